This is an optimization exercise on Yosys and OpenROAD, whose aim is small area, not a production implementation. Function was checked by simulation only, so behaviour that the tests miss may differ from the original. The runs stand in the order in which they began. Some may have run side by side, so a run need not build on the results above it, and the first need not be the original design. The series may have gaps, and a smaller design here may also do less where the tests do not look.

==> flow/design.v <==
module top(
	input      clk,
	input      rst,
	input      pio48,
	output     pio47
);
parameter TSLA                              = 0;
parameter AAPL                              = 1;
parameter WMT                               = 2;
parameter JNJ                               = 3;
parameter GOOG                              = 4;
parameter XOM                               = 5; 
parameter MSFT                              = 6; 
parameter GE                                = 7; 
parameter JPM                               = 8; 
parameter IBM                               = 9; 
parameter AMZN                              = 10; 
wire data_received_from_UART_is_valid;
wire [7:0] data_received_from_UART;
wire data_ready_for_mla;
wire [7:0] data_for_mla;
wire data_ready_for_weights;
wire [10:0] stock_selected;
wire [47:0] data_for_stock;
wire data_ready_from_TSLA;
wire [39:0] data_from_TSLA;
wire data_ready_from_AAPL;
wire [39:0] data_from_AAPL;
wire data_ready_from_WMT;
wire [39:0] data_from_WMT;
wire data_ready_from_JNJ;
wire [39:0] data_from_JNJ;
wire data_ready_from_GOOG;
wire [39:0] data_from_GOOG;
wire data_ready_from_XOM;
wire [39:0] data_from_XOM;
wire data_ready_from_MSFT;
wire [39:0] data_from_MSFT;
wire data_ready_from_GE;
wire [39:0] data_from_GE;
wire data_ready_from_JPM;
wire [39:0] data_from_JPM;
wire data_ready_from_IBM;
wire [39:0] data_from_IBM;
wire data_ready_from_AMZN;
wire [39:0] data_from_AMZN;
wire [39:0] output_to_hex_to_ascii;
wire mux_data_ready;
wire [79:0] unserialized_data;
wire unserialized_data_valid;
wire serializer_active;
wire serialized_data_ready;
wire UART_active;
wire [7:0] transmit_byte;
wire transmit_done;
UART_RX rx(clk, rst, pio48, data_received_from_UART_is_valid, data_received_from_UART);
convert_from_ASCII convert_from(clk, rst, data_received_from_UART_is_valid, data_received_from_UART, data_ready_for_mla, data_for_mla);
MLA mla(clk, rst, data_ready_for_mla, data_for_mla, data_ready_for_weights, stock_selected, data_for_stock);
stock_weight TSLA_weight(clk, rst, data_ready_for_weights, stock_selected[TSLA], data_for_stock, data_ready_from_TSLA, data_from_TSLA);  
stock_weight AAPL_weight(clk, rst, data_ready_for_weights, stock_selected[AAPL], data_for_stock, data_ready_from_AAPL, data_from_AAPL);
stock_weight WMT_weight(clk, rst, data_ready_for_weights, stock_selected[WMT], data_for_stock, data_ready_from_WMT, data_from_WMT);
stock_weight JNJ_weight(clk, rst, data_ready_for_weights, stock_selected[JNJ], data_for_stock, data_ready_from_JNJ, data_from_JNJ);
stock_weight GOOG_weight(clk, rst, data_ready_for_weights, stock_selected[GOOG], data_for_stock, data_ready_from_GOOG, data_from_GOOG);
stock_weight XOM_weight(clk, rst, data_ready_for_weights, stock_selected[XOM], data_for_stock, data_ready_from_XOM, data_from_XOM);
stock_weight MSFT_weight(clk, rst, data_ready_for_weights, stock_selected[MSFT], data_for_stock, data_ready_from_MSFT, data_from_MSFT);
stock_weight GE_weight(clk, rst, data_ready_for_weights, stock_selected[GE], data_for_stock, data_ready_from_GE, data_from_GE);
stock_weight JPM_weight(clk, rst, data_ready_for_weights, stock_selected[JPM], data_for_stock, data_ready_from_JPM, data_from_JPM);
stock_weight IBM_weight(clk, rst, data_ready_for_weights, stock_selected[IBM], data_for_stock, data_ready_from_IBM, data_from_IBM);
stock_weight AMZN_weight(clk, rst, data_ready_for_weights, stock_selected[AMZN], data_for_stock, data_ready_from_AMZN, data_from_AMZN);
mux11to1 MUX(clk, rst, data_ready_from_TSLA, data_ready_from_AAPL, data_ready_from_WMT, data_ready_from_JNJ, data_ready_from_GOOG, data_ready_from_XOM, data_ready_from_MSFT, 
        data_ready_from_GE, data_ready_from_JPM, data_ready_from_IBM, data_ready_from_AMZN, data_from_TSLA, data_from_AAPL, data_from_WMT, data_from_JNJ, data_from_GOOG, data_from_XOM,
        data_from_MSFT, data_from_GE, data_from_JPM, data_from_IBM, data_from_AMZN, stock_selected, output_to_hex_to_ascii, mux_data_ready);
convert_to_ASCII convert_to(clk, rst, serializer_active, mux_data_ready, output_to_hex_to_ascii, unserialized_data_valid, unserialized_data);
parallel_to_serial_buffer serializer(clk, rst, UART_active, unserialized_data_valid, transmit_done, unserialized_data, serialized_data_ready, serializer_active, transmit_byte);
UART_TX tx(clk, rst, serialized_data_ready, transmit_byte, UART_active, pio47, transmit_done);
endmodule
module UART_RX 
  (
   input        clk,
   input        rst,
   input        serial,
   output       data_valid,
   output [7:0] received_byte
   );
  parameter CLKS_PER_BIT   = 87;
  parameter s_IDLE         = 3'b000;
  parameter s_RX_START_BIT = 3'b001;
  parameter s_RX_DATA_BITS = 3'b010;
  parameter s_RX_STOP_BIT  = 3'b011;
  parameter s_CLEANUP      = 3'b100;
  reg           r_Rx_Data_R;
  reg           r_Rx_Data;
  reg [7:0]     r_Clock_Count;
  reg [2:0]     r_Bit_Index;  
  reg [7:0]     r_Rx_Byte;
  reg           r_Rx_DV;
  reg [2:0]     r_SM_Main;
  always @(posedge clk)
    begin
      if (rst)
        begin
          r_Rx_Data_R <= 1'b1;
          r_Rx_Data   <= 1'b1;
        end
      else
        begin
          r_Rx_Data_R <= serial;
          r_Rx_Data   <= r_Rx_Data_R;
        end
    end
  always @(posedge clk)
    begin
      if (rst)
        begin
          r_Clock_Count <= 0;
          r_Bit_Index   <= 0;
          r_Rx_Byte     <= 0;
          r_Rx_DV       <= 0;
          r_SM_Main     <= 0;
        end
      else
      case (r_SM_Main)
        s_IDLE :
          begin
            r_Rx_DV       <= 1'b0;
            r_Clock_Count <= 0;
            r_Bit_Index   <= 0;
            if (r_Rx_Data == 1'b0)           
              r_SM_Main <= s_RX_START_BIT;
            else
              r_SM_Main <= s_IDLE;
          end
        s_RX_START_BIT :
          begin
            if (r_Clock_Count == (CLKS_PER_BIT-1)/2)
              begin
                if (r_Rx_Data == 1'b0)
                  begin
                    r_Clock_Count <= 0;   
                    r_SM_Main     <= s_RX_DATA_BITS;
                  end
                else
                  r_SM_Main <= s_IDLE;
              end
            else
              begin
                r_Clock_Count <= r_Clock_Count + 1;
                r_SM_Main     <= s_RX_START_BIT;
              end
          end  
        s_RX_DATA_BITS :
          begin
            if (r_Clock_Count < CLKS_PER_BIT-1)
              begin
                r_Clock_Count <= r_Clock_Count + 1;
                r_SM_Main     <= s_RX_DATA_BITS;
              end
            else
              begin
                r_Clock_Count          <= 0;
                r_Rx_Byte[r_Bit_Index] <= r_Rx_Data;
                if (r_Bit_Index < 7)
                  begin
                    r_Bit_Index <= r_Bit_Index + 1;
                    r_SM_Main   <= s_RX_DATA_BITS;
                  end
                else
                  begin
                    r_Bit_Index <= 0;
                    r_SM_Main   <= s_RX_STOP_BIT;
                  end
              end
          end  
        s_RX_STOP_BIT :
          begin
            if (r_Clock_Count < CLKS_PER_BIT-1)
              begin
                r_Clock_Count <= r_Clock_Count + 1;
                r_SM_Main     <= s_RX_STOP_BIT;
              end
            else
              begin
                r_Rx_DV       <= 1'b1;
                r_Clock_Count <= 0;
                r_SM_Main     <= s_CLEANUP;
              end
          end  
        s_CLEANUP :
          begin
            r_SM_Main <= s_IDLE;
            r_Rx_DV   <= 1'b0;
          end
        default :
          r_SM_Main <= s_IDLE;
      endcase
    end   
  assign data_valid   = r_Rx_DV;
  assign received_byte = r_Rx_Byte;
endmodule  
module convert_from_ASCII(
  input        clk,
  input        rst,
  input        data_valid,
  input  [7:0] transmitted_byte, 
  output       ready,
  output [7:0] out     
);
parameter FIRST                 = 2'b00;
parameter SECOND                = 2'b01;
parameter CALCULATE             = 2'b10; 
reg [1:0] state;
reg [7:0] LSB_hex_value;
reg [7:0] MSB_hex_value;
reg       ready_reg;
reg [7:0] output_reg; 
always @(posedge clk)
  begin
  if (rst)
    begin
    state                       <= 0;
    LSB_hex_value               <= 0;
    MSB_hex_value               <= 0;
    ready_reg                   <= 0;
    output_reg                  <= 0;
    end
  else
  case (state)
    FIRST :
      begin
      ready_reg                 <= 0;
      output_reg                <= output_reg;           
      if (data_valid == 1'b1)
        begin
        case(transmitted_byte)
          "0":
            begin
            MSB_hex_value <= 8'h00;
            end
          "1":
            begin
            MSB_hex_value <= 8'h10;
            end
          "2":
            begin
            MSB_hex_value <= 8'h20;
            end
          "3":
            begin
            MSB_hex_value <= 8'h30;
            end
          "4":
            begin
            MSB_hex_value <= 8'h40;
            end
          "5":
            begin
            MSB_hex_value <= 8'h50;
            end
          "6":
            begin
            MSB_hex_value <= 8'h60;
            end
          "7":
            begin
            MSB_hex_value <= 8'h70;
            end
          "8":
            begin
            MSB_hex_value <= 8'h80;
            end
          "9":
            begin
            MSB_hex_value <= 8'h90;
            end
          "A":
            begin
            MSB_hex_value <= 8'hA0;
            end
          "B":
            begin
            MSB_hex_value <= 8'hB0;
            end
          "C":
            begin
            MSB_hex_value <= 8'hC0;
            end
          "D":
            begin
            MSB_hex_value <= 8'hD0;
            end
          "E":
            begin
            MSB_hex_value <= 8'hE0;
            end
          "F":
            begin
            MSB_hex_value <= 8'hF0;
            end
          "a":
            begin
            MSB_hex_value <= 8'hA0;
            end
          "b":
            begin
            MSB_hex_value <= 8'hB0;
            end
          "c":
            begin
            MSB_hex_value <= 8'hC0;
            end
          "d":
            begin
            MSB_hex_value <= 8'hD0;
            end
          "e":
            begin
            MSB_hex_value <= 8'hE0;
            end
          "f":
            begin
            MSB_hex_value <= 8'hF0;
            end
          default:
            begin
            MSB_hex_value <= 8'h00;
            end
        endcase
        state                  <= SECOND;
        end           
      else
        begin
        state                  <= FIRST;
        end
      end 
    SECOND :
      begin
      output_reg                <= output_reg;  
      ready_reg                 <= 0;           
      if (data_valid == 1'b1)
        begin
        case(transmitted_byte)
          "0":
            begin
            LSB_hex_value <= 8'h00;
            end
          "1":
            begin
            LSB_hex_value <= 8'h01;
            end
          "2":
            begin
            LSB_hex_value <= 8'h02;
            end
          "3":
            begin
            LSB_hex_value <= 8'h03;
            end
          "4":
            begin
            LSB_hex_value <= 8'h04;
            end
          "5":
            begin
            LSB_hex_value <= 8'h05;
            end
          "6":
            begin
            LSB_hex_value <= 8'h06;
            end
          "7":
            begin
            LSB_hex_value <= 8'h07;
            end
          "8":
            begin
            LSB_hex_value <= 8'h08;
            end
          "9":
            begin
            LSB_hex_value <= 8'h09;
            end
          "A":
            begin
            LSB_hex_value <= 8'h0A;
            end
          "B":
            begin
            LSB_hex_value <= 8'h0B;
            end
          "C":
            begin
            LSB_hex_value <= 8'h0C;
            end
          "D":
            begin
            LSB_hex_value <= 8'h0D;
            end
          "E":
            begin
            LSB_hex_value <= 8'h0E;
            end
          "F":
            begin
            LSB_hex_value <= 8'h0F;
            end
          "a":
            begin
            LSB_hex_value <= 8'h0A;
            end
          "b":
            begin
            LSB_hex_value <= 8'h0B;
            end
          "c":
            begin
            LSB_hex_value <= 8'h0C;
            end
          "d":
            begin
            LSB_hex_value <= 8'h0D;
            end
          "e":
            begin
            LSB_hex_value <= 8'h0E;
            end
          "f":
            begin
            LSB_hex_value <= 8'h0F;
            end
          default:
            begin
            LSB_hex_value <= 8'h00;
            end
        endcase
        state                  <= CALCULATE;
        end 
      else
        begin
        state                  <= SECOND;
        end
      end
    CALCULATE :
      begin
      output_reg                <= MSB_hex_value | LSB_hex_value; 
      ready_reg                 <= 1; 
      state                     <= FIRST;
      end
    default :
      state                     <= FIRST;   
    endcase
end
assign ready                    = ready_reg;
assign out                      = output_reg;
endmodule
module MLA(
  input             clk,
  input             rst,
  input             data_valid,
  input  [7:0]      received_byte, 
  output reg        data_ready,
  output reg [10:0]  stock,
  output reg [47:0] out
);
parameter TSLA                              = 4'h1;
parameter AAPL                              = 4'h2;
parameter WMT                               = 4'h3;
parameter JNJ                               = 4'h4;
parameter GOOG                              = 4'h5;
parameter XOM                               = 4'h6; 
parameter MSFT                              = 4'h7; 
parameter GE                                = 4'h8; 
parameter JPM                               = 4'h9; 
parameter IBM                               = 4'hA; 
parameter AMZN                              = 4'hB; 
parameter SET_STOCK_AND_CMD_STATE           = 0;
parameter DATA_ONE_STATE                    = 1;
parameter DATA_TWO_STATE                    = 2;
parameter DATA_THREE_STATE                  = 3;
parameter DATA_FOUR_STATE                   = 4;
parameter DATA_FIVE_STATE                   = 5;
parameter COMPANY_START_LOCATION            =  0;
parameter COMPANY_END_LOCATION              =  7;
parameter FOUR_START_LOCATION               =  8;
parameter FOUR_END_LOCATION                 = 15;
parameter PROFIT_START_LOCATION             = 16;
parameter PROFIT_END_LOCATION               = 23;
parameter TWITTER_START_LOCATION            = 24;
parameter TWITTER_END_LOCATION              = 31;
parameter MOVING_START_LOCATION             = 32;
parameter MOVING_END_LOCATION               = 39;
parameter CMD_START_LOCATION                = 40;
parameter CMD_END_LOCATION                  = 47;
reg [7:0] state; 
always @(posedge clk)
    begin
    if (rst)
        begin
        data_ready                                              <= 0;
        state                                                   <= SET_STOCK_AND_CMD_STATE;
        end
    else if (data_valid == 1)
        begin
        case (state)
            SET_STOCK_AND_CMD_STATE :
                begin           
                out[CMD_END_LOCATION:CMD_START_LOCATION]        <= {1'h0,received_byte[7:4]};
                case(received_byte[3:0])
                     TSLA : stock <= 11'b00000000001;
                     AAPL : stock <= 11'b00000000010;
                     WMT  : stock <= 11'b00000000100;
                     JNJ  : stock <= 11'b00000001000;
                     GOOG : stock <= 11'b00000010000;
                     XOM  : stock <= 11'b00000100000;
                     MSFT : stock <= 11'b00001000000;
                     GE   : stock <= 11'b00010000000;
                     JPM  : stock <= 11'b00100000000;
                     IBM  : stock <= 11'b01000000000;
                     AMZN : stock <= 11'b10000000000;
                     default : stock <= 11'b00000000000;
                endcase
                data_ready                                      <= 0;
                state                                           <= DATA_ONE_STATE;
                end
            DATA_ONE_STATE :
                begin           
                out[COMPANY_END_LOCATION:COMPANY_START_LOCATION]<= received_byte;
                data_ready                                      <= 0;
                state                                           <= DATA_TWO_STATE;
                end
            DATA_TWO_STATE :
                begin           
                out[FOUR_END_LOCATION:FOUR_START_LOCATION]      <= received_byte;
                data_ready                                      <= 0;
                state                                           <= DATA_THREE_STATE;
                end
            DATA_THREE_STATE :
                begin           
                out[PROFIT_END_LOCATION:PROFIT_START_LOCATION]  <= received_byte;
                data_ready                                      <= 0;
                state                                           <= DATA_FOUR_STATE;
                end
            DATA_FOUR_STATE :
                begin           
                out[TWITTER_END_LOCATION:TWITTER_START_LOCATION]<= received_byte;
                data_ready                                      <= 0;
                state                                           <= DATA_FIVE_STATE;
                end
            DATA_FIVE_STATE :
                begin           
                out[MOVING_END_LOCATION:MOVING_START_LOCATION]  <= received_byte;
                data_ready                                      <= 1;
                state                                           <= SET_STOCK_AND_CMD_STATE;
                end
            default:
                begin
                data_ready                                      <= 0;
                out                                             <= 0;
                state                                           <= SET_STOCK_AND_CMD_STATE; 
                end  
        endcase
        end
    else
        begin
        data_ready                                              <= 0;
        end
    end
endmodule
module stock_weight(
      input            clk,
      input            rst,
      input            data_valid,
      input            stock_selected,
      input  [47:0]    data, 
      output reg       data_ready,
      output reg [39:0] out
    );
parameter SET_WEIGHTS_CMD                   = 4'hA;
parameter GET_WEIGHTS_CMD                   = 4'hB;
parameter CALC_BUY_CMD                      = 4'hC;
parameter CALC_WEIGHTS_POS_CMD              = 4'hD;
parameter CALC_WEIGHTS_NEG_CMD              = 4'hE;
parameter COMPANY_START_LOCATION            =  0;
parameter COMPANY_END_LOCATION              =  7;
parameter FOUR_START_LOCATION               =  8;
parameter FOUR_END_LOCATION                 = 15;
parameter PROFIT_START_LOCATION             = 16;
parameter PROFIT_END_LOCATION               = 23;
parameter TWITTER_START_LOCATION            = 24;
parameter TWITTER_END_LOCATION              = 31;
parameter MOVING_START_LOCATION             = 32;
parameter MOVING_END_LOCATION               = 39;
parameter CMD_START_LOCATION                = 40;
parameter CMD_END_LOCATION                  = 47;
parameter EXECUTION_CONFIRMATION            = 40'hCCCCCCCCCC;
parameter EXECUTE_BUY                       = 40'h1111111111;
parameter EXECUTE_SELL                      = 40'h2222222222;
reg [39:0] stock_weight;
always @(posedge clk)
    begin
    if (rst)
        begin
        stock_weight                            <= 0;
        data_ready                              <= 0;
        end
    else if (data_valid == 1 && stock_selected == 1)
        begin
        case (data[CMD_END_LOCATION:CMD_START_LOCATION])
            SET_WEIGHTS_CMD :
                begin         
                stock_weight                    <= data[39:0];
                data_ready                      <= 1;
                out                             <= EXECUTION_CONFIRMATION;                           
                end
            GET_WEIGHTS_CMD :
                begin         
                data_ready                      <= 1;
                out                             <= stock_weight;                           
                end
            CALC_BUY_CMD :
                begin
                if((stock_weight[COMPANY_END_LOCATION:COMPANY_START_LOCATION]*data[COMPANY_END_LOCATION:COMPANY_START_LOCATION]) 
                        + (stock_weight[FOUR_END_LOCATION:FOUR_START_LOCATION]*data[FOUR_END_LOCATION:FOUR_START_LOCATION]) 
                        + (stock_weight[PROFIT_END_LOCATION:PROFIT_START_LOCATION]*data[PROFIT_END_LOCATION:PROFIT_START_LOCATION])
                        + (stock_weight[TWITTER_END_LOCATION:TWITTER_START_LOCATION]*data[TWITTER_END_LOCATION:TWITTER_START_LOCATION])
                        + (stock_weight[MOVING_END_LOCATION:MOVING_START_LOCATION]*data[MOVING_END_LOCATION:MOVING_START_LOCATION]) > 
                        (stock_weight[COMPANY_END_LOCATION:COMPANY_START_LOCATION] + stock_weight[FOUR_END_LOCATION:FOUR_START_LOCATION] 
                        + stock_weight[PROFIT_END_LOCATION:PROFIT_START_LOCATION] + stock_weight[TWITTER_END_LOCATION:TWITTER_START_LOCATION]
                        + stock_weight[MOVING_END_LOCATION:MOVING_START_LOCATION]) / 2)
                    begin
                    out                         <= EXECUTE_BUY;
                    end
                else
                    begin
                    out                         <= EXECUTE_SELL;
                    end            
                data_ready                      <= 1;                           
                end
            CALC_WEIGHTS_POS_CMD :
                begin
                if(stock_weight [COMPANY_END_LOCATION:COMPANY_START_LOCATION] < 255)
                    stock_weight [COMPANY_END_LOCATION:COMPANY_START_LOCATION]          <= stock_weight [COMPANY_END_LOCATION:COMPANY_START_LOCATION]
                        + data[COMPANY_END_LOCATION:COMPANY_START_LOCATION];
                if(stock_weight [FOUR_END_LOCATION:FOUR_START_LOCATION] < 255)
                    stock_weight [FOUR_END_LOCATION:FOUR_START_LOCATION]                <= stock_weight [FOUR_END_LOCATION:FOUR_START_LOCATION]
                        + data[FOUR_END_LOCATION:FOUR_START_LOCATION];
                if(stock_weight [PROFIT_END_LOCATION:PROFIT_START_LOCATION] < 255)
                    stock_weight [PROFIT_END_LOCATION:PROFIT_START_LOCATION]            <= stock_weight [PROFIT_END_LOCATION:PROFIT_START_LOCATION]
                        + data[PROFIT_END_LOCATION:PROFIT_START_LOCATION];
                if(stock_weight [TWITTER_END_LOCATION:TWITTER_START_LOCATION] < 255)
                    stock_weight [TWITTER_END_LOCATION:TWITTER_START_LOCATION]          <= stock_weight [TWITTER_END_LOCATION:TWITTER_START_LOCATION]
                        + data[TWITTER_END_LOCATION:TWITTER_START_LOCATION];
                if(stock_weight [MOVING_END_LOCATION:MOVING_START_LOCATION] < 255)
                    stock_weight [MOVING_END_LOCATION:MOVING_START_LOCATION]            <= stock_weight [MOVING_END_LOCATION:MOVING_START_LOCATION]
                        + data[MOVING_END_LOCATION:MOVING_START_LOCATION];
                data_ready                      <= 1;
                out                             <= EXECUTION_CONFIRMATION;                           
                end 
            CALC_WEIGHTS_NEG_CMD :
                begin
                if(stock_weight [COMPANY_END_LOCATION:COMPANY_START_LOCATION] > 0)
                    stock_weight [COMPANY_END_LOCATION:COMPANY_START_LOCATION]          <= stock_weight [COMPANY_END_LOCATION:COMPANY_START_LOCATION]
                        - data[COMPANY_END_LOCATION:COMPANY_START_LOCATION];
                if(stock_weight [FOUR_END_LOCATION:FOUR_START_LOCATION] > 0)
                    stock_weight [FOUR_END_LOCATION:FOUR_START_LOCATION]                <= stock_weight [FOUR_END_LOCATION:FOUR_START_LOCATION]
                        - data[FOUR_END_LOCATION:FOUR_START_LOCATION];
                if(stock_weight [PROFIT_END_LOCATION:PROFIT_START_LOCATION] > 0)
                    stock_weight [PROFIT_END_LOCATION:PROFIT_START_LOCATION]            <= stock_weight [PROFIT_END_LOCATION:PROFIT_START_LOCATION]
                        - data[PROFIT_END_LOCATION:PROFIT_START_LOCATION];
                if(stock_weight [TWITTER_END_LOCATION:TWITTER_START_LOCATION] > 0)
                    stock_weight [TWITTER_END_LOCATION:TWITTER_START_LOCATION]          <= stock_weight [TWITTER_END_LOCATION:TWITTER_START_LOCATION]
                        - data[TWITTER_END_LOCATION:TWITTER_START_LOCATION];
                if(stock_weight [MOVING_END_LOCATION:MOVING_START_LOCATION] > 0)
                    stock_weight [MOVING_END_LOCATION:MOVING_START_LOCATION]            <= stock_weight [MOVING_END_LOCATION:MOVING_START_LOCATION]
                        - data[MOVING_END_LOCATION:MOVING_START_LOCATION];
                data_ready                      <= 1;
                out                             <= EXECUTION_CONFIRMATION;                           
                end         
            default:
                begin
                data_ready                      <= 0;
                out                             <= 0; 
                end  
        endcase
        end
    else
        begin
        data_ready                              <= 0;
        end
    end
endmodule
module mux11to1 (      input clk,
                       input rst,
                       input data_a_ready,
                       input data_b_ready,
                       input data_c_ready,
                       input data_d_ready,
                       input data_e_ready,
                       input data_f_ready,
                       input data_g_ready,
                       input data_h_ready,
                       input data_i_ready,
                       input data_j_ready,
                       input data_k_ready,
                       input [39:0] a,                 
                       input [39:0] b,                 
                       input [39:0] c,                 
                       input [39:0] d,
                       input [39:0] e,
                       input [39:0] f,
                       input [39:0] g,
                       input [39:0] h,
                       input [39:0] i,
                       input [39:0] j,
                       input [39:0] k,                 
                       input [10:0] sel, 
                       output reg [39:0] out,
                       output reg ready);
always @ (posedge clk) begin
    if (rst) begin
        ready <= 0;
    end
    else
    case (sel)
        11'b00000000001 : 
            begin
            if(data_a_ready == 1)
                begin
                out <= a;
                ready <= 1;
                end
            else
                begin
                out <= a;
                ready <= 0;
                end
            end
        11'b00000000010 : 
            begin
            if(data_b_ready == 1)
                begin
                out <= b;
                ready <= 1;
                end
            else
                begin
                out <= b;
                ready <= 0;
                end
            end
        11'b00000000100 : 
            begin
            if(data_c_ready == 1)
                begin
                out <= c;
                ready <= 1;
                end
            else
                begin
                out <= c;
                ready <= 0;
                end
            end
        11'b00000001000 : 
            begin
            if(data_d_ready == 1)
                begin
                out <= d;
                ready <= 1;
                end
            else
                begin
                out <= d;
                ready <= 0;
                end
            end
        11'b00000010000 : 
            begin
            if(data_e_ready == 1)
                begin
                out <= e;
                ready <= 1;
                end
            else
                begin
                out <= e;
                ready <= 0;
                end
            end
        11'b00000100000 : 
            begin
            if(data_f_ready == 1)
                begin
                out <= f;
                ready <= 1;
                end
            else
                begin
                out <= f;
                ready <= 0;
                end
            end
        11'b00001000000 : 
            begin
            if(data_g_ready == 1)
                begin
                out <= g;
                ready <= 1;
                end
            else
                begin
                out <= g;
                ready <= 0;
                end
            end
        11'b00010000000 : 
            begin
            if(data_h_ready == 1)
                begin
                out <= h;
                ready <= 1;
                end
            else
                begin
                out <= h;
                ready <= 0;
                end
            end
        11'b00100000000 : 
            begin
            if(data_i_ready == 1)
                begin
                out <= i;
                ready <= 1;
                end
            else
                begin
                out <= i;
                ready <= 0;
                end
            end
        11'b01000000000 : 
            begin
            if(data_j_ready == 1)
                begin
                out <= j;
                ready <= 1;
                end
            else
                begin
                out <= j;
                ready <= 0;
                end
            end
        11'b10000000000 : 
            begin
            if(data_k_ready == 1)
                begin
                out <= k;
                ready <= 1;
                end
            else
                begin
                out <= k;
                ready <= 0;
                end
            end
        default : 
            begin
            ready <= 0;
            out <= a;
            end
    endcase
end
endmodule
module convert_to_ASCII(
  input             clk,
  input             rst,
  input             active,
  input             data_valid,
  input  [39:0]     data, 
  output reg        ready,
  output reg [79:0] data_to_send     
);
parameter IDLE                  = 0;  
parameter CONVERT               = 1;
parameter COMPANY_HEX_LOCATION              =  0;
parameter FOUR_HEX_LOCATION                 =  8;
parameter PROFIT_HEX_LOCATION               = 16;
parameter TWITTER_HEX_LOCATION              = 24;
parameter MOVING_HEX_LOCATION               = 32;
parameter COMPANY_BYTE_LOCATION             =  0;
parameter FOUR_BYTE_LOCATION                = 16;
parameter PROFIT_BYTE_LOCATION              = 32;
parameter TWITTER_BYTE_LOCATION             = 48;
parameter MOVING_BYTE_LOCATION              = 64;
reg        state;
    function [7:0] convert_from_hex;
        input [3:0] hex;
        begin
        case (hex)
            4'h0: convert_from_hex = "0"; 
            4'h1: convert_from_hex = "1";
            4'h2: convert_from_hex = "2";
            4'h3: convert_from_hex = "3";
            4'h4: convert_from_hex = "4";
            4'h5: convert_from_hex = "5";
            4'h6: convert_from_hex = "6";
            4'h7: convert_from_hex = "7";
            4'h8: convert_from_hex = "8";
            4'h9: convert_from_hex = "9";
            4'hA: convert_from_hex = "A";
            4'hB: convert_from_hex = "B";
            4'hC: convert_from_hex = "C";
            4'hD: convert_from_hex = "D";
            4'hE: convert_from_hex = "E";
            4'hF: convert_from_hex = "F";
         endcase
         end
      endfunction        
always @(posedge clk)
  begin
  if (rst)
    begin
    state <= IDLE;
    ready <= 0;
    end
  else
  case (state)
    IDLE :
      begin
      if(data_valid == 1)
        begin
        state <= CONVERT;
        ready <= 0;
        end
      else
        begin
        state <= IDLE;
        ready <= 0;
        end
      end
    CONVERT:
      begin
      if(active == 0)
        begin
        data_to_send[COMPANY_BYTE_LOCATION+7:COMPANY_BYTE_LOCATION] <= convert_from_hex(data[COMPANY_HEX_LOCATION+7:COMPANY_HEX_LOCATION+4]);
        data_to_send[COMPANY_BYTE_LOCATION+15:COMPANY_BYTE_LOCATION+8] <= convert_from_hex(data[COMPANY_HEX_LOCATION+3:COMPANY_HEX_LOCATION]);
        data_to_send[FOUR_BYTE_LOCATION+7:FOUR_BYTE_LOCATION] <= convert_from_hex(data[FOUR_HEX_LOCATION+7:FOUR_HEX_LOCATION+4]);
        data_to_send[FOUR_BYTE_LOCATION+15:FOUR_BYTE_LOCATION+8] <= convert_from_hex(data[FOUR_HEX_LOCATION+3:FOUR_HEX_LOCATION]);
        data_to_send[PROFIT_BYTE_LOCATION+7:PROFIT_BYTE_LOCATION] <= convert_from_hex(data[PROFIT_HEX_LOCATION+7:PROFIT_HEX_LOCATION+4]);
        data_to_send[PROFIT_BYTE_LOCATION+15:PROFIT_BYTE_LOCATION+8] <= convert_from_hex(data[PROFIT_HEX_LOCATION+3:PROFIT_HEX_LOCATION]);
        data_to_send[TWITTER_BYTE_LOCATION+7:TWITTER_BYTE_LOCATION] <= convert_from_hex(data[TWITTER_HEX_LOCATION+7:TWITTER_HEX_LOCATION+4]);
        data_to_send[TWITTER_BYTE_LOCATION+15:TWITTER_BYTE_LOCATION+8] <= convert_from_hex(data[TWITTER_HEX_LOCATION+3:TWITTER_HEX_LOCATION]);
        data_to_send[MOVING_BYTE_LOCATION+7:MOVING_BYTE_LOCATION] <= convert_from_hex(data[MOVING_HEX_LOCATION+7:MOVING_HEX_LOCATION+4]);
        data_to_send[MOVING_BYTE_LOCATION+15:MOVING_BYTE_LOCATION+8] <= convert_from_hex(data[MOVING_HEX_LOCATION+3:MOVING_HEX_LOCATION]);
        state <= IDLE;
        ready <= 1;
        end
      else
        begin
        data_to_send <= 0;
        state <= CONVERT;
        ready <= 0;
        end
      end
   endcase
   end
endmodule
module parallel_to_serial_buffer(
  input            clk,
  input            rst,
  input            uart_active,
  input            data_valid,
  input            uart_done,
  input  [79:0]    data, 
  output reg       ready,
  output reg       active,
  output reg [7:0] current_byte_to_send     
);
parameter IDLE                              =  0;  
parameter FIRST_BYTE                        =  1;
parameter SECOND_BYTE                       =  2;
parameter THIRD_BYTE                        =  3;
parameter FOURTH_BYTE                       =  4;
parameter FIFTH_BYTE                        =  5;
parameter SIXTH_BYTE                        =  6;
parameter SEVENTH_BYTE                      =  7;
parameter EIGHTH_BYTE                       =  8;
parameter NINTH_BYTE                        =  9;
parameter TENTH_BYTE                        = 10;
parameter WAIT_FOR_UART                     = 11;
reg [3:0]  state;
reg [79:0] data_to_send;
integer    i;
reg [3:0] next_state;
always @(posedge clk)
  begin
  if (rst)
    begin
    state <= IDLE;
    data_to_send <= 0;
    i <= 0;
    next_state <= IDLE;
    ready <= 0;
    active <= 0;
    end
  else
  case (state)
    IDLE :
      begin
      if(data_valid == 1)
        begin
        data_to_send <= data;
        state <= FIRST_BYTE;
        ready <= 0;
        active <= 1;
        end
      else
        begin
        state <= IDLE;
        ready <= 0;
        active <= 0;
        end
      end
    FIRST_BYTE :
      begin
      if(uart_active == 0)
        begin
        current_byte_to_send <= data_to_send[7:0];
        ready <= 1;
        state <= WAIT_FOR_UART;
        next_state <= SECOND_BYTE;
        active <= 1; 
        end
      else
        begin
        ready <= 0;
        active <= 1;
        state <= FIRST_BYTE;
        end
      end
    SECOND_BYTE :
      begin
      if(uart_active == 0)
        begin
        current_byte_to_send <= data_to_send[15:8];
        ready <= 1;
        state <= WAIT_FOR_UART;
        next_state <= THIRD_BYTE;
        active <= 1; 
        end
      else
        begin
        ready <= 0;
        active <= 1;
        state <= SECOND_BYTE;
        end
      end
    THIRD_BYTE :
      begin
      if(uart_active == 0)
        begin
        current_byte_to_send <= data_to_send[23:16];
        ready <= 1;
        state <= WAIT_FOR_UART;
        next_state <= FOURTH_BYTE;
        active <= 1; 
        end
      else
        begin
        ready <= 0;
        active <= 1;
        state <= THIRD_BYTE;
        end
      end
    FOURTH_BYTE :
      begin
      if(uart_active == 0)
        begin
        current_byte_to_send <= data_to_send[31:24];
        ready <= 1;
        state <= WAIT_FOR_UART;
        next_state <= FIFTH_BYTE;
        active <= 1; 
        end
      else
        begin
        ready <= 0;
        active <= 1;
        state <= FOURTH_BYTE;
        end
      end
    FIFTH_BYTE :
      begin
      if(uart_active == 0)
        begin
        current_byte_to_send <= data_to_send[39:32];
        ready <= 1;
        state <= WAIT_FOR_UART;
        next_state <= SIXTH_BYTE;
        active <= 1; 
        end
      else
        begin
        ready <= 0;
        active <= 1;
        state <= FIFTH_BYTE;
        end
      end
    SIXTH_BYTE :
      begin
      if(uart_active == 0)
        begin
        current_byte_to_send <= data_to_send[47:40];
        ready <= 1;
        state <= WAIT_FOR_UART;
        next_state <= SEVENTH_BYTE;
        active <= 1; 
        end
      else
        begin
        ready <= 0;
        active <= 1;
        state <= SIXTH_BYTE;
        end
      end
    SEVENTH_BYTE :
      begin
      if(uart_active == 0)
        begin
        current_byte_to_send <= data_to_send[55:48];
        ready <= 1;
        state <= WAIT_FOR_UART;
        next_state <= EIGHTH_BYTE;
        active <= 1; 
        end
      else
        begin
        ready <= 0;
        active <= 1;
        state <= SEVENTH_BYTE;
        end
      end
    EIGHTH_BYTE :
      begin
      if(uart_active == 0)
        begin
        current_byte_to_send <= data_to_send[63:56];
        ready <= 1;
        state <= WAIT_FOR_UART;
        next_state <= NINTH_BYTE;
        active <= 1; 
        end
      else
        begin
        ready <= 0;
        active <= 1;
        state <= EIGHTH_BYTE;
        end
      end
    NINTH_BYTE :
      begin
      if(uart_active == 0)
        begin
        current_byte_to_send <= data_to_send[71:64];
        ready <= 1;
        state <= WAIT_FOR_UART;
        next_state <= TENTH_BYTE;
        active <= 1; 
        end
      else
        begin
        ready <= 0;
        active <= 1;
        state <= NINTH_BYTE;
        end
      end
    TENTH_BYTE :
      begin
      if(uart_active == 0)
        begin
        current_byte_to_send <= data_to_send[79:72];
        ready <= 1;
        state <= WAIT_FOR_UART;
        next_state <= IDLE;
        active <= 1; 
        end
      else
        begin
        ready <= 0;
        active <= 1;
        state <= TENTH_BYTE;
        end
      end
    WAIT_FOR_UART :
      begin
      if(i > 10000)
        begin
        i <= 0;
        ready <= 0;
        state <= next_state;
        active <= 1; 
        end
      else
        begin
        i <= i + 1;
        ready <= 0;
        active <= 1;
        state <= WAIT_FOR_UART;
        end
      end
    default:
        begin
        state <= IDLE;
        ready <= 0;
        end
    endcase
  end
endmodule
module UART_TX 
  (
   input       clk,
   input       rst,
   input       data_valid,
   input [7:0] transmit_byte, 
   output      active,
   output reg  serial,
   output      transmit_done
   );
  parameter CLKS_PER_BIT   = 87;
  parameter s_IDLE         = 3'b000;
  parameter s_TX_START_BIT = 3'b001;
  parameter s_TX_DATA_BITS = 3'b010;
  parameter s_TX_STOP_BIT  = 3'b011;
  parameter s_CLEANUP      = 3'b100;
  reg [2:0]    r_SM_Main;
  reg [7:0]    r_Clock_Count;
  reg [2:0]    r_Bit_Index;
  reg [7:0]    r_Tx_Data;
  reg          r_Tx_Done;
  reg          r_Tx_Active;
  always @(posedge clk)
    begin
      if (rst)
        begin
          serial        <= 1'b1;
          r_SM_Main     <= 0;
          r_Clock_Count <= 0;
          r_Bit_Index   <= 0;
          r_Tx_Data     <= 0;
          r_Tx_Done     <= 0;
          r_Tx_Active   <= 0;
        end
      else
      case (r_SM_Main)
        s_IDLE :
          begin
            serial   <= 1'b1;          
            r_Tx_Done     <= 1'b0;
            r_Clock_Count <= 0;
            r_Bit_Index   <= 0;
            if (data_valid == 1'b1)
              begin
                r_Tx_Active <= 1'b1;
                r_Tx_Data   <= transmit_byte;
                r_SM_Main   <= s_TX_START_BIT;
              end
            else
              r_SM_Main <= s_IDLE;
          end  
        s_TX_START_BIT :
          begin
            serial <= 1'b0;
            if (r_Clock_Count < CLKS_PER_BIT-1)
              begin
                r_Clock_Count <= r_Clock_Count + 1;
                r_SM_Main     <= s_TX_START_BIT;
              end
            else
              begin
                r_Clock_Count <= 0;
                r_SM_Main     <= s_TX_DATA_BITS;
              end
          end  
        s_TX_DATA_BITS :
          begin
            serial <= r_Tx_Data[r_Bit_Index];
            if (r_Clock_Count < CLKS_PER_BIT-1)
              begin
                r_Clock_Count <= r_Clock_Count + 1;
                r_SM_Main     <= s_TX_DATA_BITS;
              end
            else
              begin
                r_Clock_Count <= 0;
                if (r_Bit_Index < 7)
                  begin
                    r_Bit_Index <= r_Bit_Index + 1;
                    r_SM_Main   <= s_TX_DATA_BITS;
                  end
                else
                  begin
                    r_Bit_Index <= 0;
                    r_SM_Main   <= s_TX_STOP_BIT;
                  end
              end
          end  
        s_TX_STOP_BIT :
          begin
            serial <= 1'b1;
            if (r_Clock_Count < CLKS_PER_BIT-1)
              begin
                r_Clock_Count <= r_Clock_Count + 1;
                r_SM_Main     <= s_TX_STOP_BIT;
              end
            else
              begin
                r_Tx_Done     <= 1'b1;
                r_Clock_Count <= 0;
                r_SM_Main     <= s_CLEANUP;
                r_Tx_Active   <= 1'b0;
              end
          end  
        s_CLEANUP :
          begin
            r_Tx_Done <= 1'b1;
            r_SM_Main <= s_IDLE;
          end
        default :
          r_SM_Main <= s_IDLE;
      endcase
    end
  assign active = r_Tx_Active;
  assign transmit_done   = r_Tx_Done;
endmodule
==> flow/run.sh <==
#!/bin/bash
# synth_recipe.tcl (not shown) runs the flow's synth.tcl, then flattens the netlist and writes it again
# the make line also repeats each setting of config.mk as NAME=value (left out here)
make -C /OpenROAD-flow-scripts/flow DESIGN_CONFIG=/design/flow/config.mk WORK_HOME=/design/flow/orfs CLKGATE_MAP_FILE= SYNTH_SCRIPT=/design/flow/synth_recipe.tcl finish
==> flow/config.mk <==
export PLATFORM = sky130hd
export DESIGN_NAME = top
export DESIGN_NICKNAME = top
export VERILOG_FILES = /design/flow/design.v
export SDC_FILE = /design/flow/constraint.sdc
export NUM_CORES = 8
export LEC_CHECK = 0
export CAP_MARGIN = 20
export CORE_MARGIN = 2
export CORE_UTILIZATION = 40
export SLEW_MARGIN = 20
==> flow/constraint.sdc <==
create_clock -name core_clock -period 20.0 [get_ports {clk}]
set_input_delay 4.0000 -clock core_clock [delete_from_list [all_inputs] [get_ports {clk}]]
set_output_delay 4.0000 -clock core_clock [all_outputs]
set_load 0.01 [all_outputs]
==> results_dict.tcl, run 1 <==
set metrics [dict create \
    vias 182000 \
    hold_viol_final 0 \
    synth_edf_count 601 \
    cts_sinks 1227 \
    htreeDepth 4 \
    synth_top_family_by_area "adder cells" \
    avgSynthCellArea_um2 8.58 \
    antenna_found_initial 95 \
    use_met3_pct 6.30 \
    slew_headroom_pct 12.0 \
    ys_seq_area_share_pct 14.1 \
    initial_core_util_pct 40.1 \
    post_cts_resized 0 \
    max_freq_ghz 0.0929 \
    synth_seq_cells 1227 \
    rows 270 \
    ys_async_sr_fraction_pct 0 \
    netlist.area_leader.share_pct 25.3 \
    ios 4 \
    avgRoutedWirePerCell_um 26.3 \
    holdCritStartpoint "serializer.data_to_send[34]" \
    min_to "serializer.data_to_send[34]" \
    gp_congestion 1.06 \
    holdBufCountCts 0 \
    yosysMostFrequentCell "inv_1" \
    start_kind "register" \
    worst_path_most_repeated_cell "fa_1" \
    cts_tree "built" \
    period_share_pct 53.8 \
    critPathTopFamily "adder cells" \
    cp.arrival_ns 11.32 \
    tightest_slew_ns 1.32 \
    clock_path_buffers 4 \
    slew_viol_final 0 \
    synth_top_cells_by_count "inv_1 (4111), ha_1 (2959), fa_1 (2739), nand2_1 (2161), nor2_1 (2017)" \
    synth_cells 25300 \
    hpwl_mm 648 \
    met2_usage_pct 45.4 \
    clock-root-buffer "clkbuf_16" \
    io_buffers 3 \
    max_stage_delay_ns 0.70 \
    synth-compound-area-share_pct 10.6 \
    synthMuxAreaShare_pct 0.809 \
    r2r_start "mla.out[21]" \
    reg2reg_depth 32 \
    synthTopCellsByArea "fa_1 (25%), ha_1 (17%), edfxtp_1 (8.3%)" \
    largestRegisters "convert_to.data_to_send x60, serializer.data_to_send x60, mla.out x44" \
    dieArea_um2 548000 \
    status "no timing/DRC/antenna violations" \
    synth-simple-area-share_pct 17.8 \
    nets 30400 \
    die_x_um 741 \
    yosys.area.top_type "fa_1" \
    crit_path_end_kind "register" \
    coreArea_um2 541000 \
    track_usage_pct 30.2 \
    clk_pin_slew_worst_paths_ns 0.07 \
    yosys.area_share.adder_pct 42.3 \
    grt-busiest-layer "met2" \
    crit_type "reg -> reg" \
    grt_setup_unrepaired "false" \
    drive_gt1_share_pct 4.08 \
    yosys_warnings 8 \
    postCtsSetupRepairBufs 0 \
    hold_class "reg -> reg" \
    grt_first_pass_wirelength_mm 1220 \
    drc 0 \
    initialDrtViolationCount 20400 \
    placed_cell_area_um2 226000 \
    crit_path_max_fanout 33 \
    fin_crit_ns 10.76 \
    grt_pass1_vias 176000 \
    crit-reg2reg-capture "AAPL_weight.out[4]" \
    wl_mm 842 \
    drv_cap 0 \
    cp_slowest_cell "o31ai_2" \
    cp_num_buf_inv 8 \
    setup_viol 0 \
    clock_skew_ns 0.0690 \
    via_per_inst 5.66 \
    gr-total-overflow 0 \
    synth_fp_nets 31000 \
    dr.pass1.iters 9 \
    fin_setup_tns_ns 0 \
    synth_top_flop_cell "dfxtp_1" \
    clk_latency_ns 0.89 \
    syn2layout_area_growth_pct 6.60 \
    drtAntennaViolNets 0 \
    syn-cell-area_um2 217000 \
    use_met1_pct 40.6 \
    synthXorXnorAreaFrac_pct 5.01 \
    whs_path_depth 2 \
    fin_area_um2 231000 \
    grt_max_degree 123 \
    cts_buffers 155 \
    die_h_um 741 \
    ff2ff_setup_slack_ns 9.24 \
    cp_data_required_time_ns 20.56 \
    ys_types 109 \
]
[per-stage QoR]
stage	hold WS [ns]	setup slack, ns	instances	utilization [%]
after global placement	0.440	9.19	31700	41.8
after global routing	0.472	8.90	32000	42.8
final	0.452	9.24	32100	42.8
after detailed placement	0.445	9.54	31700	41.8
after CTS	0.453	9.45	32000	42.7
after floorplan	0.389	11.30	25300	-
[cell usage in the layout, fill, tap and decap left out, types with 163 or more instances in the layout]
master and n:
a211oi_1 223, a21o_1 255, a21oi_1 1381, and2_1 1751, buf_4 493, dfxtp_1 625
edfxtp_1 601, fa_1 2739, ha_1 2959, inv_1 4102, nand2_1 2152, nand3_1 322
nand4_1 197, nor2_1 1999, nor2b_1 336, nor3_1 382, o21ai_0 585, o21bai_1 171
or3_1 163, xnor2_1 904, xor2_1 307
[cell families after synthesis]
group / after synthesis
and+or+nand+nor: 7907
adders and majority gates: 5698
buffers and inverters: 5413
AOI/OAI and AO/OA: 3629
xor gates and xnor gates: 1241
DFF: 1227
muxes: 172
[worst max-delay path by stage]
stage / startpoint / end / cells past startpoint
after floorplan: mla.out[31] / MSFT_weight.out[37] / 34
after global placement: mla.out[35] / AMZN_weight.out[32] / 33
after detailed placement: mla.out[21] / AAPL_weight.out[4] / 32
after CTS: mla.out[21] / AAPL_weight.out[4] / 32
after global routing: mla.out[21] / AAPL_weight.out[4] / 32
final: mla.out[21] / AAPL_weight.out[4] / 32
[routing by layer]
| layer | share of wire [%] | wire length, um | vias up |
|---|---|---|---|
| met4 | 6.5 | 54900 | 12 |
| met5 | 0.0084 | 71 | - |
| met3 | 10 | 83800 | 1794 |
| met1 | 41 | 346000 | 90300 |
| met2 | 42 | 358000 | 8864 |
| li1 | - | - | 80600 |
[final cells by class]
class,count,area (um^2)
inverter,4119,15500
sequential,1227,30600
tap,7208,9020
clock inverter,68,779
clock buffer,208,4340
fill,53700,309000
antenna,86,215
timing repair buffer,514,4060
multi-input combinational,18600,167000
[worst min-delay path, cell delays in order, from the launching register on]
cell	delay, ns
dfxtp_1	0.31
nand2_1	0.05
a21oi_1	0.05
Power of run 1 is not shown: the default activity estimate is doubtful for this run.
==> run 2, diff against run 1 <==
==> flow/design.v (replaced) <==
module top(
  input  clk,
  input  rst,
  input  pio48,
  output pio47
);
reg  [6:0] bd;
wire       tick = (bd == 7'd86);
always @(posedge clk)
  bd <= (bd >= 7'd86) ? 7'd0 : bd + 7'd1;
reg  [2:0] bc;
reg  [3:0] sc;
always @(posedge clk)
  if (rst) begin
    bc <= 3'd0;
    sc <= 4'd1;
  end else begin
    bc <= bc + 3'd1;
    if (bc == 3'd7) sc <= (sc == 4'd11) ? 4'd1 : sc + 4'd1;
  end
reg        txm;         
reg  [3:0] bitc;        
reg  [3:0] chc;         
reg  [7:0] sr;          
reg  [3:0] hold;        
reg  [2:0] cmd;         
reg  [3:0] S;           
reg        pend;        
reg        go;          
reg  [2:0] pc;          
reg        ph;          
reg        by;          
reg        cy;          
reg        f;           
reg [10:0] acc;
reg  [3:0] sig;         
reg        clr;         
reg        txd;
reg [87:0] ch0, ch1, ch2, ch3, ch4;
wire isA = (cmd == 3'b010);
wire isB = (cmd == 3'b011);
wire isC = (cmd == 3'b100);
wire isD = (cmd == 3'b101);
wire isE = (cmd == 3'b110);
wire isDE = isD | isE;
wire [3:0] lo4 = sr[3:0];
wire [3:0] up4 = sr[7:4];
wire isdig = (up4 == 4'h3) && (lo4 <= 4'd9);
wire islet = ((up4 == 4'h4) || (up4 == 4'h6)) && (lo4 >= 4'd1) && (lo4 <= 4'd6);
wire [3:0] dec = isdig ? lo4 : (islet ? lo4 + 4'd9 : 4'd0);
reg [4:0] sel;
always @(*)
  case (chc)
    4'd3, 4'd4:   sel = 5'b00001;
    4'd5, 4'd6:   sel = 5'b00010;
    4'd7, 4'd8:   sel = 5'b00100;
    4'd9, 4'd10:  sel = 5'b01000;
    4'd11, 4'd12: sel = 5'b10000;
    default:      sel = 5'b00000;
  endcase
wire hi = chc[0];     
wire [4:0] tails = {ch4[87], ch3[87], ch2[87], ch1[87], ch0[87]};
wire t = |(tails & sel);
wire win   = go & (sc == S);
wire step0 = win & (bc == 3'd0);
wire cpass = ~txm & isC;
wire arot  = (win & cpass) | ph;
wire first = cpass & (chc == 4'd3) & (pc == 3'd0);
wire ad = win & cpass & ((~hi & (pc == 3'd0)) ? ~t : (hold[0] & t));
wire cbit = (sig == 4'd2) | (sig == 4'd8) | (sig == 4'd9);
wire x = (first & ~(ph & (bc == 3'd3))) ? cbit : acc[0];
wire cinit = step0 | (win & (bc == 3'd4) & hi & ~cpass);
wire fa_a = cpass ? x : t;
wire fa_b = cpass ? ad : (hold[0] ^ isE);
wire fa_c = cinit ? isE : cy;
wire sum = fa_a ^ fa_b ^ fa_c;
wire co  = (fa_a & fa_b) | (fa_a & fa_c) | (fa_b & fa_c);
wire bycur = step0 ? 1'b0 : by;
wire wrap  = (sig == 4'd10);
wire wr = ~txm & win & ((isA & (bc[2] == hi)) |
                        (isDE & f & (hi ? ((pc == 3'd1) & bc[2]) : 1'b1)));
wire nb = isA ? hold[0] : sum;
wire hsh_w = ~txm & win & ((isA & (bc[2] == hi)) |
                           (isDE & (hi ? ((pc == 3'd1) & bc[2]) : 1'b1)));
wire pass_end = (win & (bc == 3'd7) & ~cpass) | (ph & (bc == 3'd3));
wire last = txm ? 1'b1 :
            isA ? 1'b1 :
            isDE ? (~hi | pc[0]) :
            (hi ? (pc == 3'd5) : (pc == 3'd4));
wire hsh = hsh_w | (cpass & ph & (bc == 3'd3) & ~(~hi & (pc == 3'd0)));
wire [1:0] k2 = bc[1:0];
wire cb = isB ? t : (isC ? (f ? (k2 == 2'd0) : (k2 == 2'd1)) : k2[1]);
wire [3:0] v = sr[7:4];
wire [7:0] hexc = (v < 4'd10) ? {4'h3, v} : {4'h4, v - 4'd9};
wire [2:0] kb = bitc[2:0] - 3'd1;
wire txbit = hexc[kb];
wire procneed = (cmd != 3'b000) & ~isB;
wire [4:0] heads;
genvar gi;
generate
  for (gi = 0; gi < 5; gi = gi + 1) begin : g_head
    assign heads[gi] = clr ? 1'b0 : ((wr & sel[gi]) ? nb : tails[gi]);
  end
endgenerate
always @(posedge clk) begin
  ch0 <= {ch0[86:0], heads[0]};
  ch1 <= {ch1[86:0], heads[1]};
  ch2 <= {ch2[86:0], heads[2]};
  ch3 <= {ch3[86:0], heads[3]};
  ch4 <= {ch4[86:0], heads[4]};
end
always @(posedge clk)
  if (rst) clr <= 1'b1;
  else if ((sc == 4'd11) && (bc == 3'd7)) clr <= 1'b0;
always @(posedge clk) begin
  if (cpass & arot) begin
    if (!bycur) cy <= wrap ? 1'b0 : co;
  end else if (win)
    cy <= co;
  if (arot) begin
    acc <= {(bycur ? x : sum), acc[10:1]};
    sig <= wrap ? 4'd0 : sig + 4'd1;
    by  <= bycur | wrap;
  end
  if (cpass & arot)
    f <= ((first & step0) ? 1'b0 : f) | (bycur ? ad : (wrap & co));
  else if (~txm & isDE & hi & (pc == 3'd0) & win)
    f <= ((bc == 3'd0) ? 1'b0 : f) | (t ^ isD);
  if (~txm & tick & (bitc == 4'd9) & (chc >= 4'd2))
    hold <= dec;
  else if (hsh)
    hold <= {1'b0, hold[3:1]};
  if (~txm & tick & (bitc >= 4'd1) & (bitc <= 4'd8))
    sr <= {pio48, sr[7:1]};
  else if (txm & win & (bc[2] == hi))
    sr <= {cb, sr[7:1]};
  if (~txm & tick & (bitc == 4'd9)) begin
    if (chc == 4'd0) begin
      cmd <= ((dec >= 4'd10) && (dec <= 4'd14)) ? dec[2:0] : 3'b000;
      sig <= 4'd5;
    end
    if (chc == 4'd1) begin
      S <= dec;
      if ((dec == 4'd0) || (dec >= 4'd12)) cmd <= 3'b000;
    end
  end
  if (bc == 3'd7) go <= pend;
  if (cpass & win & (bc == 3'd7)) ph <= 1'b1;
  else if (bc == 3'd3) ph <= 1'b0;
  if (pass_end) begin
    if (last) begin
      pend <= 1'b0;
      if (txm) bitc <= 4'd11;
    end else
      pc <= pc + 3'd1;
  end
  if (~txm & (chc == 4'd12) & ~pend) begin
    if (cmd != 3'b000) begin
      txm  <= 1'b1;
      chc  <= 4'd3;
      pend <= 1'b1;
      pc   <= 3'd0;
    end else
      chc <= 4'd0;
  end
  if (tick) begin
    if (~txm) begin
      if (bitc == 4'd0) begin
        if (~pio48) bitc <= 4'd1;
      end else if (bitc == 4'd9) begin
        bitc <= 4'd0;
        chc  <= chc + 4'd1;
        if (chc >= 4'd2) begin
          pend <= procneed;
          pc   <= 3'd0;
        end
      end else
        bitc <= bitc + 4'd1;
    end else begin
      if (bitc == 4'd11) begin
        bitc <= 4'd1;
        txd  <= 1'b0;
      end else if ((bitc >= 4'd1) && (bitc <= 4'd8)) begin
        bitc <= bitc + 4'd1;
        txd  <= txbit;
      end else if (bitc == 4'd9) begin
        bitc <= 4'd10;
        txd  <= 1'b1;
      end else if (bitc == 4'd10) begin
        bitc <= 4'd0;
        if (chc == 4'd12) begin
          txm <= 1'b0;
          chc <= 4'd0;
        end else begin
          chc  <= chc + 4'd1;
          pend <= 1'b1;
          pc   <= 3'd0;
        end
      end
    end
  end
  if (rst) begin
    txm  <= 1'b0;
    bitc <= 4'd0;
    chc  <= 4'd0;
    pend <= 1'b0;
    go   <= 1'b0;
    ph   <= 1'b0;
    txd  <= 1'b1;
  end
end
assign pio47 = txd;
endmodule
==> run 2 against run 1 <==
Maximum frequency rose by 92%. Cell count fell by 95%. Wire length fell by 98%. First-iteration DRC count fell by 98%. Non-clock buffer count fell by 510. Still clean on timing, DRC and antenna. Count of clock-buffer cells in the layout fell by 139. Worst hold slack got worse by 0.14 ns. Via count fell by 96%.
==> results_dict.tcl, run 2 <==
set metrics [dict create \
    status "no timing/DRC/antenna violations" \
    drv_cap 0 \
    cts_sinks 513 \
    htreeDepth 2 \
    period_share_pct 28.0 \
    drc 0 \
    die_h_um 187 \
    gr-total-overflow 0 \
    crit_path_max_fanout 24 \
    clock_path_buffers 3 \
    grt_setup_unrepaired "false" \
    crit_path_end_kind "register" \
    crit_type "in -> reg" \
    synth_fp_nets 973 \
    hold_viol_final 0 \
    grt_first_pass_wirelength_mm 31.2 \
    final_cell_mix "dfxtp_1 (480), nor2_1 (50), clkbuf_16 (49)" \
    grt_max_degree 25 \
    initial_core_util_pct 40.9 \
    cp.arrival_ns 5.99 \
    cts_buffers 48 \
    yosysMostFrequentCell "dfxtp_1" \
    postCtsSetupRepairBufs 0 \
    ys_async_sr_fraction_pct 0 \
    max_freq_ghz 0.178 \
    post_cts_resized 0 \
    wl_mm 18.1 \
    cts_tree "built" \
    drive_gt1_share_pct 8.71 \
    holdCritStartpoint "ch0[8]" \
    layout_commonest_cell "dfxtp_1" \
    synth_edf_count 33 \
    gp_congestion 0.844 \
    cp_data_required_time_ns 20.38 \
    slew_viol_final 0 \
    synth_cells 940 \
    die_x_um 187 \
    antenna_found_initial 0 \
    rows 66 \
    synthTopCellsByArea "dfxtp_1 (72%), edfxtp_1 (7.4%), ha_1 (2.7%)" \
    synth_top_cells_by_count "dfxtp_1 (480), nor2_1 (50), a21oi_1 (40), nand2_1 (40), edfxtp_1 (33)" \
    clk_latency_ns 0.53 \
    synth_top_flop_cell "dfxtp_1" \
    coreArea_um2 32700 \
    ys_types 72 \
    syn2layout_area_growth_pct 15.6 \
    dieArea_um2 34900 \
    r2r_start "cmd[0]" \
    drtAntennaViolNets 0 \
    netlist.area_leader.share_pct 71.9 \
    ios 4 \
    clock_skew_ns 0.0117 \
    clk_pin_slew_worst_paths_ns 0.06 \
    syn-cell-area_um2 13400 \
    nets 1010 \
    holdBufCountCts 0 \
    avgRoutedWirePerCell_um 12.5 \
    slew_headroom_pct 35.8 \
    hpwl_mm 10.5 \
    diodes 0 \
    avgSynthCellArea_um2 14.2 \
    hold_class "reg -> reg" \
    fin_crit_ns 5.60 \
    yosys.area.top_type "dfxtp_1" \
    io_buffers 3 \
    track_usage_pct 10.8 \
    yosys_warnings 1 \
    initialDrtViolationCount 432 \
    crit_start "rst" \
    setup_viol 0 \
    vias 6463 \
    synth_seq_cells 513 \
    start_kind "primary input" \
    tightest_slew_ns 0.960 \
    dr.pass1.iters 5 \
    clock-root-buffer "clkbuf_16" \
    ys_seq_area_share_pct 79.3 \
    fin_setup_tns_ns 0 \
    via_per_inst 4.45 \
    grt_pass1_vias 6261 \
]
==> run 2: worst paths after layout <==
| path | endpoint | slack [ns] | depth (start not counted) |
|---|---|---|---|
| max reg2reg | ch4[0] | 16.48 | 10 |
| min reg2reg | ch0[9] | 0.32 | 0 |
| min | ch0[9] | 0.32 | 0 |
| max | sel[4] | 14.40 | 5 |
==> run 2: worst max-delay path, cell delays in order <==
cell             delay, ns
clkdlybuf4s50_1       0.90
a2111oi_0             0.58
a31o_2                0.20
mux2i_1               0.24
nor3_1                0.06
==> run 2: final cells by class <==
cell class | instances | area, um^2
timing repair buffer | 4 | 37.5
sequential | 513 | 10600
clock buffer | 69 | 1380
fill | 2872 | 17300
multi-input combinational | 384 | 2600
tap | 442 | 553
inverter | 26 | 97.6
clock inverter | 14 | 178
==> run 2: kinds of logic after synthesis <==
family / Yosys count / synth area share, %
XOR/XNOR: 16 / 1.05
multiplexers: 14 / 1.12
AO/OA/AOI/OAI: 136 / 6.98
adder cells (fa/ha/maj): 30 / 2.86
flip-flops: 513 / 79.3
buffers and inverters: 43 / 1.25
AND/OR/NAND/NOR: 188 / 7.42
==> run 2: per-stage QoR <==
step	cell area, um^2	worst slack (ns)	cells	hold slack [ns]	util, %
after CTS	15400	14.36	1452	0.321	47.2
after global placement	13900	13.88	1369	0.311	42.5
after floorplan	13400	15.07	940	0.310	-
after global routing	15400	14.15	1452	0.324	47.2
after detailed placement	13900	13.78	1369	0.312	42.5
final	15400	14.40	1452	0.316	47.2
==> run 2: routing by layer <==
layer / up-vias / part of all wire [%] / global-route usage [%] / wire length [um]
li1: 3258 / - / - / -
met2: 139 / 39 / 14.8 / 7140
met5: - / 0 / 0 / 0
met4: 0 / 2.8 / 4.88 / 513
met1: 3019 / 53 / 15.9 / 9540
met3: 47 / 5.1 / 2.61 / 933
Power of run 2 is not shown: the default activity estimate is doubtful for this run.
==> run 3, diff against run 2 <==
==> flow/design.v (replaced) <==
module top(
  input  clk,
  input  rst,
  input  pio48,
  output pio47
);
reg  [6:0] bd;
wire       tick = (bd == 7'd86);
always @(posedge clk)
  bd <= (bd >= 7'd86) ? 7'd0 : bd + 7'd1;
reg  [2:0] bc;
reg  [3:0] sc;
always @(posedge clk)
  if (rst) begin
    bc <= 3'd0;
    sc <= 4'd1;
  end else begin
    bc <= bc + 3'd1;
    if (bc == 3'd7) sc <= (sc == 4'd11) ? 4'd1 : sc + 4'd1;
  end
reg        txm;         
reg  [3:0] bitc;        
reg  [3:0] chc;         
reg  [7:0] sr;          
reg  [3:0] hold;        
reg  [2:0] cmd;         
reg  [3:0] S;           
reg        pend;        
reg        go;          
reg        p1;          
reg        ph;          
reg        by;          
reg        cy;          
reg        f;           
reg [10:0] acc;
reg  [3:0] sig;         
reg        clr;         
reg        txd;
reg [87:0] ch0, ch1, ch2, ch3, ch4;
wire isA = (cmd == 3'b010);
wire isB = (cmd == 3'b011);
wire isC = (cmd == 3'b100);
wire isD = (cmd == 3'b101);
wire isE = (cmd == 3'b110);
wire isDE = isD | isE;
wire [3:0] lo4 = sr[3:0];
wire [3:0] up4 = sr[7:4];
wire isdig = (up4 == 4'h3) && (lo4 <= 4'd9);
wire islet = ((up4 == 4'h4) || (up4 == 4'h6)) && (lo4 >= 4'd1) && (lo4 <= 4'd6);
wire [3:0] dec = isdig ? lo4 : (islet ? lo4 + 4'd9 : 4'd0);
wire [2:0] fld = chc[3:1];
wire [4:0] sel = {fld == 3'd4, fld == 3'd3, fld == 3'd2, fld == 3'd1, fld == 3'd0};
wire hi = ~chc[0];     
wire [4:0] tails = {ch4[87], ch3[87], ch2[87], ch1[87], ch0[87]};
wire t = |(tails & sel);
wire win   = go & (sc == S);
wire step0 = win & (bc == 3'd0);
wire cpass = ~txm & isC;
wire arot  = (win & cpass) | ph;
wire first = cpass & (chc == 4'd0) & ~p1;
wire last11 = ph & (bc == 3'd3);        
wire nw = ~hi & (sig == {1'b0, bc});
wire ad = win & cpass & (nw ? ~t : (hold[0] & t));
wire cbit = (sig == 4'd2) | (sig == 4'd8) | (sig == 4'd9);
wire x = (first & ~last11) ? cbit : acc[0];
wire cinit = step0 | (win & (bc == 3'd4) & hi & ~cpass);
wire fa_a = cpass ? x : t;
wire fa_b = cpass ? ad : (hold[0] ^ isE);
wire fa_c = cinit ? isE : cy;
wire sum = fa_a ^ fa_b ^ fa_c;
wire co  = (fa_a & fa_b) | (fa_a & fa_c) | (fa_b & fa_c);
wire bycur = step0 ? 1'b0 : by;
wire wrap  = (sig == 4'd10);
wire demod = isDE & (hi ? (p1 & bc[2]) : 1'b1);
wire aw    = isA & (bc[2] == hi);
wire wr  = ~txm & win & (aw | (demod & f));
wire nb  = isA ? hold[0] : sum;
wire pass_end = (win & (bc == 3'd7) & ~cpass) | last11;
wire last = txm | isA | (isDE & (p1 | ~hi)) |
            (isC & (hi ? (sig == 4'd10) : (sig == 4'd4)));
wire hsh = (~txm & win & (aw | demod)) |
           (cpass & last11 & ~(~hi & (sig == 4'd0)));
wire [1:0] k2 = bc[1:0];
wire cb = isB ? t : (isC ? (f ? (k2 == 2'd0) : (k2 == 2'd1)) : k2[1]);
wire [3:0] v = sr[7:4];
wire [7:0] hexc = (v < 4'd10) ? {4'h3, v} : {4'h4, v - 4'd9};
wire txbit = hexc[bitc[2:0]];
wire procneed = (cmd != 3'b000) & ~isB;
wire cdone = tick & (bitc == 4'd0);
wire [4:0] heads;
genvar gi;
generate
  for (gi = 0; gi < 5; gi = gi + 1) begin : g_head
    assign heads[gi] = (wr & sel[gi]) ? nb : (tails[gi] & ~clr);
  end
endgenerate
always @(posedge clk) begin
  ch0 <= {ch0[86:0], heads[0]};
  ch1 <= {ch1[86:0], heads[1]};
  ch2 <= {ch2[86:0], heads[2]};
  ch3 <= {ch3[86:0], heads[3]};
  ch4 <= {ch4[86:0], heads[4]};
end
always @(posedge clk)
  if (rst) clr <= 1'b1;
  else if ((sc == 4'd11) && (bc == 3'd7)) clr <= 1'b0;
always @(posedge clk) begin
  if (cpass & arot) begin
    if (!bycur) cy <= wrap ? 1'b0 : co;
  end else if (win)
    cy <= co;
  if (arot) begin
    acc <= {(bycur ? x : sum), acc[10:1]};
    sig <= wrap ? 4'd0 : sig + 4'd1;
    by  <= bycur | wrap;
  end
  if (cpass & arot)
    f <= ((first & step0) ? 1'b0 : f) | (bycur ? ad : (wrap & co));
  else if (~txm & isDE & hi & ~p1 & win)
    f <= ((bc == 3'd0) ? 1'b0 : f) | (t ^ isD);
  if (~txm & cdone & (chc != 4'd13) & (chc != 4'd14))
    hold <= dec;
  else if (hsh)
    hold <= {1'b0, hold[3:1]};
  if ((~txm & tick & bitc[3]) | (txm & win & (bc[2] == hi)))
    sr <= {(txm ? cb : pio48), sr[7:1]};
  if (~txm & cdone) begin
    if (chc == 4'd13) begin
      cmd <= ((dec >= 4'd10) && (dec <= 4'd14)) ? dec[2:0] : 3'b000;
      sig <= 4'd5;
    end
    if (chc == 4'd14) begin
      S <= dec;
      if ((dec == 4'd0) || (dec >= 4'd12)) cmd <= 3'b000;
    end
  end
  if (bc == 3'd7) go <= pend;
  if (cpass & win & (bc == 3'd7)) ph <= 1'b1;
  else if (bc == 3'd3) ph <= 1'b0;
  if (pass_end) begin
    if (last) pend <= 1'b0;
    else      p1   <= 1'b1;
  end
  if (~txm & (chc == 4'd9) & ~pend) begin
    if (cmd != 3'b000) begin
      txm  <= 1'b1;
      chc  <= 4'd0;
      pend <= 1'b1;
    end else
      chc <= 4'd13;
  end
  if (tick) begin
    if (bitc == 4'd1) begin
      if (txm ? ~pend : ~pio48) begin
        bitc <= 4'd8;
        if (txm) txd <= 1'b0;
      end
    end else begin
      bitc <= bitc + 4'd1;
      if (txm) txd <= bitc[3] ? txbit : 1'b1;
      if (bitc == 4'd0) begin
        if (txm & (chc == 4'd9)) begin
          txm <= 1'b0;
          chc <= 4'd13;
        end else begin
          chc <= chc + 4'd1;
          if (txm | ((chc != 4'd13) & (chc != 4'd14))) begin
            pend <= txm | procneed;
            p1   <= 1'b0;
          end
        end
      end
    end
  end
  if (rst) begin
    txm  <= 1'b0;
    bitc <= 4'd1;
    chc  <= 4'd13;
    pend <= 1'b0;
    go   <= 1'b0;
    ph   <= 1'b0;
    txd  <= 1'b1;
  end
end
assign pio47 = txd;
endmodule
--- a/flow/config.mk
+++ b/flow/config.mk
@@ -8,4 +8,6 @@
 export CAP_MARGIN = 20
 export CORE_MARGIN = 2
-export CORE_UTILIZATION = 40
+export CORE_UTILIZATION = 70
+export CTS_CLUSTER_DIAMETER = 100
+export CTS_CLUSTER_SIZE = 30
 export SLEW_MARGIN = 20
==> run 3 against run 2 <==
Critical path depth down 4. Cell count down 23%. Count of clock-buffer cells in the layout down 43. Register-to-register slack better by 0.23 ns. Wire length up 12%. Critical path type is now reg -> out. Utilization up 28 points. Still clean on timing, DRC and antenna. Non-clock buffer count down 1. Flip-flop and latch count down 7. Maximum frequency up 2.8%. Largest cell class unchanged.
==> results_dict.tcl, run 3 <==
set metrics [dict create \
    hold_class "reg -> reg" \
    cts_buffers 20 \
    synth_cells 879 \
    slew_headroom_pct 38.2 \
    synth_top_cells_by_count "dfxtp_1 (473), nor2_1 (44), a21oi_1 (33), edfxtp_1 (33), o21ai_0 (27)" \
    yosys.area.top_type "dfxtp_1" \
    avgSynthCellArea_um2 14.6 \
    drc 0 \
    avgRoutedWirePerCell_um 18.1 \
    gp_congestion 0.825 \
    die_h_um 139 \
    critPathTopFamily "buffers and inverters" \
    clk_pin_slew_worst_paths_ns 0.12 \
    ys_async_sr_fraction_pct 0 \
    cts_sinks 506 \
    postCtsSetupRepairBufs 0 \
    fin_setup_tns_ns 0 \
    rows 49 \
    hold_viol_final 0 \
    max_freq_ghz 0.183 \
    die_x_um 139 \
    clk_latency_ns 0.54 \
    diodes 0 \
    coreArea_um2 18000 \
    synthTopCellsByArea "dfxtp_1 (74%), edfxtp_1 (7.7%), ha_1 (1.9%)" \
    slew_viol_final 0 \
    synthXorXnorAreaFrac_pct 1.16 \
    holdBufCountCts 0 \
    status "no timing/DRC/antenna violations" \
    grt_max_degree 32 \
    yosys_warnings 1 \
    fin_crit_ns 5.45 \
    antenna_found_initial 0 \
    initial_core_util_pct 71.4 \
    yosys.area_share.adder_pct 2.01 \
    yosysMostFrequentCell "dfxtp_1" \
    netlist.area_leader.share_pct 73.8 \
    path_cells "clkdlybuf4s50_1" \
    synth-compound-area-share_pct 5.31 \
    final_cell_mix "dfxtp_1 (473), nor2_1 (44), edfxtp_1 (33), a21oi_1 (33), o21ai_0 (27)" \
    hpwl_mm 11.6 \
    synth_top_family_by_area "simple AND/OR/NAND/NOR gates" \
    via_per_inst 5.43 \
    synth-simple-area-share_pct 7.02 \
    crit_type "reg -> out" \
    drive_gt1_share_pct 4.85 \
    synth_seq_cells 506 \
    dr.pass1.iters 5 \
    ys_seq_area_share_pct 81.6 \
    max_stage_delay_ns 0.55 \
    clock-root-buffer "clkbuf_16" \
    gr-total-overflow 0 \
    grt_first_pass_wirelength_mm 32.7 \
    setup_viol 0 \
    wl_mm 20.2 \
    initialDrtViolationCount 481 \
    dp_slack_ns 14.58 \
    cp_slowest_cell "clkdlybuf4s50_1" \
    setup_ws_ns 14.55 \
    io_buffers 3 \
    cp_data_required_time_ns 16.00 \
    syn2layout_area_growth_pct 6.04 \
    vias 6059 \
    crit_path_max_fanout 2 \
    grt_pass1_vias 5997 \
    dieArea_um2 19400 \
    cts_tree "built" \
    layout_commonest_cell "dfxtp_1" \
    clock_skew_ns 0.0239 \
    grt_setup_unrepaired "false" \
    drtAntennaViolNets 0 \
    period_share_pct 27.3 \
    start_kind "register" \
    nets 904 \
    synth_top_flop_cell "dfxtp_1" \
    synthMuxAreaShare_pct 1.62 \
    cp.arrival_ns 1.45 \
    track_usage_pct 21.3 \
    synth_fp_nets 902 \
    whs_ns 0.328 \
    synth_edf_count 33 \
    post_cts_resized 0 \
    ys_types 63 \
    n_fill_cell 1025 \
    cp_num_buf_inv 1 \
    htreeDepth 1 \
    tightest_slew_ns 0.912 \
    crit_path_end_kind "output port" \
    ios 4 \
    syn-cell-area_um2 12800 \
    clock_path_buffers 3 \
    drv_cap 0 \
]
-- run 3: cell count changes in the layout (fill, tap and decap cells not counted), moves of 7 or more --
| cell | delta |
|---|---|
| a21oi_1 | -7 |
| and3_1 | -7 |
| clkbuf_1 | -7 |
| clkbuf_16 | -28 |
| clkbuf_8 | -8 |
| dfxtp_1 | -7 |
| ha_1 | -10 |
| inv_1 | -8 |
| nand2_1 | -14 |
| xnor2_1 | -7 |
| xor2_1 | +8 |
-- run 3: cells by family (layout without fill, tap and decap cells) --
group / count (synthesis) / count (layout)
compound gates: 105 / 105
xor+xnor: 17 / 17
fa+ha+maj: 20 / 20
buf+inv: 41 / 48
flops: 506 / 506
mux: 20 / 20
simple gates: 170 / 170
-- run 3: path summary, 6_finish.rpt --
kind,from,endpoint,slack (ns),cells after the start
min,ch0[15],ch0[16],0.33,0
min reg2reg,ch0[15],ch0[16],0.33,0
max reg2reg,chc[1],ch0[0],16.71,9
max,txd,pio47,14.55,1
-- run 3: metrics by stage --
| stage | util (%) | instance area (um^2) | std cells |
|---|---|---|---|
| 6_report | 75.7 | 13600 | 1115 |
| 5_1_grt | 75.7 | 13600 | 1115 |
| 4_1_cts | 75.7 | 13600 | 1115 |
| 3_5_place_dp | 72.6 | 13000 | 1088 |
| 3_3_place_gp | 72.6 | 13000 | 1088 |
| 2_1_floorplan | - | 12800 | 879 |
-- run 3: final cells by class --
cell class	count	area, um^2	area share (%)
Sequential cell	506	10500	76.9
Inverter	18	67.6	0.497
Clock buffer	26	544	4.00
Tap cell	229	287	2.11
Timing Repair Buffer	3	30.0	0.221
Multi-Input combinational cell	332	2200	16.1
Clock inverter	1	16.3	0.120
-- run 3: routing by layer --
layer  up-vias  share of wire [%]  track usage (%)  routed length, um
met5         -                  0                0                  0
met4         0                2.3             5.42                466
met3        44                4.1             2.92                821
met2       157                 48             35.2               9710
met1      2932                 46             30.2               9220
li1       2926                  -                -                  -
Power of run 3 is not shown: the default activity estimate is doubtful for this run.

## afterwards: timing with drivers on the ports
The flow's constraints put no driver on any port. The routed layouts listed below were extracted and timed again, unchanged, in two steps. Step 1 sets driving cells, clkbuf_16 on the clock port and buf_2 on the other inputs (assumed; they add their load-dependent delay and slew). Step 2, shift: input delay + t, output delay - t, t = (earliest + latest rising clock arrival at the registers) / 2. This alone moves slack from input paths to output paths. Slacks: no drivers / after step 1 / after step 2; pairs: no drivers / after step 1.
run	t (ns)	slack for setup (ns)	worst setup path at the end	latest minus earliest clock arrival (ns)	worst slew at a driven data input, ns
run 1	0.926	9.239 / 9.239 / 9.239	register to register	0.082 / 0.082	0.17
run 2	0.577	14.395 / 14.422 / 13.845	input to register	0.012 / 0.012	0.03
run 3	0.579	14.549 / 14.501 / 14.553	input to register	0.030 / 0.029	0.03
After both steps setup and hold are still met in every run listed. For run 2, which loses most, drivers alone change the setup slack by +0.027 ns; drivers and shift together by -0.550 ns.
